Context: an optimization exercise on an open-source flow, tuned for small area, a short achievable clock period and few clock cycles. The choices shown serve that exercise and are no tape-out recipe.
At most, simulation tests tie the RTL to the original design; equivalence was not proved.
Runs are listed by start time; runs that overlapped did not see each other's results, and the first one shown may already differ from the original design.
The series may have gaps, and a smaller design here may also do less where the tests do not look.
Function not checked in runs 5 to 7: the RTL went through the layout flow alone.

==> flow/config.mk <==
export PLATFORM = sky130hd
export DESIGN_NAME = udp_transmit
export DESIGN_NICKNAME = udp_transmit
export VERILOG_FILES = /design/flow/design.v
export SDC_FILE = /design/flow/constraint.sdc
export NUM_CORES = 4
export LEC_CHECK = 0
export CAP_MARGIN = 20
export CORE_MARGIN = 2
export CORE_UTILIZATION = 40
export PLACE_DENSITY = 0.6
export SETUP_SLACK_MARGIN = 2.5
export SLEW_MARGIN = 20
==> flow/constraint.sdc <==
create_clock -name core_clock -period 5.0 [get_ports {clk}]
set_input_delay 1.0000 -clock core_clock [delete_from_list [all_inputs] [get_ports {clk}]]
set_output_delay 1.0000 -clock core_clock [all_outputs]
set_load 0.01 [all_outputs]
==> flow/design.v <==
module udp_send_data_buf;
endmodule
module crc_calc;
endmodule
`timescale 1 ns / 1 ps
module udp_transmit
(
    input wire  clk,
    input wire  rst,
    output wire  eth_txd_tvalid,
    output wire [31 : 0] eth_txd_tdata,
    output wire [3 : 0] eth_txd_tkeep,
    output wire  eth_txd_tlast,
    input wire  eth_txd_tready,
    output wire                    eth_txc_tvalid,
    output wire [31 : 0] eth_txc_tdata,
    output wire [3 : 0] eth_txc_tkeep,
    output wire  eth_txc_tlast,
    input wire  eth_txc_tready,
    input wire [31 : 0]   s_axis_data_tdata,
    input wire                      s_axis_data_tvalid,
    output wire                     s_axis_data_tready,
    input wire                      s_axis_data_tlast
);
    reg [8:0]  cnt;
    reg        c_done, d_done;   
    reg [31:0] h;        
    reg        h_v;
    reg [15:0] p;        
    wire ctrl    = (cnt < 9'd6);
    wire hdr     = (cnt < 9'd10);
    wire payload = (cnt >= 9'd10) && (cnt <= 9'd265);
    wire lastb   = (cnt == 9'd266);
    assign eth_txc_tvalid = ctrl && h_v && !c_done;
    wire c_first = (cnt == 9'd0);
    assign eth_txc_tdata  = {c_first, 1'b0, c_first, cnt[8:3], 23'h0};
    assign eth_txc_tkeep  = {4{h_v}};
    assign eth_txc_tlast  = (cnt == 9'd5);
    wire [3:0]  b = cnt[3:0];
    wire [31:0] hv = (b == 4'd0) ? 32'h0000_0100 :
                     (b == 4'd1) ? 32'h0002_0000 :
                     (b == 4'd3) ? 32'h0045_0008 :
                     (b == 4'd4) ? 32'h0000_1c04 :
                     (b == 4'd5) ? 32'h1180_0000 :
                     (b == 4'd6) ? 32'ha8c0_e767 :
                     (b == 4'd7) ? 32'hc0a8_8001 :
                     (b == 4'd8) ? 32'h1879_0164 :
                     (b == 4'd9) ? 32'h0804_3075 : 32'h0;
    assign eth_txd_tvalid = ctrl ? (h_v && !d_done) : (!payload || h_v);
    assign eth_txd_tdata[31:16] = (hdr || lastb) ? hv[31:16] : h[15:0];
    assign eth_txd_tdata[15:0]  = (hdr || cnt == 9'd10) ? hv[15:0] : p;
    assign eth_txd_tkeep  = {{2{!lastb}}, {2{!d_done}}};
    assign eth_txd_tlast  = lastb;
    wire c_go = eth_txc_tvalid && eth_txc_tready;
    wire d_go = eth_txd_tvalid && eth_txd_tready;
    wire take = payload && h_v && eth_txd_tready;
    assign s_axis_data_tready = !h_v || (payload && eth_txd_tready);
    wire wr = s_axis_data_tvalid && s_axis_data_tready;
    always @(posedge clk) begin
        if (rst) begin
            cnt <= 9'd0;
            h_v <= 1'b0;
            c_done <= 1'b0;
            d_done <= 1'b0;
        end else begin
            if (ctrl) begin
                if ((c_done || c_go) && (d_done || d_go)) begin
                    cnt <= cnt + 9'd1;
                    c_done <= 1'b0;
                    d_done <= 1'b0;
                end else begin
                    c_done <= c_done || c_go;
                    d_done <= d_done || d_go;
                end
            end else if (d_go)
                cnt <= lastb ? 9'd0 : cnt + 9'd1;
            if (wr) h_v <= 1'b1;
            else if (take) h_v <= 1'b0;
        end
    end
    always @(posedge clk) begin
        if (wr) h <= s_axis_data_tdata;
        if (take) p <= h[31:16];
    end
endmodule
==> flow/run.sh <==
#!/bin/bash
# synth_recipe.tcl (not shown) runs the flow's synth.tcl, then flattens the netlist and writes it again
# the make line also repeats each setting of config.mk as NAME=value (left out here)
make -C /OpenROAD-flow-scripts/flow DESIGN_CONFIG=/design/flow/config.mk WORK_HOME=/design/flow/orfs CLKGATE_MAP_FILE= SYNTH_SCRIPT=/design/flow/synth_recipe.tcl finish
==> impl_results.md, run 1 <==
* Setup violations, final at 0
* DR vias/cell at 4.958
* R2R Setup Slk at 2240 ps
* FF+latch count, synth at 60
* Post-Route Setup TNS at 0 ps
* Seq/Total Area, Yosys at 0.5563
* Overall Global Routing Usage at 0.1862
* Maximum clock insertion buffer count at 2
* Critical-path top delay cell: or4_4
* Area Overhead vs Synth at 71.32%
* CP arrival at 2210 ps
* Die H at 90.93 um
* Die area at 8268 um^2
* Count leader, synth: edfxtp_1
* DR vias at 2,712
* Period minus WS final at 3205 ps
* Initial core utilization at 0.4146
* IO Pins at 115
* Max-cap check violation count at 0
* CTS Hold Bufs at 0
* Part of the cycle the worst path needs at 0.6410
* Final hold vios at 0
* Initial antenna violation count at 0
* Synth Flop Type: edfxtp_1
* Fmax at 312.0 MHz
* RSZ-0062 raised after global routing: yes
* Synth Cell Area at 3023 um^2
* Critical path's top delay family: compound AO/OA/AOI/OAI gates
* DRC Markers at 0
* Clock Skew at 9.266 ps
* EDFF count, synth at 48
* Utilization after layout at 0.7102
* CP startpoint kind: flop
* TritonCTS Buffers at 9
* CP Buf/Inv Count at 1
* Crit Path Class: reg2out
* Skew-Pair Late Insertion Delay at 340 ps
* TritonCTS clock tree: built
* Mean Syn Cell Area at 10.42 um^2
* Library cells used by synthesis at 45
* Top post-synthesis cells by area: edfxtp_1 (48%), buf_4 (8.2%), dfxtp_1 (7.9%)
* Share of cells above drive strength 1 at 0.4821
* # nets final at 485
* Post-DP HPWL at 4935 um
* CP Capture Type: output pin
* Area share of the largest cell type after synthesis at 0.4768
* Starting DRT DRC Count at 142
* Async set-reset flop share out of synthesis at 0
* Chip width at 90.93 um
* Rows at 31
* # clock sinks at 60
* WL/cell at 15.81 um
* Worst-path cell chain: or4_4 > a222oi_1 > o21a_2 > a21o_1 > buf_2
* Synth area leader: edfxtp_1
* Gpl congestion at 0.8050
* Rel. slew slack at 0.3017
* Fin. max-slew vios at 0
* Vias in the first global route at 2,492
* Filler Cell Count at 522
* Required @ worst endpoint at 4000 ps
* Clk Tree Root Cell: clkbuf_8
* Seq. cell area at 1710 um^2
* Drt total wl at 8646 um
* Status: complete, no violations
* Crit path max fanout at 4
* Largest net degree at the start of global routing at 33
* Port Buffer Count at 89
* Area of the multi-input gates at 1583 um^2
* CP peak stage delay at 600 ps
* H-Tree Depth at 3
* # diodes at 0
* GRT Residual Overflow at 0
* Worst Tran Pin Value at 1045 ps
* Pre-Repair DR Iteration Count at 4
* Clock Pin Slew Worst Setup and Hold Paths at 80 ps
* Hold Path Class: reg2reg
* Core area at 7292 um^2
* Yosys warning count at 1
* Synthesized netlist cell count at 290
* First-pass GRT wire length at 12,040 um
* Synth top cells by count: edfxtp_1 (48), nand2_1 (40), buf_4 (33)
* ANT nets after route at 0
[flip-flops by register name (all words and copies together), names as in the netlist]
| signal | count |
|---|---|
| c_done | 1 |
| h | 32 |
| h_v | 1 |
| p | 16 |
| d_done | 1 |
| cnt | 9 |
[placed cells by master, fill, tap and decap left out, types with 6 or more instances in the layout]
master	netlist	final
buf_6	1	36
dfxtp_4	0	7
buf_4	33	41
clkbuf_8	0	9
nor2_1	24	17
edfxtp_1	48	48
nand2_1	40	23
clkdlybuf4s50_1	0	47
buf_2	0	25
o21ai_2	1	11
nand2_2	0	8
a21oi_1	16	11
nand2_4	0	7
inv_1	9	6
conb_1	1	24
[repair_timing]
action | 4_1_cts | 5_1_grt
gates cloned | 0 | 2
pin swaps | 26 | 47
setup buffers | 39 | 32
hold endpoints to repair | 0 | 0
endpoints found under the setup margin | 85 | 82
resized for setup | 181 | 135
[final timing paths]
kind	cells after the start	startpoint	endpoint
max reg2reg	10	cnt[7]	h[1]
max	5	cnt[7]	eth_txd_tvalid
min reg2reg	0	h[21]	p[5]
min	0	h[21]	p[5]
[cell families after synthesis]
family | after synthesis | synth area share
AO/OA/AOI/OAI | 63 | 0.1325
multiplexers | 5 | 0.01780
XOR/XNOR | 1 | 0.002898
adder cells (fa/ha/maj) | 4 | 0.01656
other | 1 | 0.001241
flip-flops | 60 | 0.5563
AND/OR/NAND/NOR | 103 | 0.1635
buffers and inverters | 53 | 0.1093
[through the flow]
| stage | hold WS, ps | std cells | worst slack [ps] | instance area [um^2] |
|---|---|---|---|---|
| 5_1_grt | 426.0 | 547 | 1716 | 5179 |
| 2_1_floorplan | 400.3 | 313 | 2391 | 3234 |
| 6_report | 413.3 | 547 | 1795 | 5179 |
| 3_5_place_dp | 404.5 | 458 | 1506 | 3948 |
| 3_3_place_gp | 400.1 | 458 | 1546 | 3948 |
| 4_1_cts | 421.9 | 513 | 1802 | 4661 |
[per-layer routing]
metal | vias to the layer above | track usage | routed length, um
met3 | 13 | 0.06307 | 611
met4 | 0 | 0.06061 | 123
met5 | - | 0 | 0
met1 | 1292 | 0.2250 | 3491
li1 | 1299 | - | -
met2 | 108 | 0.3123 | 4419
[area by class of cell]
class,instances,share of cell area
Clock buffer,9,0.02392
Timing Repair Buffer,162,0.2887
Inverter,9,0.008215
Clock inverter,7,0.01933
Tap cell,99,0.02392
Sequential cell,60,0.3303
Multi-Input combinational cell,201,0.3056
Testbench counts, summed over its fixed seeds: cycles 26,443.
Power of run 1 is not shown: the default activity estimate is doubtful for this run.
==> run 2, diff against run 1 <==
==> flow/design.v (replaced) <==
module udp_send_data_buf;
endmodule
module crc_calc;
endmodule
`timescale 1 ns / 1 ps
module udp_transmit
(
    input wire  clk,
    input wire  rst,
    output wire  eth_txd_tvalid,
    output wire [31 : 0] eth_txd_tdata,
    output wire [3 : 0] eth_txd_tkeep,
    output wire  eth_txd_tlast,
    input wire  eth_txd_tready,
    output wire                    eth_txc_tvalid,
    output wire [31 : 0] eth_txc_tdata,
    output wire [3 : 0] eth_txc_tkeep,
    output wire  eth_txc_tlast,
    input wire  eth_txc_tready,
    input wire [31 : 0]   s_axis_data_tdata,
    input wire                      s_axis_data_tvalid,
    output wire                     s_axis_data_tready,
    input wire                      s_axis_data_tlast
);
    reg [8:0]  nb;           
    reg [31:0] s;            
    reg        s_rdy;        
    reg [15:0] p;
    reg [31:0] o;            
    reg        o_v, o_last;
    reg        c_v, c_first, c_last;
    wire ctrl    = (nb >= 9'd506);
    wire hdr     = !ctrl && (nb < 9'd10);
    wire payload = !ctrl && (nb >= 9'd10) && (nb <= 9'd265);
    wire lastb   = (nb == 9'd266);
    wire [3:0]  b = nb[3:0];
    wire [31:0] hv = (b == 4'd0) ? 32'h0000_0100 :
                     (b == 4'd1) ? 32'h0002_0000 :
                     (b == 4'd3) ? 32'h0045_0008 :
                     (b == 4'd4) ? 32'h0000_1c04 :
                     (b == 4'd5) ? 32'h1180_0000 :
                     (b == 4'd6) ? 32'ha8c0_e767 :
                     (b == 4'd7) ? 32'hc0a8_8001 :
                     (b == 4'd8) ? 32'h1879_0164 :
                     (b == 4'd9) ? 32'h0804_3075 : 32'h0;
    wire acc    = s_axis_data_tvalid && s_rdy;
    wire have_w = !s_rdy || s_axis_data_tvalid;
    wire [31:0] w = s_rdy ? s_axis_data_tdata : s;
    wire c_free = !c_v || eth_txc_tready;
    wire o_free = !o_v || eth_txd_tready;
    wire c_step = ctrl && c_free && (nb != 9'd506 || !s_rdy);
    wire o_step = !ctrl && o_free && (!payload || have_w);
    wire take   = o_step && payload;
    always @(posedge clk) begin
        if (rst) begin
            nb <= 9'd506;
            s_rdy <= 1'b1;
            o_v <= 1'b0;
            c_v <= 1'b0;
        end else begin
            if (c_step || o_step)
                nb <= lastb ? 9'd506 : nb + 9'd1;
            if (take) s_rdy <= 1'b1;
            else if (acc) s_rdy <= 1'b0;
            if (o_free) o_v <= o_step;
            if (c_free) c_v <= c_step;
        end
    end
    always @(posedge clk) begin
        if (s_rdy) s <= s_axis_data_tdata;
        if (take) p <= w[31:16];
        if (o_free) begin
            o[31:16] <= (hdr || lastb) ? hv[31:16] : w[15:0];
            o[15:0]  <= (hdr || nb == 9'd10) ? hv[15:0] : p;
            o_last   <= lastb;
        end
        if (c_free) begin
            c_first <= (nb == 9'd506);
            c_last  <= (nb == 9'd511);
        end
    end
    assign s_axis_data_tready = s_rdy;
    assign eth_txd_tvalid = o_v;
    assign eth_txd_tdata  = o;
    assign eth_txd_tkeep  = {{2{!o_last}}, {2{o_v}}};
    assign eth_txd_tlast  = o_last;
    assign eth_txc_tvalid = c_v;
    assign eth_txc_tdata  = {c_first, 1'b0, c_first, {5{!c_v}}, 24'h0};
    assign eth_txc_tkeep  = {4{c_v}};
    assign eth_txc_tlast  = c_last;
endmodule
--- a/flow/config.mk
+++ b/flow/config.mk
@@ -10,4 +10,4 @@
 export CORE_UTILIZATION = 40
 export PLACE_DENSITY = 0.6
-export SETUP_SLACK_MARGIN = 2.5
+export SETUP_SLACK_MARGIN = 3.2
 export SLEW_MARGIN = 20
==> run 2 against run 1 <==
  * Final cell count increased by 15%
  * Area after synthesis grew 41%
  * First-iteration DRC count rose by 36%
  * Die area rose by 39%
  * Worst hold slack improved by 68 ps
  * Clock skew rose by 0.50 ps
  * Global-route usage down 0.93 points
  * Non-clock buffer count fell by 23
==> impl_results.md, run 2 <==
* Synth Flop Type: edfxtp_1 (unchanged)
* Crit path max fanout at 6 (was 4)
* Hold path depth at 1 (was 0)
* Rows at 37 (was 31)
* FF-to-FF End: nb[6] (was h[1])
* Worst Tran Pin Value at 612.8 ps (was 1045 ps)
* Largest registers: o x32, s x32, p x16 (was h x32, p x16, cnt x9)
* Rel. slew slack at 0.5887 (was 0.3017)
* Clock Skew at 9.770 ps (was 9.266 ps)
* Die area at 11,530 um^2 (was 8268 um^2)
* DRC Markers at 0 (unchanged)
* Synth top cells by count: edfxtp_1 (51), dfxtp_1 (44), buf_4 (38) (was edfxtp_1 (48), nand2_1 (40), buf_4 (33))
* Part of the cycle the worst path needs at 0.4004 (was 0.6410)
* Largest net degree at the start of global routing at 23 (was 33)
* Area Overhead vs Synth at 39.72% (was 71.32%)
* Seq. cell area at 2452 um^2 (was 1710 um^2)
* Maximum clock insertion buffer count at 2 (unchanged)
* # clock sinks at 95 (was 60)
* # diodes at 0 (unchanged)
* Filler Cell Count at 876 (was 522)
* Async set-reset flop share out of synthesis at 0 (unchanged)
* Post-DP HPWL at 5985 um (was 4935 um)
* Area of the multi-input gates at 1933 um^2 (was 1583 um^2)
* Chip width at 107.4 um (was 90.93 um)
* Max-cap check violation count at 0 (unchanged)
* Die H at 107.4 um (was 90.93 um)
* IO Pins at 115 (unchanged)
* CP Capture Type: flop (was output pin)
* Seq/Total Area, Yosys at 0.5644 (was 0.5563)
* Most common cell after layout, fill and taps aside: edfxtp_1 (unchanged)
* FF+latch count, synth at 95 (was 60)
* Final hold vios at 0 (unchanged)
* R2R Setup Slk at 3010 ps (was 2240 ps)
* Top post-synthesis cells by area: edfxtp_1 (36%), dfxtp_1 (21%), mux2_2 (9.7%) (was edfxtp_1 (48%), buf_4 (8.2%), dfxtp_1 (7.9%))
* First-pass GRT wire length at 15,560 um (was 12,040 um)
* Library cells used by synthesis at 51 (was 45)
* Overall Global Routing Usage at 0.1769 (was 0.1862)
* Synth Cell Area at 4274 um^2 (was 3023 um^2)
* Area share of the largest cell type after synthesis at 0.3583 (was 0.4768)
* Initial antenna violation count at 0 (unchanged)
* Skew-Pair Late Insertion Delay at 370 ps (was 340 ps)
* Fin. max-slew vios at 0 (unchanged)
* Required @ worst endpoint at 5270 ps (was 4000 ps)
* WL/cell at 16.75 um (was 15.81 um)
* Pre-Repair DR Iteration Count at 4 (unchanged)
* Min-delay src: s[10] (was h[21])
* Port Buffer Count at 88 (was 89)
* Setup violations, final at 0 (unchanged)
* TritonCTS clock tree: built (unchanged)
* Core area at 10,370 um^2 (was 7292 um^2)
* Hold EP: s[10] (was p[5])
* Hold Path Class: reg2reg (unchanged)
* TritonCTS Buffers at 9 (unchanged)
* Most frequent cells in the layout: edfxtp_1 (51), buf_4 (39), buf_2 (38), mux2_2 (32), dfxtp_1 (32) (was edfxtp_1 (48), clkdlybuf4s50_1 (47), buf_4 (41), buf_6 (36), buf_2 (25))
* DR vias at 3,118 (was 2,712)
* Initial core utilization at 0.4122 (was 0.4146)
* Crit Reg-Reg Startpoint: s_rdy (was cnt[7])
* EDFF count, synth at 51 (was 48)
* Mean Syn Cell Area at 11.65 um^2 (was 10.42 um^2)
* Status: complete, no violations (unchanged)
* Synthesized netlist cell count at 367 (was 290)
* Period minus WS final at 2002 ps (was 3205 ps)
* Synth area leader: edfxtp_1 (unchanged)
* Fmax at 499.6 MHz (was 312.0 MHz)
* Vias in the first global route at 2,882 (was 2,492)
* Yosys warning count at 1 (unchanged)
* Crit Path Class: in2reg (was reg2out)
* Count leader, synth: edfxtp_1 (unchanged)
* Post-Route Setup TNS at 0 ps (unchanged)
* R2R cell count at 8 (was 10)
* Starting DRT DRC Count at 193 (was 142)
* RSZ-0062 raised after global routing: yes (unchanged)
* CP arrival at 2270 ps (was 2210 ps)
* ANT nets after route at 0 (unchanged)
* H-Tree Depth at 3 (unchanged)
* CP startpoint kind: primary input (was flop)
* # nets final at 530 (was 485)
* CTS Hold Bufs at 0 (unchanged)
* Share of cells above drive strength 1 at 0.4492 (was 0.4821)
* DR vias/cell at 4.965 (was 4.958)
* Clock Pin Slew Worst Setup and Hold Paths at 100 ps (was 80 ps)
* Clk Tree Root Cell: clkbuf_8 (unchanged)
* Drt total wl at 10,520 um (was 8646 um)
* GRT Residual Overflow at 0 (unchanged)
* Gpl congestion at 0.7619 (was 0.8050)
==> run 2: cell count changes in the layout (fill, tap and decap cells not counted), moves of 7 or more <==
cell             delta
buf_6              -12
buf_2              +13
o21ai_2            -11
nor2_1              +8
dfxtp_1            +29
nand2_4             -7
mux2_2             +32
clkdlybuf4s50_1    -17
==> run 2: cell type report <==
cell class | count | share of cell area
Clock inverter | 6 | 0.01069
Inverter | 7 | 0.005657
Timing Repair Buffer | 139 | 0.1978
Tap cell | 136 | 0.02849
Clock buffer | 10 | 0.02305
Multi-Input combinational cell | 235 | 0.3237
Sequential cell | 95 | 0.4106
==> run 2: repair_timing <==
action                                  CTS  global route
gates cloned                              4             0
buffers inserted                         26            23
endpoints found under the setup margin  152           102
pin swaps                                17            21
gates resized for setup                 303            38
==> run 2: metrics by stage <==
stage	instance area [um^2]	worst slack, ps	hold WS [ps]	utilization	std cells
6_report	5972	2998	481.7	0.5759	628
3_3_place_gp	5090	1528	453.0	0.4908	559
3_5_place_dp	5090	1494	457.7	0.4908	559
4_1_cts	5627	3020	479.3	0.5426	605
5_1_grt	5972	2943	490.3	0.5759	628
2_1_floorplan	4431	2582	444.5	-	391
==> run 2: worst max path at each step <==
stage,from,endpoint,slack (ps),depth (start not counted)
after global routing,s_rdy,nb[6],2940,8
final,s_axis_data_tvalid,nb[6],3000,7
after CTS,o_last,eth_txd_tkeep[2],3020,2
after floorplan,eth_txd_tready,nb[6],2580,6
after detailed placement,eth_txd_tready,nb[7],1490,6
after global placement,eth_txd_tready,nb[7],1530,6
==> run 2: worst max-delay path: stages <==
cell and delay, ps:
buf_6 80, nor2b_4 40, and3_4 190, a211oi_4 370, buf_4 180, o21bai_1 70, a221o_1 340
==> run 2: kinds of logic after synthesis <==
logic type / synth area share
buffers and inverters: 0.09719
other: 0.0008774
and+or+nand+nor: 0.1215
adders and majority gates: 0.01464
DFF: 0.5644
muxes: 0.1022
AOI/OAI and AO/OA: 0.09924
==> run 2: metal layers <==
metal | share of wire | track usage | vias to the layer above
li1 | - | - | 1493
met1 | 0.42 | 0.2326 | 1497
met2 | 0.50 | 0.2934 | 114
met3 | 0.061 | 0.02966 | 14
met4 | 0.015 | 0.06685 | 0
met5 | 0 | 0 | -
Testbench counts for the RTL of run 2, summed over its fixed seeds: cycles 26,921.
Power of run 2 is not shown: the default activity estimate is doubtful for this run.
==> run 3, diff against run 2 <==
--- a/flow/config.mk
+++ b/flow/config.mk
@@ -8,6 +8,6 @@
 export CAP_MARGIN = 20
 export CORE_MARGIN = 2
-export CORE_UTILIZATION = 40
-export PLACE_DENSITY = 0.6
-export SETUP_SLACK_MARGIN = 3.2
+export CORE_UTILIZATION = 60
+export PLACE_DENSITY = 0.7
+export SETUP_SLACK_MARGIN = 2.6
 export SLEW_MARGIN = 20
==> run 3 against run 2 <==
  * Die area shrank 32%
  * Critical path depth decreased by 6
  * Final area is 9.9% lower
  * Fmax is 14% lower
  * Clock skew decreased by 2.5 ps
  * Via count down 7.0%
==> impl_results.md, run 3 <==
* Worst Tran Pin Value at 572.9 ps (was 612.8 ps)
* Overall Global Routing Usage at 0.2314 (was 0.1769)
* Final setup margin at 2680 ps (was 2998 ps)
* Clk Tree Root Cell: clkbuf_8 (unchanged)
* CP startpoint kind: flop (was primary input)
* Seq/Total Area, Yosys at 0.5644 (unchanged)
* Required @ worst endpoint at 4000 ps (was 5270 ps)
* Core area at 6832 um^2 (was 10,370 um^2)
* Part of the cycle the worst path needs at 0.4641 (was 0.4004)
* Post-synthesis mux area share at 0.1022 (unchanged)
* Gpl congestion at 0.8082 (was 0.7619)
* Top post-synthesis cells by area: edfxtp_1 (36%), dfxtp_1 (21%), mux2_2 (9.7%) (unchanged)
* H-Tree Depth at 3 (unchanged)
* Seq. cell area at 2421 um^2 (was 2452 um^2)
* Period minus WS final at 2320 ps (was 2002 ps)
* Synth Cell Area at 4274 um^2 (unchanged)
* Stages on worst setup path at 1 (was 7)
* Synthesized netlist cell count at 367 (unchanged)
* ANT nets after route at 0 (unchanged)
* Final hold vios at 0 (unchanged)
* Maximum clock insertion buffer count at 2 (unchanged)
* Critical-path top delay cell: clkdlybuf4s50_1 (was a211oi_4)
* Setup violations, final at 0 (unchanged)
* Skew-Pair Late Insertion Delay at 350 ps (was 370 ps)
* CP peak stage delay at 560 ps (was 370 ps)
* Filler Cell Count at 457 (was 876)
* Post-DP Area at 5010 um^2 (was 5090 um^2)
* IO Pins at 115 (unchanged)
* Max-cap check violation count at 0 (unchanged)
* Largest registers: o x32, s x32, p x16 (unchanged)
* Worst-path cell chain: clkdlybuf4s50_1 (was buf_6 > nor2b_4 > and3_4 > a211oi_4 > buf_4 > o21bai_1 > a221o_1)
* Synth area leader: edfxtp_1 (unchanged)
* Cell area after layout at 5380 um^2 (was 5972 um^2)
* RSZ-0062 raised after global routing: no (was yes)
* Status: complete, no violations (unchanged)
* Crit Path Class: reg2out (was in2reg)
* Initial antenna violation count at 0 (unchanged)
* Die H at 88.40 um (was 107.4 um)
* EDFF count, synth at 51 (unchanged)
* R2R Setup Slk at 2770 ps (was 3010 ps)
* Area of the multi-input gates at 1622 um^2 (was 1933 um^2)
* Hold path depth at 1 (unchanged)
* Library cells used by synthesis at 51 (unchanged)
* Adder-Cell Fraction of Synth Area at 0.01464 (unchanged)
* Largest net degree at the start of global routing at 22 (was 23)
* Yosys warning count at 1 (unchanged)
* Initial core utilization at 0.6256 (was 0.4122)
* Crit path max fanout at 5 (was 6)
* CP Buf/Inv Count at 1 (was 2)
* Die area at 7815 um^2 (was 11,530 um^2)
* Drt total wl at 8693 um (was 10,520 um)
* Most frequent cells in the layout: clkdlybuf4s50_1 (79), edfxtp_1 (51), dfxtp_1 (39), mux2_2 (37), nand2_1 (30) (was edfxtp_1 (51), buf_4 (39), buf_2 (38), mux2_2 (32), dfxtp_1 (32))
* Synth Flop Type: edfxtp_1 (unchanged)
* Fin. max-slew vios at 0 (unchanged)
* Rel. slew slack at 0.6175 (was 0.5887)
* CP arrival at 1320 ps (was 2270 ps)
* Critical path's top delay family: buffers and inverters (was compound AO/OA/AOI/OAI gates)
* DR vias at 2,900 (was 3,118)
* Count leader, synth: edfxtp_1 (unchanged)
* Hold Path Class: reg2reg (unchanged)
* TritonCTS Buffers at 9 (unchanged)
* Setup WS pre-CTS at 1493 ps (was 1494 ps)
* Most common cell after layout, fill and taps aside: clkdlybuf4s50_1 (was edfxtp_1)
* Port Buffer Count at 88 (unchanged)
* Vias in the first global route at 2,715 (was 2,882)
* Area share of the largest cell type after synthesis at 0.3583 (unchanged)
* Clock Skew at 7.235 ps (was 9.770 ps)
* Simple-gate portion of the synthesized area at 0.1215 (unchanged)
* GRT Residual Overflow at 0 (unchanged)
* First-pass GRT wire length at 13,480 um (was 15,560 um)
* Mean Syn Cell Area at 11.65 um^2 (unchanged)
* WL/cell at 15.98 um (was 16.75 um)
* # diodes at 0 (unchanged)
* CP Capture Type: output pin (was flop)
* Async set-reset flop share out of synthesis at 0 (unchanged)
* Post-DP HPWL at 5554 um (was 5985 um)
* DRC Markers at 0 (unchanged)
* Post-synthesis xor/xnor area fraction at 0 (unchanged)
* Post-synthesis compound-gate area fraction at 0.09924 (unchanged)
* Synth top cells by count: edfxtp_1 (51), dfxtp_1 (44), buf_4 (38) (unchanged)
* Rows at 30 (was 37)
* Chip width at 88.40 um (was 107.4 um)
* Pre-Repair DR Iteration Count at 5 (was 4)
* TritonCTS clock tree: built (unchanged)
* Fmax at 430.9 MHz (was 499.6 MHz)
* DR vias/cell at 5.331 (was 4.965)
* Clock Pin Slew Worst Setup and Hold Paths at 80 ps (was 100 ps)
* FF+latch count, synth at 95 (unchanged)
* Post-Route Setup TNS at 0 ps (unchanged)
* # nets final at 486 (was 530)
* Area Overhead vs Synth at 25.88% (was 39.72%)
* Utilization after layout at 0.7875 (was 0.5759)
* # clock sinks at 95 (unchanged)
* Starting DRT DRC Count at 183 (was 193)
* Share of cells above drive strength 1 at 0.1897 (was 0.4492)
* Largest family of logic cells by synthesized area: simple AND/OR/NAND/NOR gates (unchanged)
* R2R cell count at 7 (was 8)
## run 3: cell count changes in the layout (fill, tap and decap cells not counted), moves of 7 or more
cell and delta:
dfxtp_1 +7, clkdlybuf4s50_1 +49, dfxtp_4 -9, buf_2 -38, buf_6 -24, buf_4 -32
## run 3: cell type report
| class | instances | area share |
|---|---|---|
| tap | 96 | 0.02233 |
| clock inverter | 4 | 0.01000 |
| timing repair buffer | 97 | 0.1844 |
| inverter | 7 | 0.004884 |
| sequential | 95 | 0.4500 |
| clock buffer | 12 | 0.02698 |
| multi-input combinational | 233 | 0.3014 |
## run 3: final timing paths
path | from | end
min | s[0] | s[0]
min reg2reg | s[0] | s[0]
max | o_v | eth_txd_tkeep[0]
max reg2reg | nb[0] | nb[7]
## run 3: per-layer routing
layer	track usage	part of all wire	wire length (um)
met3	0.04384	0.054	466
met5	0	0	0
met1	0.3004	0.43	3715
met2	0.3814	0.50	4358
met4	0.1006	0.018	153
## run 3: cell families after synthesis
logic type | after synthesis
flip-flops | 95
buffers and inverters | 64
other | 1
AO/OA/AOI/OAI | 60
AND/OR/NAND/NOR | 103
multiplexers | 39
adder cells (fa/ha/maj) | 5
## run 3: metrics by stage
step	std cells	hold WS [ps]
final	544	477.5
after global routing	544	490.2
after CTS	542	480.0
after detailed placement	518	458.6
after global placement	518	453.1
after floorplan	391	444.5
## run 3: repair_timing
action / CTS / global route
hold buffers: 0 / 0
setup buffers: 7 / 2
gates resized for setup: 9 / 15
endpoints found under the setup margin: 43 / 37
pin swaps: 2 / 3
cloned: 1 / 0
Power of run 3 is not shown: the default activity estimate is doubtful for this run.
==> run 4, diff against run 3 <==
--- a/flow/config.mk
+++ b/flow/config.mk
@@ -10,4 +10,3 @@
 export CORE_UTILIZATION = 60
 export PLACE_DENSITY = 0.7
-export SETUP_SLACK_MARGIN = 2.6
 export SLEW_MARGIN = 20
==> run 4 against run 3 <==
  * Die area unchanged
  * Critical path type unchanged
  * Synthesized cell count unchanged
  * Highest routed layer unchanged
  * Sequential share of layout area up 1.0 points
==> impl_results.md, run 4 <==
* Count leader, synth: edfxtp_1 (unchanged)
* Port Buffer Count at 88 (unchanged)
* CP arrival at 2200 ps (was 1320 ps)
* Chip width at 88.40 um (unchanged)
* Hold Path Class: reg2reg (unchanged)
* Worst Tran Pin Value at 1002 ps (was 572.9 ps)
* Stages on worst setup path at 2 (was 1)
* DRC Markers at 0 (unchanged)
* Area share of the largest cell type after synthesis at 0.3583 (unchanged)
* DR vias at 2,865 (was 2,900)
* Crit Reg-Reg Startpoint: nb[1] (was nb[0])
* Die H at 88.40 um (unchanged)
* Synth area leader: edfxtp_1 (unchanged)
* Seq/Total Area, Yosys at 0.5644 (unchanged)
* Clk Tree Root Cell: clkbuf_8 (unchanged)
* CP startpoint kind: flop (unchanged)
* Clock Pin Slew Worst Setup and Hold Paths at 90 ps (was 80 ps)
* GRT Residual Overflow at 0 (unchanged)
* Rows at 30 (unchanged)
* Yosys warning count at 1 (unchanged)
* Critical-path top delay cell: dfxtp_1 (was clkdlybuf4s50_1)
* Skew-Pair Late Insertion Delay at 350 ps (about the same)
* Setup violations, final at 0 (unchanged)
* Crit path max fanout at 20 (was 5)
* Library cells used by synthesis at 51 (unchanged)
* CP Buf/Inv Count at 2 (was 1)
* Die area at 7815 um^2 (unchanged)
* EDFF count, synth at 51 (unchanged)
* Synth Cell Area at 4274 um^2 (unchanged)
* R2R Setup Slk at 2310 ps (was 2770 ps)
* IO Pins at 115 (unchanged)
* Worst setup path start: s_rdy (was o_v)
* FF-to-FF End: nb[7] (unchanged)
* ANT nets after route at 0 (unchanged)
* Post-DP HPWL at 5740 um (was 5554 um)
* CTS Hold Bufs at 0 (unchanged)
* Overall Global Routing Usage at 0.2179 (was 0.2314)
* FF+latch count, synth at 95 (unchanged)
* Setup bufs post-CTS at 0 (was 7)
* TritonCTS clock tree: built (unchanged)
* Top post-synthesis cells by area: edfxtp_1 (36%), dfxtp_1 (21%), mux2_2 (9.7%) (unchanged)
* WL/cell at 15.17 um (was 15.98 um)
* Final hold vios at 0 (unchanged)
* First-pass GRT wire length at 13,000 um (was 13,480 um)
* Initial antenna violation count at 0 (unchanged)
* Pre-Repair DR Iteration Count at 4 (was 5)
* Hold path depth at 1 (unchanged)
* Clock Skew at 6.377 ps (was 7.235 ps)
* TritonCTS Buffers at 9 (unchanged)
* Mean Syn Cell Area at 11.65 um^2 (unchanged)
* # diodes at 0 (unchanged)
* CP peak stage delay at 830 ps (was 560 ps)
* Share of cells above drive strength 1 at 0.1474 (was 0.1897)
* RSZ-0062 raised after global routing: no (unchanged)
* # nets final at 479 (was 486)
* Synth top cells by count: edfxtp_1 (51), dfxtp_1 (44), buf_4 (38) (unchanged)
* Largest net degree at the start of global routing at 36 (was 22)
* Area Overhead vs Synth at 22.57% (was 25.88%)
* Post-CTS resize count at 0 (was 9)
* R2R cell count at 7 (unchanged)
* Maximum clock insertion buffer count at 2 (unchanged)
* # clock sinks at 95 (unchanged)
* CP Capture Type: output pin (unchanged)
* Most common cell after layout, fill and taps aside: clkdlybuf4s50_1 (unchanged)
* Worst-path cell chain: buf_4 > clkdlybuf4s50_1 (was clkdlybuf4s50_1)
* Drt total wl at 8148 um (was 8693 um)
* Utilization after layout at 0.7669 (was 0.7875)
* Vias in the first global route at 2,739 (was 2,715)
* Fin. max-slew vios at 0 (unchanged)
* Post-Route Setup TNS at 0 ps (unchanged)
* Critical path's top delay family: buffers and inverters (unchanged)
* Max-cap check violation count at 0 (unchanged)
* Synth Flop Type: edfxtp_1 (unchanged)
* Largest registers: o x32, s x32, p x16 (unchanged)
* CP Capture Point: s_axis_data_tready (was eth_txd_tkeep[0])
* Async set-reset flop share out of synthesis at 0 (unchanged)
* Initial core utilization at 0.6256 (unchanged)
* Gpl congestion at 0.8134 (was 0.8082)
* Crit Path Class: reg2out (unchanged)
* Synthesized netlist cell count at 367 (unchanged)
* Period minus WS final at 3198 ps (was 2320 ps)
* Most frequent cells in the layout: clkdlybuf4s50_1 (88), edfxtp_1 (51), dfxtp_1 (44), mux2_2 (37), nand2_1 (30) (was clkdlybuf4s50_1 (79), edfxtp_1 (51), dfxtp_1 (39), mux2_2 (37), nand2_1 (30))
* H-Tree Depth at 3 (unchanged)
* Required @ worst endpoint at 4000 ps (about the same)
* DR vias/cell at 5.335 (was 5.331)
* Starting DRT DRC Count at 215 (was 183)
* Status: complete, no violations (unchanged)
* Fmax at 312.6 MHz (was 430.9 MHz)
* Hold_ws at 477.4 ps (was 477.5 ps)
* Core area at 6832 um^2 (unchanged)
* Rel. slew slack at 0.3304 (was 0.6175)
* Part of the cycle the worst path needs at 0.6397 (was 0.4641)
[run 4: cells by family (layout without fill, tap and decap cells)]
kind of cell / after synthesis / count (layout) / synth area share
AO/OA/AOI/OAI: 60 / 60 / 0.09924
buffers and inverters: 64 / 114 / 0.09719
multiplexers: 39 / 39 / 0.1022
other: 1 / 25 / 0.0008774
flip-flops: 95 / 95 / 0.5644
adder cells (fa/ha/maj): 5 / 5 / 0.01464
AND/OR/NAND/NOR: 103 / 103 / 0.1215
[run 4: cell type report]
type,instances,area (um^2)
Clock buffer,12,156.4
Clock inverter,4,76.32
Fill cell,490,1593
Inverter,7,26.28
Multi-Input combinational cell,232,1544
Sequential cell,95,2412
Tap cell,96,120.1
Timing Repair Buffer,91,903.4
[run 4: how the worst min path moves through the flow]
stage                from  endpoint  slack [ps]
floorplan           s[10]     s[10]         440
finish               s[0]      s[0]         480
global route         s[9]      s[9]         500
CTS                 s[13]     s[13]         480
detailed placement  s[13]     s[13]         460
global placement     s[9]      s[9]         450
[run 4: metrics by stage]
step / std cells / cell area, um^2 / worst slack (ps)
floorplan: 391 / 4364 / 1241
global placement: 521 / 5006 / 1506
detailed placement: 521 / 5006 / 1464
CTS: 537 / 5239 / 1764
global route: 537 / 5239 / 1670
finish: 537 / 5239 / 1802
[run 4: metal layers]
metal,share of wire,routed length (um),global-route usage,vias to the layer above
li1,-,-,-,1379
met1,0.42,3454,0.2837,1369
met2,0.50,4052,0.3616,107
met3,0.067,543,0.05597,10
met4,0.012,97,0.06612,0
met5,0,0,0,-
Power of run 4 is not shown: the default activity estimate is doubtful for this run.
==> run 5, diff against run 4 <==
--- a/flow/design.v
+++ b/flow/design.v
@@ -30,7 +30,7 @@
     reg        o_v, o_last;
     reg        c_v, c_first, c_last;
-    wire ctrl    = (nb >= 9'd506);
-    wire hdr     = !ctrl && (nb < 9'd10);
-    wire payload = !ctrl && (nb >= 9'd10) && (nb <= 9'd265);
+    wire ctrl    = (nb < 9'd6);
+    wire hdr     = (nb < 9'd10);
+    wire payload = (nb >= 9'd10) && (nb <= 9'd265);
     wire lastb   = (nb == 9'd266);
     wire [3:0]  b = nb[3:0];
@@ -49,20 +49,19 @@
     wire c_free = !c_v || eth_txc_tready;
     wire o_free = !o_v || eth_txd_tready;
-    wire c_step = ctrl && c_free && (nb != 9'd506 || !s_rdy);
-    wire o_step = !ctrl && o_free && (!payload || have_w);
-    wire take   = o_step && payload;
+    wire step   = o_free && (ctrl ? (c_free && (nb != 9'd0 || !s_rdy)) : (!payload || have_w));
+    wire take   = step && payload;
     always @(posedge clk) begin
         if (rst) begin
-            nb <= 9'd506;
+            nb <= 9'd0;
             s_rdy <= 1'b1;
             o_v <= 1'b0;
             c_v <= 1'b0;
         end else begin
-            if (c_step || o_step)
-                nb <= lastb ? 9'd506 : nb + 9'd1;
+            if (step)
+                nb <= lastb ? 9'd0 : nb + 9'd1;
             if (take) s_rdy <= 1'b1;
             else if (acc) s_rdy <= 1'b0;
-            if (o_free) o_v <= o_step;
-            if (c_free) c_v <= c_step;
+            if (o_free) o_v <= step;
+            if (c_free) c_v <= step && ctrl;
         end
     end
@@ -76,6 +75,6 @@
         end
         if (c_free) begin
-            c_first <= (nb == 9'd506);
-            c_last  <= (nb == 9'd511);
+            c_first <= (nb == 9'd0);
+            c_last  <= (nb == 9'd5);
         end
     end
--- a/flow/config.mk
+++ b/flow/config.mk
@@ -10,3 +10,4 @@
 export CORE_UTILIZATION = 60
 export PLACE_DENSITY = 0.7
+export SETUP_SLACK_MARGIN = 3.6
 export SLEW_MARGIN = 20
==> run 5 against run 4 <==
  * The flow now stops in global routing
  * Synthesized cell count is 2.7% lower
  * Area after synthesis is 3.5% lower
==> impl_results.md, run 5 <==
* Overall Global Routing Usage at 0.8771
* IO Pins at 115 (unchanged)
* Error message: [ERROR GRT-0232] Routing congestion too high. Check the congestion heatmap in the GUI.
* Synth Cell Area at 4123 um^2 (was 4274 um^2)
* Area share of the largest cell type after synthesis at 0.3715 (was 0.3583)
* Gpl congestion at 0.8140 (was 0.8134)
* Port Buffer Count at 88 (unchanged)
* Top post-synthesis cells by area: edfxtp_1 (37%), dfxtp_1 (21%), mux2_2 (8.7%) (was edfxtp_1 (36%), dfxtp_1 (21%), mux2_2 (9.7%))
* Initial core utilization at 0.6136 (was 0.6256)
* Initial antenna violation count at 3
* Mean Syn Cell Area at 11.55 um^2 (was 11.65 um^2)
* Count leader, synth: edfxtp_1 (unchanged)
* Yosys warning count at 1 (unchanged)
* Largest net degree at the start of global routing at 20
* # clock sinks at 95 (unchanged)
* Synth Flop Type: edfxtp_1 (unchanged)
* EDFF count, synth at 51 (unchanged)
* CTS Hold Bufs at 0 (unchanged)
* Maximum clock insertion buffer count at 2 (unchanged)
* Seq/Total Area, Yosys at 0.5851 (was 0.5644)
* Synth top cells by count: edfxtp_1 (51), dfxtp_1 (44), buf_4 (38) (unchanged)
* Die H at 86.89 um (was 88.40 um)
* Setup WS pre-CTS at 1415 ps (was 1464 ps)
* TritonCTS Buffers at 9 (unchanged)
* Worst Endpoint after GRT Repair: nb[2]$_SDFFE_PP0N_/D
* Post-DP HPWL at 5663 um (was 5740 um)
* Rows at 30 (unchanged)
* Clk Tree Root Cell: clkbuf_8 (unchanged)
* FF+latch count, synth at 95 (unchanged)
* Chip width at 86.89 um (was 88.40 um)
* GRT Residual Overflow at 206
* Library cells used by synthesis at 42 (was 51)
* Synth area leader: edfxtp_1 (unchanged)
* Async set-reset flop share out of synthesis at 0 (unchanged)
* H-Tree Depth at 3 (unchanged)
* Synthesized netlist cell count at 357 (was 367)
* Worst-path end type: register input
* Status: stopped before the end (was complete, no violations)
* Stop stage: global routing
run 5: cell count changes after synthesis, moves of 4 or more:
| cell | delta |
|---|---|
| nand3_1 | +5 |
| a31oi_1 | +5 |
| nor3_1 | -10 |
| mux2_2 | -5 |
| clkbuf_1 | +9 |
| buf_2 | -7 |
| nand2_1 | -14 |
| a21oi_1 | +4 |
| a21o_1 | +4 |
| and3_1 | +4 |
| nor2_1 | +8 |
run 5: logic make-up after synthesis:
kind of cell	after synthesis	synth area share
AOI/OAI and AO/OA	63	0.09833
muxes	32	0.08741
adders and majority gates	4	0.01214
buffers and inverters	65	0.09560
other	1	0.0009096
DFF	95	0.5851
and+or+nand+nor	97	0.1205
run 5: stage by stage:
stage / cells / area (um^2)
3_3_place_gp: 494 / 5057
3_5_place_dp: 494 / 5057
2_1_floorplan: 381 / 4547
4_1_cts: 589 / 6166
run 5: timing repair:
action	in CTS
gates cloned	5
pin swaps	33
endpoints found under the setup margin	187
resized for setup	344
setup buffers	74
endpoints found under the hold margin	0
run 5: worst max-delay path by stage:
stage,to,cells after the start
detailed placement,s_rdy,6
global placement,s_rdy,6
floorplan,s_rdy,6
CTS,p[1],8
run 5: per-layer routing:
metal,track usage,overflow
met1,0.8310,0
met2,1.034,109
met3,0.7308,0
met4,0.9986,97
met5,0.2867,0
==> run 6, diff against run 5 <==
--- a/flow/config.mk
+++ b/flow/config.mk
@@ -10,4 +10,4 @@
 export CORE_UTILIZATION = 60
 export PLACE_DENSITY = 0.7
-export SETUP_SLACK_MARGIN = 3.6
+export SETUP_SLACK_MARGIN = 3.3
 export SLEW_MARGIN = 20
==> run 6 against run 5 <==
  * Area after synthesis unchanged
  * Synthesized cell count is the same
  * The run now finishes clean
==> impl_results.md, run 6 <==
* Status: complete, no violations (was stopped before the end)
* CP Capture Type: flop
* Vias in the first global route at 3,079
* Clock Pin Slew Worst Setup and Hold Paths at 90 ps
* Async set-reset flop share out of synthesis at 0 (unchanged)
* # nets final at 548
* H-Tree Depth at 3 (unchanged)
* Overall Global Routing Usage at 0.2797
* Synth top cells by count: edfxtp_1 (51), dfxtp_1 (44), buf_4 (38) (unchanged)
* DR vias at 3,531
* CP Buf/Inv Count at 1
* Synthesized netlist cell count at 357 (unchanged)
* Critical path's top delay family: compound AO/OA/AOI/OAI gates
* Rows at 30 (unchanged)
* Fmax at 418.1 MHz
* Area Overhead vs Synth at 48.86%
* Post-DP HPWL at 5447 um (was 5663 um)
* EDFF count, synth at 51 (unchanged)
* DRC Markers at 0
* Hold_ws at 484.3 ps
* Share of cells above drive strength 1 at 0.4795
* Drt total wl at 13,080 um
* CP peak stage delay at 610 ps
* Top post-synthesis cells by area: edfxtp_1 (37%), dfxtp_1 (21%), mux2_2 (8.7%) (unchanged)
* Die area at 7550 um^2
* Synth area leader: edfxtp_1 (unchanged)
* Required @ worst endpoint at 5240 ps
* Post-Route Setup TNS at 0 ps
* TritonCTS Buffers at 9 (unchanged)
* CP startpoint kind: flop
* Library cells used by synthesis at 42 (unchanged)
* RSZ-0062 raised after global routing: yes
* Synth Flop Type: edfxtp_1 (unchanged)
* IO Pins at 115 (unchanged)
* Post-synthesis compound-gate area fraction at 0.09833 (unchanged)
* Area share of the largest cell type after synthesis at 0.3715 (unchanged)
* Most common cell after layout, fill and taps aside: edfxtp_1
* Worst Tran Pin Value at 821.9 ps
* FF+latch count, synth at 95 (unchanged)
* Fin. max-slew vios at 0
* Period minus WS final at 2392 ps
* Seq/Total Area, Yosys at 0.5851 (unchanged)
* TritonCTS clock tree: built
* GRT Residual Overflow at 0
* Core area at 6719 um^2
* Simple-gate portion of the synthesized area at 0.1205 (unchanged)
* Cell area after layout at 6137 um^2
* Post-DP Area at 4930 um^2 (was 5057 um^2)
* WL/cell at 22.14 um
* Crit Path Class: reg2reg
* CTS Hold Bufs at 0 (unchanged)
* Adder-Cell Fraction of Synth Area at 0.01214 (unchanged)
* CP arrival at 2630 ps
* Port Buffer Count at 88 (unchanged)
* Part of the cycle the worst path needs at 0.4784
* # clock sinks at 95 (unchanged)
* Yosys warning count at 1 (unchanged)
* Worst-path cell chain: o21ai_0 > a21oi_1 > a31oi_4 > o311ai_4 > buf_6 > nor2_4 > or3_1
* Chip width at 86.89 um (unchanged)
* Post-synthesis mux area share at 0.08741 (unchanged)
* Gpl congestion at 0.7977 (was 0.8140)
* Critical-path top delay cell: dfxtp_2
* # diodes at 0
* Largest registers: o x32, s x32, p x16
* Pre-Repair DR Iteration Count at 5
* Synth Cell Area at 4123 um^2 (unchanged)
* Initial antenna violation count at 0
* First-pass GRT wire length at 15,780 um
* Clock Skew at 10.94 ps
* Initial core utilization at 0.6136 (unchanged)
* Rel. slew slack at 0.4521
* Largest family of logic cells by synthesized area: simple AND/OR/NAND/NOR gates (unchanged)
* DR vias/cell at 5.975
* Max-cap check violation count at 0
* Post-synthesis xor/xnor area fraction at 0 (unchanged)
* Setup violations, final at 0
* Starting DRT DRC Count at 407
* ANT nets after route at 0
* Count leader, synth: edfxtp_1 (unchanged)
* Hold Path Class: reg2reg
* Die H at 86.89 um (unchanged)
* Largest net degree at the start of global routing at 20
* Clk Tree Root Cell: clkbuf_8 (unchanged)
* Final hold vios at 0
* Maximum clock insertion buffer count at 2 (unchanged)
* Skew-Pair Late Insertion Delay at 370 ps
* Mean Syn Cell Area at 11.55 um^2 (unchanged)
* Most frequent cells in the layout: edfxtp_1 (51), buf_4 (41), buf_2 (38), buf_6 (38), dfxtp_1 (33)
* Crit path max fanout at 19
-- run 6: cell counts after synthesis --
No cell type changed its count.
-- run 6: logic make-up after synthesis --
family / after synthesis
DFF: 95
and+or+nand+nor: 97
adders and majority gates: 4
other: 1
buffers and inverters: 65
AOI/OAI and AO/OA: 63
muxes: 32
-- run 6: final cells by class --
| type | instances | area [um^2] |
|---|---|---|
| Sequential cell | 95 | 2444 |
| Timing Repair Buffer | 165 | 1570 |
| Clock buffer | 9 | 123.9 |
| Multi-Input combinational cell | 225 | 1790 |
| Clock inverter | 7 | 53.80 |
| Timing Repair inverter | 1 | 7.507 |
| Fill cell | 250 | 581.8 |
| Inverter | 9 | 47.55 |
| Tap cell | 80 | 100.1 |
-- run 6: worst register-to-register path, cell delays in order, from the launching register on --
cell and delay (ps):
dfxtp_2 610, o21ai_0 210, a21oi_1 340, a31oi_4 90, o311ai_4 420, buf_6 190, nor2_4 50, or3_1 360
-- run 6: final timing paths --
path,slack (ps),startpoint,to,depth (start not counted)
max,2610,nb[2],s_rdy,7
min,480,s[25],s[25],1
max reg2reg,2610,nb[2],s_rdy,7
min reg2reg,480,s[25],s[25],1
-- run 6: metrics by stage --
| step | cells | utilization | setup slack, ps |
|---|---|---|---|
| after floorplan | 381 | - | 2400 |
| after global placement | 494 | 0.7337 | 1470 |
| after detailed placement | 494 | 0.7337 | 1419 |
| after CTS | 556 | 0.8346 | 2700 |
| after global routing | 591 | 0.9134 | 2521 |
| final | 591 | 0.9134 | 2608 |
-- run 6: metal layers --
layer	share of wire	GRT usage
met1	0.37	0.3498
met2	0.50	0.4705
met3	0.078	0.05498
met4	0.051	0.1250
met5	0	0
-- run 6: timing repair --
| action | 4_1_cts | 5_1_grt |
|---|---|---|
| buffers inserted | 39 | 34 |
| resized for setup | 286 | 69 |
| pin swaps | 20 | 26 |
| gates cloned | 7 | 1 |
| endpoints found under the setup margin | 150 | 130 |
Power of run 6 is not shown: the default activity estimate is doubtful for this run.
==> run 7, diff against run 6 <==
--- a/flow/config.mk
+++ b/flow/config.mk
@@ -8,6 +8,6 @@
 export CAP_MARGIN = 20
 export CORE_MARGIN = 2
-export CORE_UTILIZATION = 60
-export PLACE_DENSITY = 0.7
-export SETUP_SLACK_MARGIN = 3.3
+export CORE_UTILIZATION = 40
+export PLACE_DENSITY = 0.6
+export SETUP_SLACK_MARGIN = 3.2
 export SLEW_MARGIN = 20
==> run 7 against run 6 <==
  * Still clean on timing, DRC and antenna
  * Synthesized cell count unchanged
  * Sequential share of layout area increased by 2.5 points
  * Final cell count increased by 5.8%
  * Sequential cell count unchanged
  * Final area decreased by 5.8%
  * Non-clock buffer count decreased by 19
  * Via count decreased by 13%
  * Critical endpoint is now nb[2]
  * Largest cell class unchanged
==> impl_results.md, run 7 <==
* Largest registers: o x32, s x32, p x16 (unchanged)
* # diodes at 0 (unchanged)
* Part of the cycle the worst path needs at 0.4636 (was 0.4784)
* Area Overhead vs Synth at 40.18% (was 48.86%)
* Synth Flop Type: edfxtp_1 (unchanged)
* # nets final at 526 (was 548)
* DR vias/cell at 4.912 (was 5.975)
* Crit path max fanout at 5 (was 19)
* CP peak stage delay at 480 ps (was 610 ps)
* TritonCTS clock tree: built (unchanged)
* Clock Pin Slew Worst Setup and Hold Paths at 100 ps (was 90 ps)
* Chip width at 105.5 um (was 86.89 um)
* # clock sinks at 95 (unchanged)
* Overall Global Routing Usage at 0.1761 (was 0.2797)
* R2R Setup Slk at 2680 ps (was 2610 ps)
* Vias in the first global route at 2,973 (was 3,079)
* Crit Path Class: reg2reg (unchanged)
* Yosys warning count at 1 (unchanged)
* Final hold vios at 0 (unchanged)
* EDFF count, synth at 51 (unchanged)
* CP Capture Type: flop (unchanged)
* Area share of the largest cell type after synthesis at 0.3715 (unchanged)
* WL/cell at 16.05 um (was 22.14 um)
* Gpl congestion at 0.7647 (was 0.7977)
* Pre-Repair DR Iteration Count at 4 (was 5)
* Worst Tran Pin Value at 511.1 ps (was 821.9 ps)
* GRT Residual Overflow at 0 (unchanged)
* TritonCTS Buffers at 9 (unchanged)
* Worst-path cell chain: buf_4 > nor4_4 > a21oi_1 > a31oi_4 > o311ai_4 > buf_6 > or4b_4 > a21oi_2 (was o21ai_0 > a21oi_1 > a31oi_4 > o311ai_4 > buf_6 > nor2_4 > or3_1)
* Synthesized netlist cell count at 357 (unchanged)
* Clk Tree Root Cell: clkbuf_8 (unchanged)
* Post-DP HPWL at 5584 um (was 5447 um)
* ANT nets after route at 0 (unchanged)
* First-pass GRT wire length at 15,080 um (was 15,780 um)
* Async set-reset flop share out of synthesis at 0 (unchanged)
* Synth area leader: edfxtp_1 (unchanged)
* Drt total wl at 10,030 um (was 13,080 um)
* Core area at 10,180 um^2 (was 6719 um^2)
* Share of cells above drive strength 1 at 0.4213 (was 0.4795)
* RSZ-0062 raised after global routing: yes (unchanged)
* FF+latch count, synth at 95 (unchanged)
* Most common cell after layout, fill and taps aside: edfxtp_1 (unchanged)
* H-Tree Depth at 3 (unchanged)
* Rows at 37 (was 30)
* Critical path's top delay family: simple AND/OR/NAND/NOR gates (was compound AO/OA/AOI/OAI gates)
* Most frequent cells in the layout: edfxtp_1 (51), buf_2 (36), buf_4 (34) (was edfxtp_1 (51), buf_4 (41), buf_2 (38), buf_6 (38), dfxtp_1 (33))
* Post-Route Setup TNS at 0 ps (unchanged)
* Port Buffer Count at 88 (unchanged)
* Clock Skew at 8.653 ps (was 10.94 ps)
* Rel. slew slack at 0.6582 (was 0.4521)
* Fin. max-slew vios at 0 (unchanged)
* Hold Path Class: reg2reg (unchanged)
* Die H at 105.5 um (was 86.89 um)
* Library cells used by synthesis at 42 (unchanged)
* Die area at 11,130 um^2 (was 7550 um^2)
* Skew-Pair Late Insertion Delay at 360 ps (was 370 ps)
* CP Buf/Inv Count at 2 (was 1)
* IO Pins at 115 (unchanged)
* Required @ worst endpoint at 5290 ps (was 5240 ps)
* Synth Cell Area at 4123 um^2 (unchanged)
* Setup violations, final at 0 (unchanged)
* Count leader, synth: edfxtp_1 (unchanged)
* Seq/Total Area, Yosys at 0.5851 (unchanged)
* Mean Syn Cell Area at 11.55 um^2 (unchanged)
* Maximum clock insertion buffer count at 2 (unchanged)
* Synth top cells by count: edfxtp_1 (51), dfxtp_1 (44), buf_4 (38) (unchanged)
* Initial core utilization at 0.4048 (was 0.6136)
* CTS Hold Bufs at 0 (unchanged)
* DRC Markers at 0 (unchanged)
* Starting DRT DRC Count at 211 (was 407)
* Period minus WS final at 2318 ps (was 2392 ps)
* Status: complete, no violations (unchanged)
* Max-cap check violation count at 0 (unchanged)
* Critical-path top delay cell: or4b_4 (was dfxtp_2)
* DR vias at 3,070 (was 3,531)
* CP arrival at 2610 ps (was 2630 ps)
* Fmax at 431.4 MHz (was 418.1 MHz)
* Initial antenna violation count at 0 (unchanged)
* Largest net degree at the start of global routing at 20 (unchanged)
* Top post-synthesis cells by area: edfxtp_1 (37%), dfxtp_1 (21%), mux2_2 (8.7%) (unchanged)
* CP startpoint kind: flop (unchanged)
## run 7: stage by stage
step	cells	instance area, um^2	setup WS, ps	utilization	hold WS, ps
2_1_floorplan	381	4302	2400	-	445.0
3_3_place_gp	549	4972	1414	0.4882	451.2
3_5_place_dp	549	4972	1389	0.4882	460.1
4_1_cts	608	5488	2653	0.5388	483.3
5_1_grt	625	5779	2630	0.5674	499.6
6_report	625	5779	2682	0.5674	479.2
## run 7: cells by family after synthesis
| kind of cell | count (synthesis) | share of synthesized area |
|---|---|---|
| other | 1 | 0.0009096 |
| multiplexers | 32 | 0.08741 |
| AO/OA/AOI/OAI | 63 | 0.09833 |
| AND/OR/NAND/NOR | 97 | 0.1205 |
| buffers and inverters | 65 | 0.09560 |
| flip-flops | 95 | 0.5851 |
| adder cells (fa/ha/maj) | 4 | 0.01214 |
## run 7: area by class of cell
class | instances | area, um^2
Clock inverter | 7 | 53.80
Inverter | 9 | 47.55
Tap cell | 136 | 170.2
Timing Repair inverter | 1 | 7.507
Clock buffer | 9 | 123.9
Timing Repair Buffer | 146 | 1287
Sequential cell | 95 | 2444
Multi-Input combinational cell | 222 | 1645
Fill cell | 873 | 4405
## run 7: path summary, 6_finish.rpt
check	start	end	depth (start not counted)
worst max-delay path	nb[5]	nb[2]	8
worst min-delay path	s[10]	s[10]	1
worst max register to register	nb[5]	nb[2]	8
worst min register to register	s[10]	s[10]	1
## run 7: repair_timing
item,CTS,global route
endpoints found under the setup margin,145,112
gates cloned,2,0
resized for setup,268,37
pin swaps,13,15
setup buffers,41,17
## run 7: layer usage
metal	routed length, um	vias to the layer above	share of wire	global-route usage
met4	197	0	0.020	0.08459
met1	4188	1475	0.42	0.2192
met5	0	-	0	0
met3	581	19	0.058	0.02783
li1	-	1457	-	-
met2	5066	119	0.50	0.2986
Power of run 7 is not shown: the default activity estimate is doubtful for this run.
==> run 8, diff against run 7 <==
--- a/flow/design.v
+++ b/flow/design.v
@@ -24,4 +24,9 @@
 );
     reg [8:0]  nb;           
+    reg        first;        
+    reg        ctrl;         
+    reg        hdr;          
+    reg        payload;      
+    reg        lastb;        
     reg [31:0] s;            
     reg        s_rdy;        
@@ -30,8 +35,4 @@
     reg        o_v, o_last;
     reg        c_v, c_first, c_last;
-    wire ctrl    = (nb < 9'd6);
-    wire hdr     = (nb < 9'd10);
-    wire payload = (nb >= 9'd10) && (nb <= 9'd265);
-    wire lastb   = (nb == 9'd266);
     wire [3:0]  b = nb[3:0];
     wire [31:0] hv = (b == 4'd0) ? 32'h0000_0100 :
@@ -45,19 +46,30 @@
                      (b == 4'd9) ? 32'h0804_3075 : 32'h0;
     wire acc    = s_axis_data_tvalid && s_rdy;
-    wire have_w = !s_rdy || s_axis_data_tvalid;
     wire [31:0] w = s_rdy ? s_axis_data_tdata : s;
     wire c_free = !c_v || eth_txc_tready;
     wire o_free = !o_v || eth_txd_tready;
-    wire step   = o_free && (ctrl ? (c_free && (nb != 9'd0 || !s_rdy)) : (!payload || have_w));
+    wire step   = o_free && (ctrl ? (c_free && (!first || !s_rdy))
+                                  : (!payload || !s_rdy || s_axis_data_tvalid));
     wire take   = step && payload;
     always @(posedge clk) begin
         if (rst) begin
             nb <= 9'd0;
+            first <= 1'b1;
+            ctrl <= 1'b1;
+            hdr <= 1'b1;
+            payload <= 1'b0;
+            lastb <= 1'b0;
             s_rdy <= 1'b1;
             o_v <= 1'b0;
             c_v <= 1'b0;
         end else begin
-            if (step)
-                nb <= lastb ? 9'd0 : nb + 9'd1;
+            if (step) begin
+                nb      <= lastb ? 9'd0 : nb + 9'd1;
+                first   <= lastb;
+                ctrl    <= lastb || (ctrl && nb != 9'd5);
+                hdr     <= lastb || (hdr && nb != 9'd9);
+                payload <= (nb == 9'd9) || (payload && nb != 9'd265);
+                lastb   <= (nb == 9'd265);
+            end
             if (take) s_rdy <= 1'b1;
             else if (acc) s_rdy <= 1'b0;
@@ -75,5 +87,5 @@
         end
         if (c_free) begin
-            c_first <= (nb == 9'd0);
+            c_first <= first;
             c_last  <= (nb == 9'd5);
         end
--- a/flow/config.mk
+++ b/flow/config.mk
@@ -8,6 +8,8 @@
 export CAP_MARGIN = 20
 export CORE_MARGIN = 2
-export CORE_UTILIZATION = 40
-export PLACE_DENSITY = 0.6
+export CORE_UTILIZATION = 50
+export CTS_CLUSTER_DIAMETER = 100
+export CTS_CLUSTER_SIZE = 50
+export PLACE_DENSITY = 0.65
 export SETUP_SLACK_MARGIN = 3.2
 export SLEW_MARGIN = 20
==> run 8 against run 7 <==
  * Clock skew is 7.9 ps higher
  * Die area is 14% lower
  * Via count is 5.0% higher
  * Register-to-register slack better by 560 ps
  * Utilization is 10 points higher
  * Critical path depth is 6 lower
  * Sequential share of layout area is 1.4 points higher
  * Worst hold slack better by 2.5 ps
==> impl_results.md, run 8 <==
* Clock Skew at 16.54 ps (was 8.653 ps)
* WL/cell at 17.57 um (was 16.05 um)
* Vias in the first global route at 2,986 (was 2,973)
* Library cells used by synthesis at 58 (was 42)
* Drt total wl at 10,470 um (was 10,030 um)
* Rel. slew slack at 0.5741 (was 0.6582)
* Part of the cycle the worst path needs at 0.3902 (was 0.4636)
* Worst Tran Pin Value at 637.9 ps (was 511.1 ps)
* CP arrival at 950 ps (was 2610 ps)
* Initial core utilization at 0.5109 (was 0.4048)
* CP Capture Type: output pin (was flop)
* Chip width at 97.94 um (was 105.5 um)
* Synth Flop Type: edfxtp_1 (unchanged)
* Clk Tree Root Cell: clkbuf_8 (unchanged)
* Die area at 9591 um^2 (was 11,130 um^2)
* Synthesized netlist cell count at 375 (was 357)
* R2R Setup Slk at 3240 ps (was 2680 ps)
* Top post-synthesis cells by area: edfxtp_1 (35%), dfxtp_1 (22%), mux2_2 (8.7%) (was edfxtp_1 (37%), dfxtp_1 (21%), mux2_2 (8.7%))
* Port Buffer Count at 88 (unchanged)
* R2R cell count at 7 (was 8)
* DR vias/cell at 5.411 (was 4.912)
* Gpl congestion at 0.8181 (was 0.7647)
* Most common cell after layout, fill and taps aside: edfxtp_1 (unchanged)
* Fmax at 512.6 MHz (was 431.4 MHz)
* Final hold vios at 0 (unchanged)
* Share of cells above drive strength 1 at 0.4221 (was 0.4213)
* Overall Global Routing Usage at 0.2107 (was 0.1761)
* Async set-reset flop share out of synthesis at 0 (unchanged)
* Die H at 97.94 um (was 105.5 um)
* Synth Cell Area at 4412 um^2 (was 4123 um^2)
* RSZ-0062 raised after global routing: yes (unchanged)
* TritonCTS clock tree: built (unchanged)
* Pre-Repair DR Iteration Count at 5 (was 4)
* Starting DRT DRC Count at 237 (was 211)
* FF+latch count, synth at 100 (was 95)
* Status: complete, no violations (unchanged)
* GRT Residual Overflow at 0 (unchanged)
* Required @ worst endpoint at 4000 ps (was 5290 ps)
* Largest registers: o x32, s x32, p x16 (unchanged)
* CTS Hold Bufs at 0 (unchanged)
* Most frequent cells in the layout: edfxtp_1 (51), buf_2 (43), dfxtp_1 (40), mux2_2 (34), clkdlybuf4s50_1 (32) (was edfxtp_1 (51), buf_2 (36), buf_4 (34))
* Max-cap check violation count at 0 (unchanged)
* Yosys warning count at 1 (unchanged)
* ANT nets after route at 0 (unchanged)
* Period minus WS final at 1951 ps (was 2318 ps)
* Setup violations, final at 0 (unchanged)
* Crit Reg-Reg Startpoint: s_rdy (was nb[5])
* # nets final at 525 (was 526)
* Post-Route Setup TNS at 0 ps (unchanged)
* Fin. max-slew vios at 0 (unchanged)
* Rows at 34 (was 37)
* DR vias at 3,225 (was 3,070)
* Hold path depth at 1 (unchanged)
* Synth top cells by count: edfxtp_1 (51), dfxtp_1 (49), buf_4 (39) (was edfxtp_1 (51), dfxtp_1 (44), buf_4 (38))
* EDFF count, synth at 51 (unchanged)
* First-pass GRT wire length at 15,740 um (was 15,080 um)
* Area share of the largest cell type after synthesis at 0.3471 (was 0.3715)
* H-Tree Depth at 3 (unchanged)
* Seq/Total Area, Yosys at 0.5695 (was 0.5851)
* DRC Markers at 0 (unchanged)
* Initial antenna violation count at 0 (unchanged)
* Hold EP: s[25] (was s[10])
* IO Pins at 115 (unchanged)
* Crit path max fanout at 7 (was 5)
* Min-delay src: s[25] (was s[10])
* # diodes at 0 (unchanged)
* Synth area leader: edfxtp_1 (unchanged)
* CP startpoint kind: flop (unchanged)
* Hold Path Class: reg2reg (unchanged)
* Count leader, synth: edfxtp_1 (unchanged)
* Core area at 8636 um^2 (was 10,180 um^2)
* Maximum clock insertion buffer count at 2 (unchanged)
* Area Overhead vs Synth at 31.51% (was 40.18%)
* Crit Path Class: reg2out (was reg2reg)
* # clock sinks at 100 (was 95)
* Post-DP HPWL at 5696 um (was 5584 um)
* Clock Pin Slew Worst Setup and Hold Paths at 110 ps (was 100 ps)
* Skew-Pair Late Insertion Delay at 380 ps (was 360 ps)
* Hold_ws at 481.8 ps (was 479.2 ps)
* Largest net degree at the start of global routing at 20 (unchanged)
* Mean Syn Cell Area at 11.76 um^2 (was 11.55 um^2)
* TritonCTS Buffers at 9 (unchanged)
## run 8: worst max-delay path by stage
stage / startpoint / endpoint / slack (ps) / depth (start not counted)
after global placement: eth_txd_tready / o[9] / 2150 / 3
after global routing: o_last / eth_txd_tkeep[2] / 3010 / 2
after detailed placement: eth_txd_tready / o[14] / 2120 / 3
after floorplan: s_axis_data_tvalid / p[0] / 2930 / 3
final: c_v / eth_txc_tdata[26] / 3050 / 2
after CTS: o_last / eth_txd_tkeep[3] / 3040 / 2
## run 8: kinds of logic (layout without fill, tap and decap cells)
logic type,Yosys count,after routing,synth area share
DFF,100,100,0.5695
buffers and inverters,75,159,0.1029
adders and majority gates,4,4,0.01134
and+or+nand+nor,88,91,0.1106
other,1,25,0.0008500
AOI/OAI and AO/OA,73,75,0.1180
muxes,34,34,0.08678
## run 8: layout make-up
type                    count  area (um^2)
flip-flops and latches    100         2536
multi-input cells         229         1821
inverters                  14        65.06
clock buffers               9        123.9
clock inverters             7        57.56
repair buffers            128         1056
repair inverters            1        7.507
fillers                   670         2834
well taps                 108        135.1
## run 8: what timing repair did
action	CTS	global route
hold endpoints to repair	0	0
pin swaps	13	9
setup endpoints to repair	145	95
resized for setup	261	41
setup buffers	30	10
gates cloned	6	0
## run 8: through the flow
| stage | setup slack [ps] | utilization | instances | instance area, um^2 |
|---|---|---|---|---|
| global placement | 2150 | 0.5971 | 534 | 5156 |
| detailed placement | 2118 | 0.5971 | 534 | 5156 |
| floorplan | 2935 | - | 399 | 4549 |
| finish | 3049 | 0.6718 | 596 | 5802 |
| CTS | 3037 | 0.6436 | 586 | 5558 |
| global route | 3013 | 0.6718 | 596 | 5802 |
## run 8: worst max-delay path, cell delays in order (launching register included)
cell and delay, ps:
dfxtp_4 410, inv_6 50, buf_6 110
## run 8: metal layers
metal	up-vias	GRT usage	wire, um
met5	-	0	0
met4	0	0.07372	109
met3	10	0.03508	669
met2	130	0.3388	5156
met1	1570	0.2911	4538
li1	1515	-	-
Testbench counts for the RTL of run 8, summed over its fixed seeds: cycles 26,377.
Power of run 8 is not shown: the default activity estimate is doubtful for this run.
==> run 9, diff against run 8 <==
--- a/flow/config.mk
+++ b/flow/config.mk
@@ -8,8 +8,6 @@
 export CAP_MARGIN = 20
 export CORE_MARGIN = 2
-export CORE_UTILIZATION = 50
-export CTS_CLUSTER_DIAMETER = 100
-export CTS_CLUSTER_SIZE = 50
-export PLACE_DENSITY = 0.65
+export CORE_UTILIZATION = 40
+export PLACE_DENSITY = 0.6
 export SETUP_SLACK_MARGIN = 3.2
 export SLEW_MARGIN = 20
==> run 9 against run 8 <==
  * Clock-buffer cell count is the same
  * Worst setup slack lost 8.6 ps
  * Global-route usage shrank 3.0 points
  * Largest cell class unchanged
  * Non-clock buffer count shrank 13
  * Die area grew 24%
  * Fmax shrank 0.44%
  * Critical path type unchanged
  * Register-to-register slack gained 30 ps
  * Worst hold slack lost 2.5 ps
  * Via count shrank 1.6%
  * Highest routed layer unchanged
==> impl_results.md, run 9 <==
* Status: complete, no violations (unchanged)
* Initial core utilization at 0.4088 (was 0.5109)
* Largest registers: o x32, s x32, p x16 (unchanged)
* Skew-Pair Late Insertion Delay at 370 ps (was 380 ps)
* # diodes at 0 (unchanged)
* Clock Pin Slew Worst Setup and Hold Paths at 100 ps (was 110 ps)
* FF-to-FF End: p[10]
* Simple-gate portion of the synthesized area at 0.1106 (unchanged)
* Chip width at 109.0 um (was 97.94 um)
* DR vias at 3,174 (was 3,225)
* Port Buffer Count at 88 (unchanged)
* Pre-Repair DR Iteration Count at 4 (was 5)
* Synth top cells by count: edfxtp_1 (51), dfxtp_1 (49), buf_4 (39) (unchanged)
* Library cells used by synthesis at 58 (unchanged)
* Post-synthesis xor/xnor area fraction at 0 (unchanged)
* Mean Syn Cell Area at 11.76 um^2 (unchanged)
* CP startpoint kind: flop (unchanged)
* Overall Global Routing Usage at 0.1805 (was 0.2107)
* Drt total wl at 10,350 um (was 10,470 um)
* CP peak stage delay at 420 ps (was 410 ps)
* Top post-synthesis cells by area: edfxtp_1 (35%), dfxtp_1 (22%), mux2_2 (8.7%) (unchanged)
* Worst Tran Pin Value at 646.4 ps (was 637.9 ps)
* Adder-Cell Fraction of Synth Area at 0.01134 (unchanged)
* Post-DP HPWL at 5995 um (was 5696 um)
* Post-Route Setup TNS at 0 ps (unchanged)
* Post-synthesis mux area share at 0.08678 (unchanged)
* GRT Residual Overflow at 0 (unchanged)
* Worst-path cell chain: inv_6 > buf_6 (unchanged)
* Max-cap check violation count at 0 (unchanged)
* Count leader, synth: edfxtp_1 (unchanged)
* DR vias/cell at 5.153 (was 5.411)
* Yosys warning count at 1 (unchanged)
* Period minus WS final at 1959 ps (was 1951 ps)
* Required @ worst endpoint at 4000 ps (about the same)
* First-pass GRT wire length at 16,210 um (was 15,740 um)
* TritonCTS Buffers at 9 (unchanged)
* Setup violations, final at 0 (unchanged)
* DRC Markers at 0 (unchanged)
* R2R cell count at 4 (was 7)
* Synth Flop Type: edfxtp_1 (unchanged)
* Part of the cycle the worst path needs at 0.3919 (was 0.3902)
* Clk Tree Root Cell: clkbuf_8 (unchanged)
* Vias in the first global route at 3,021 (was 2,986)
* Synthesized netlist cell count at 375 (unchanged)
* Synth Cell Area at 4412 um^2 (unchanged)
* Async set-reset flop share out of synthesis at 0 (unchanged)
* Hold path depth at 1 (unchanged)
* FF+latch count, synth at 100 (unchanged)
* Area Overhead vs Synth at 29.84% (was 31.51%)
* # nets final at 513 (was 525)
* Area share of the largest cell type after synthesis at 0.3471 (unchanged)
* Seq/Total Area, Yosys at 0.5695 (unchanged)
* Post-synthesis compound-gate area fraction at 0.1180 (unchanged)
* Fin. max-slew vios at 0 (unchanged)
* R2R Setup Slk at 3270 ps (was 3240 ps)
* Hold EP: s[10] (was s[25])
* Min-delay src: s[10] (was s[25])
* Starting DRT DRC Count at 175 (was 237)
* RSZ-0062 raised after global routing: yes (unchanged)
* Final hold vios at 0 (unchanged)
* Synth area leader: edfxtp_1 (unchanged)
* WL/cell at 16.80 um (was 17.57 um)
* Initial antenna violation count at 0 (unchanged)
* Crit Reg-Reg Startpoint: s_rdy (unchanged)
* Most common cell after layout, fill and taps aside: edfxtp_1 (unchanged)
* Clock Skew at 10.47 ps (was 16.54 ps)
* Core area at 10,790 um^2 (was 8636 um^2)
* Most frequent cells in the layout: edfxtp_1 (51), dfxtp_1 (42), buf_2 (41), mux2_2 (34), clkdlybuf4s50_1 (32) (was edfxtp_1 (51), buf_2 (43), dfxtp_1 (40), mux2_2 (34), clkdlybuf4s50_1 (32))
* Rows at 38 (was 34)
* H-Tree Depth at 3 (unchanged)
* EDFF count, synth at 51 (unchanged)
* Rel. slew slack at 0.5684 (was 0.5741)
* CTS Hold Bufs at 0 (unchanged)
* Die area at 11,890 um^2 (was 9591 um^2)
* CP arrival at 960 ps (was 950 ps)
* Crit path max fanout at 7 (unchanged)
* IO Pins at 115 (unchanged)
* Largest net degree at the start of global routing at 20 (unchanged)
* Share of cells above drive strength 1 at 0.3929 (was 0.4221)
* Die H at 109.0 um (was 97.94 um)
* ANT nets after route at 0 (unchanged)
* Crit Path Class: reg2out (unchanged)
* Fmax at 510.3 MHz (was 512.6 MHz)
* Critical-path top delay cell: dfxtp_4 (unchanged)
* Largest family of logic cells by synthesized area: compound AO/OA/AOI/OAI gates (unchanged)
* # clock sinks at 100 (unchanged)
* TritonCTS clock tree: built (unchanged)
* Maximum clock insertion buffer count at 2 (unchanged)
* Gpl congestion at 0.7840 (was 0.8181)
* Hold Path Class: reg2reg (unchanged)
* CP Capture Type: output pin (unchanged)
## run 9: cell count changes in the layout (fill, tap and decap cells not counted), sizes merged
cell	delta
a41oi	+1
inv	+2
clkbuf	-1
clkinv	-1
buf	-12
clkinvlp	-1
## run 9: layout make-up
cell class,count,area (um^2)
Fill cell,978,5065
Sequential cell,100,2539
Multi-Input combinational cell,230,1800
Timing Repair Buffer,115,953.4
Tap cell,140,175.2
Clock buffer,9,123.9
Clock inverter,7,67.56
Inverter,14,61.31
Timing Repair inverter,1,7.507
## run 9: worst max-delay path by stage
stage	start	end	slack (ps)	cells past startpoint
after floorplan	s_axis_data_tvalid	p[0]	2930	3
after global placement	eth_txd_tready	o[9]	2130	3
after detailed placement	s_axis_data_tvalid	nb[4]	2120	5
after CTS	o[11]	eth_txd_tdata[11]	3040	1
after global routing	o_last	eth_txd_tkeep[3]	2990	2
final	c_v	eth_txc_tdata[27]	3040	2
## run 9: timing repair
item | in CTS | in global routing
gates resized for setup | 264 | 30
cloned | 7 | 0
setup buffers | 21 | 6
pin swaps | 11 | 9
endpoints found under the setup margin | 147 | 88
## run 9: cell families (layout without fill, tap and decap cells)
kind of cell	count (synthesis)	count (layout)
AND/OR/NAND/NOR	88	91
other	1	25
buffers and inverters	75	146
AO/OA/AOI/OAI	73	76
flip-flops	100	100
multiplexers	34	34
adder cells (fa/ha/maj)	4	4
## run 9: per-layer routing
metal	up-vias	track usage	wire, um
met5	-	0	0
li1	1497	-	-
met2	123	0.2946	5052
met3	21	0.03108	686
met1	1533	0.2420	4390
met4	0	0.06319	221
## run 9: critical path, delay by kind of cell, from the launching register on
family                 cells  cell delay, ps
DFF                        1             420
buffers and inverters      2             180
## run 9: stage by stage
stage	std cells	utilization	setup slack (ps)	hold WS, ps	area [um^2]
final	616	0.5307	3041	479.3	5728
after global routing	616	0.5307	2995	496.0	5728
after CTS	610	0.5146	3035	476.6	5554
after detailed placement	566	0.4815	2120	451.2	5196
after global placement	566	0.4815	2134	446.0	5196
after floorplan	399	-	2935	426.6	4549
Power of run 9 is not shown: the default activity estimate is doubtful for this run.

## port drivers added, routing unchanged
In the flow no input, the clock included, has a driving cell. The finished layouts below were timed again as built, in two steps.
Step 1, drivers: a clkbuf_16 drives clk and a buf_2 each remaining input, both assumed.
Step 2 times the ports against the registers' clock, not the clock port: input delays grow and output delays shrink by t, the midpoint of the rising clock arrivals with the driver on.
Slacks: no drivers / after step 1 / after step 2; pairs: no drivers / after step 1.
run | shift t [ns] | setup WS [ns] | hold slack, ns | clock arrival spread, ns
run 1 | 0.363 | 1.795 / 1.769 / 2.132 | 0.413 / 0.413 / 0.413 | 0.010 / 0.010
run 2 | 0.398 | 2.998 / 2.970 / 2.572 | 0.482 / 0.482 / 0.482 | 0.009 / 0.010
run 3 | 0.375 | 2.680 / 2.649 / 2.492 | 0.478 / 0.478 / 0.478 | 0.007 / 0.008
run 4 | 0.377 | 1.802 / 1.773 / 1.466 | 0.477 / 0.477 / 0.477 | 0.007 / 0.007
run 6 | 0.394 | 2.608 / 2.608 / 2.440 | 0.484 / 0.484 / 0.484 | 0.011 / 0.011
run 7 | 0.395 | 2.682 / 2.682 / 2.427 | 0.479 / 0.479 / 0.479 | 0.009 / 0.009
run 8 | 0.400 | 3.049 / 3.017 / 2.766 | 0.482 / 0.482 / 0.482 | 0.017 / 0.017
run 9 | 0.394 | 3.041 / 3.010 / 2.743 | 0.479 / 0.479 / 0.479 | 0.012 / 0.011
After both steps every run listed still meets setup and hold. The setup slack of run 2, which loses most, moves by -0.028 ns with the drivers and by -0.426 ns with both steps.
